What follows belongs to an exercise in optimizing a design on an open flow for small area and a short achievable clock period; a production flow would make more cautious choices. In this exercise RTL edits were held to simulation tests only and were not proved equivalent to the original. Order is by start time. A run may have started before the one above it ended, and the first run may already hold edits. The series may have gaps, and a smaller design here may also do less where the tests do not look. Power figures rest on the tool's default switching activity, not on a simulated workload.

**run.sh**
```bash
#!/bin/bash
# synth_recipe.tcl (not shown) runs the flow's synth.tcl, then flattens the netlist and writes it again
# the make line also repeats each setting of config.mk as NAME=value (left out here)
make -C /OpenROAD-flow-scripts/flow DESIGN_CONFIG=/design/flow/config.mk WORK_HOME=/design/flow/orfs CLKGATE_MAP_FILE= SYNTH_SCRIPT=/design/flow/synth_recipe.tcl finish
```
**config.mk**
```make
export PLATFORM = sky130hd
export DESIGN_NAME = Pipelined_design
export DESIGN_NICKNAME = Pipelined_design
export VERILOG_FILES = /design/flow/design.v
export SDC_FILE = /design/flow/constraint.sdc
export NUM_CORES = 4
export LEC_CHECK = 0
export CAP_MARGIN = 20
export CORE_MARGIN = 2
export CORE_UTILIZATION = 30
export PLACE_DENSITY = 0.45
export SLEW_MARGIN = 20
```
**constraint.sdc**
```tcl
create_clock -name core_clock -period 18.0 [get_ports {clk}]
set_input_delay 3.6000 -clock core_clock [delete_from_list [all_inputs] [get_ports {clk}]]
set_output_delay 3.6000 -clock core_clock [all_outputs]
set_load 0.01 [all_outputs]
```
**design.v**
```verilog
`timescale 1ns / 1ps
module HA(
    input x,
    input y,
    output cout,
    output s);
    assign cout = x & y;
    assign s = x ^ y;
endmodule
`timescale 1ns / 1ps
module FA(
    input x,
    input y,
    input ci,
    output cout,
    output s);
    wire c0, c1, s0;
    HA half_adder_1(
        .x(x),
        .y(y),
        .cout(c0),
        .s(s0));
    HA half_adder_2(
        .x(ci),
        .y(s0),
        .cout(c1),
        .s(s));
    assign cout = c0 | c1;
endmodule
`timescale 1ns / 1ps
module RCA#(parameter size = 32)(x,y,ci,cout,s);
    input  [size-1:0] x;
    input  [size-1:0] y;
    input        ci;
    output       cout;
    output [size-1:0] s;
    wire [size:0] c;
    assign c[0] = ci;
    assign cout = c[size];
    genvar i;
    generate
        for(i=0;i < size;i=i+1) begin
            FA full_adder(
                .x(x[i]),
                .y(y[i]),
                .ci(c[i]),
                .cout(c[i+1]),
                .s(s[i]));
        end  
    endgenerate
endmodule
`timescale 1ns / 1ps
module CSA#(parameter size = 32)(
    input [size-1:0] A,
    input [size-1:0] B,
    input [size-1:0] C,
    output [size-1:0] S,
    output cout,
    output v);
    wire [size-1:0] S1;
    wire [size-1:0] C1;
    wire [size-1:0] RCA_out;
    assign S[0] = S1[0];
    assign S[size-1:1] = RCA_out[size-2:0];
    assign cout = RCA_out[size-1];
    assign v = (S[size-1]^A[size-1]) & ~(A[size-1]^B[size-1]);
    genvar i;
    generate 
        for(i = 0; i < size; i = i+1)
        begin 
            FA first_stage(
                .x(A[i]),
                .y(B[i]),
                .ci(C[i]),
                .cout(C1[i]),
                .s(S1[i]));
        end
    endgenerate
    defparam final_stage.size = size;
    RCA final_stage(
        .x({1'b0,S1[size-1:1]}),
        .y(C1),
        .ci(1'b0),
        .cout(),
        .s(RCA_out));
endmodule
`timescale 1ns / 1ps
module Parametric_mux#(parameter mem_width = 16, parameter mem_depth = 16)(
    input [$clog2(mem_depth)-1 : 0] addr,
    input [mem_width*mem_depth-1 : 0] data_in,
    output [mem_width-1 : 0] data_out );
    wire [mem_width-1:0]inside_w[0:mem_depth-1] ;
    genvar i ;
    generate 
        for(i = 0; i < mem_depth; i=i+1) begin
             assign inside_w[i] = data_in[(i+1)*mem_width-1 : i*mem_width]; 
        end 
    endgenerate
    assign data_out = inside_w[addr];
endmodule
`timescale 1ns / 1ps
module Parametric_decoder#(parameter mem_depth = 8)(
    input [$clog2(mem_depth)-1 : 0] addr,
    output [mem_depth-1:0] dec_out );
    genvar i;
	generate 
	  for (i = 0; i < mem_depth; i = i + 1)  begin
		assign dec_out[i] = addr==i ? 1'b1 : 1'b0;
	  end
	endgenerate
endmodule
`timescale 1ns / 1ps
module D_FF_async_rst#(parameter mem_width = 8)(
    input clk,
    input reset,
    input [mem_width-1 : 0] Rin,
    input we,
    output reg [mem_width-1 : 0] Rout);
    always @(posedge clk) begin 
        if(!reset) begin
            Rout <= 0;
        end
        else if(we) begin
            Rout <= Rin;
        end
    end
endmodule
`timescale 1ns / 1ps
module new_DFF#(parameter mem_width = 8)(
    input clk,
    input reset,
    input [mem_width-1 : 0] Rin,
    input we,
    output reg [mem_width-1 : 0] Rout);
    always @(posedge clk) begin 
        if(!reset) begin
            Rout <= 0;
        end
        else if(we) begin
            Rout <= Rin;
        end
    end
endmodule
`timescale 1ns / 1ps
module new_DFF_block#(parameter mem_width = 16, parameter mem_depth = 16)(
    input clk,
    input reset,
    input [mem_width-1 : 0] Rin,
    input we,
    input [mem_depth-1:0] S,
    output [mem_width*mem_depth-1:0] Rout);
    genvar i;
    generate 
    for(i = 0; i < mem_depth; i = i+1) begin
        defparam DFF.mem_width = mem_width;
        new_DFF DFF(
        .clk(clk),
        .reset(reset),
        .Rin(Rin),
        .we(S[i] & we),
        .Rout(Rout[(i+1)*mem_width-1 :i*mem_width])
        );
    end
    endgenerate
endmodule
`timescale 1ns / 1ps
module RegisterFile#(parameter mem_width = 32, parameter mem_depth = 32)(
    input clk,
    input reset,
    input we,
    input [mem_width-1 : 0] Rin,
    input [$clog2(mem_depth)-1 : 0] A_select,
	input [$clog2(mem_depth)-1 : 0] B_select,
	input [$clog2(mem_depth)-1 : 0] D_addr,
    output [mem_width-1 : 0] A_out,
	output [mem_width-1 : 0] B_out);
    wire [mem_depth-1:0] S;
    wire [mem_width*mem_depth-1:0] FF_out;
    wire [mem_width-1 : 0] A_reg;
    wire [mem_width-1 : 0] B_reg;
    defparam decoder_in.mem_depth = mem_depth;
    defparam registers.mem_depth = mem_depth;
    defparam A_mux_out.mem_depth = mem_depth;
	defparam B_mux_out.mem_depth = mem_depth;
    defparam registers.mem_width = mem_width;
    defparam A_mux_out.mem_width = mem_width;
	defparam B_mux_out.mem_width = mem_width;
    Parametric_decoder decoder_in(
        .addr(D_addr),
        .dec_out(S));
    new_DFF_block registers(
        .clk(clk),
        .reset(reset),
        .Rin(Rin),
        .we(we),
        .S(S),
        .Rout(FF_out));
    Parametric_mux A_mux_out(
        .addr(A_select),
        .data_in(FF_out),
        .data_out(A_reg));
    Parametric_mux B_mux_out(
        .addr(B_select),
        .data_in(FF_out),
        .data_out(B_reg));
    assign A_out = (we & (D_addr == A_select)) ? Rin : A_reg;
    assign B_out = (we & (D_addr == B_select)) ? Rin : B_reg;
endmodule
`timescale 1ns / 1ps
module Zero_comparator#(parameter size = 32)(
    input [size-1:0] A,
    output Z);
    wire [15:0] first_stage; 
    wire [7:0] second_stage;
	wire [3:0] third_stage;
	wire [1:0] fourth_stage;
	genvar i;
	for(i=0;i<16;i = i+1) begin
		assign first_stage[i] = A[2*i] | A[2*i+1];
	end
	for(i=0;i<8;i = i+1) begin	
		assign second_stage[i] = first_stage[2*i] | first_stage[2*i+1];
	end
	for(i=0;i<4;i = i+1) begin
		assign third_stage[i] = second_stage[2*i] | second_stage[2*i+1];
	end
	assign fourth_stage[0] = third_stage[1] | third_stage[0];
	assign fourth_stage[1] = third_stage[3] | third_stage[2];
	assign Z = ~(fourth_stage[0] | fourth_stage[1]);
endmodule
`timescale 1ns / 1ps
module arithmetic_unit#(parameter size = 32)(
    input [size-1:0] A,
    input [size-1:0] B,
    input [1:0] Sel,
    output [size-1:0] S,
    output C,
    output V,
    output N,
    output Z);
    wire [size-1:0] B1;
    wire [size-1:0] add_sub_out;
    wire sub;
    wire usign;
    wire out_select;
    assign sub = (Sel[0] | Sel[1]);
    assign usign = Sel[1] & Sel[0];
    assign out_select = Sel[1];
    assign B1 = {size{sub}} ^ B;
    defparam ADD_SUB.size = size;
    defparam N_mux.mem_width = 1;
    defparam N_mux.mem_depth = 2;
    defparam zero.size = size;
    defparam out_mux.mem_width = size;
    defparam out_mux.mem_depth = 2;
    CSA ADD_SUB(
        .A(A),
        .B(B1),
        .C({{(size-1){1'b0}},sub}),
        .S(add_sub_out),
        .cout(C),
        .v(V));
    Parametric_mux N_mux(
        .addr((A[size-1] ^ B[size-1]) & usign),
        .data_in({B[size-1],add_sub_out[size-1]}),
        .data_out(N));
    Zero_comparator zero(
        .A(S),
        .Z(Z));
    Parametric_mux out_mux(
        .addr(out_select),
        .data_in({{size-1{1'b0}},N,add_sub_out}),
        .data_out(S));
endmodule
`timescale 1ns / 1ps
module logical_unit#(parameter size = 32)(
    input [size-1:0] A,
    input [size-1:0] B,
    input [1:0] Sel,
    output [size-1:0] S);
    wire [size-1:0] xor_w;
    wire [size-1:0] or_w;
    wire [size-1:0] and_w;
    assign xor_w = A ^ B;
    assign or_w  = A | B;
    assign and_w = A & B;
    defparam out_mux.mem_width = size;
    defparam out_mux.mem_depth = 4;
    Parametric_mux out_mux(
        .addr(Sel),
        .data_in({{size{1'b0}},and_w,or_w,xor_w}),
        .data_out(S));
endmodule
`timescale 1ns / 1ps
module ALU#(parameter size = 32)(
    input [size-1:0] A,
    input [size-1:0] B,
    input [2:0] Sel,
    output [size-1:0] S,
    output C,
    output V,
    output Z,
    output N);
    wire [size-1:0] arithmetic_out;
    wire [size-1:0] logical_out;
    defparam arithmetic.size = size;
    defparam logical.size = size;
    defparam out_mux.mem_width = size;
    defparam out_mux.mem_depth = 2;
    arithmetic_unit arithmetic(
        .A(A),
        .B(B),
        .Sel(Sel[1:0]),
        .S(arithmetic_out),
        .C(C),
        .V(V),
        .Z(Z),
        .N(N));
    logical_unit logical(
        .A(A),
        .B(B),
        .Sel(Sel[1:0]),
        .S(logical_out));
    Parametric_mux out_mux(
        .addr(Sel[2]),
        .data_in({logical_out, arithmetic_out}),
        .data_out(S));
endmodule
`timescale 1ns / 1ps
module shifter#(parameter size = 32)(
    input [1:0] Sel,
    input [$clog2(size)-1 : 0] shamt,
    input [size-1:0] Data_in,
    output [size-1:0] Data_out);
    wire [size-1:0] shifter_in;
    wire [size-1:0] shifter_out;
    wire arithmetic_shifter_in;
	wire left;
    genvar i;
    genvar j;
    assign arithmetic_shifter_in = Data_in[size-1]  & Sel[0];
	assign left = ~(Sel[1] | Sel[0]);
    for(j = 0; j <size; j= j+1)
    begin    
        assign shifter_in[j] = (left & Data_in[size-1-j]) | (~left & Data_in[j]);
        assign Data_out[j] = (left & shifter_out[size-1-j]) | (~left & shifter_out[j]);
    end
    generate 
        for(i = 0; i < size; i = i+1) begin
            defparam mux.mem_width = 1;
            defparam mux.mem_depth = size;
            Parametric_mux mux(
                .addr(shamt),
                .data_in({{i{arithmetic_shifter_in}},{shifter_in[(size-1):i]}}),
                .data_out(shifter_out[i]));
        end
    endgenerate
endmodule
`timescale 1ns / 1ps
module FU#(parameter size = 32)(
    input [size-1:0] A, 
    input [size-1:0] B, 
    input [3:0] Sel, 
    output [size-1:0] S,
    output C,
    output V,
    output N,
    output Z);
    wire [size-1:0] alu_out; 
    wire [size-1:0] shifter_out; 
    wire ALU_C, ALU_V, ALU_N, ALU_Z;
    assign C = ALU_C & ~Sel[3];
    assign V = ALU_V & ~Sel[3];
    assign N = ALU_N & ~Sel[3];
    assign Z = ALU_Z & ~Sel[3];
    defparam ALU.size = size;
    defparam shifter.size = size;
    defparam out_mux.mem_width = size;
    defparam out_mux.mem_depth = 2; 
    ALU ALU(
        .A(A),
        .B(B),
        .Sel(Sel[2:0]),
        .S(alu_out),
        .C(ALU_C),
        .V(ALU_V),
        .Z(ALU_Z),
        .N(ALU_N));
    shifter shifter(
        .Sel(Sel[1:0]),
        .shamt(B[$clog2(size)-1 :0]),
        .Data_in(A),
        .Data_out(shifter_out));
    Parametric_mux out_mux(
        .addr(Sel[3]),
        .data_in({shifter_out,alu_out}),
        .data_out(S));
endmodule
`timescale 1ns / 1ps
module Branch_predictor#(parameter size = 32)(
    input [size-1 : 0] instruction,
    input [size-1 : 0] IMM,
    input isValid,
    output Predicted_MPC,
	output JALR);
	wire J;
	wire B;
	assign J = instruction[6] & instruction[5] & ~instruction[4] & instruction[3] & instruction[2];
	assign B = instruction[6] & instruction[5] & ~instruction[4] & ~instruction[3] & ~instruction[2];
    assign Predicted_MPC = J | (B & 1'b1);
	assign JALR = (instruction[6] & instruction[5] & ~instruction[4] & ~instruction[3] & instruction[2]);
endmodule
`timescale 1ns / 1ps
module ES_IMM_Decoder#(parameter size = 32)(
    input [size-1 : 0] instruction,
    output [size-1 : 0 ] IMM_out);
    wire [size-1: 0] I_imm;
    wire [size-1: 0] S_imm;
    wire [size-1: 0] B_imm;
    wire [size-1: 0] U_imm;
    wire [size-1: 0] J_imm;
    wire [2:0] IMM_sel;
    wire S;
    wire B;
    wire U;
    wire J;
    assign S = ~instruction[6] & instruction[5] &  ~instruction[4] & ~instruction[3] & ~instruction[2];
    assign B = instruction[6] & instruction[5] & ~instruction[4] & ~instruction[3] & ~instruction[2];
    assign U = ~instruction[6] & instruction[4] & ~instruction[3] & instruction[2];
    assign J = instruction[6] & instruction[5] & ~instruction[4] & instruction[3] & instruction[2];
    assign IMM_sel[2] = J;
    assign IMM_sel[1] = U | B;
    assign IMM_sel[0] = U | S;
    assign I_imm = {{20{instruction[31]}},instruction[31:20]};
    assign S_imm = {{20{instruction[31]}},instruction[31:25],instruction[11:7]};
    assign B_imm = {{20{instruction[31]}},instruction[7],instruction[30:25],instruction[11:8], 1'b0};
    assign U_imm = {instruction[31:12], {12{1'b0}}};
    assign J_imm = {{12{instruction[31]}},instruction[19:12],instruction[20],instruction[30:21],1'b0};
    defparam MUX.mem_width = size;
    defparam MUX.mem_depth = 8;
    Parametric_mux MUX(
        .data_in({96'd0,J_imm,U_imm,B_imm,S_imm,I_imm}),
        .addr(IMM_sel),
        .data_out(IMM_out));
endmodule
`timescale 1ns / 1ps
module PC_new#(parameter size = 32)(
	input clk,
	input reset,
	input buble,
	input MPC,
	input JALR,
	input [size-1 : 0] IMM,
	input [size-1 : 0] Correct_PC,
	input isValid,
	output [size-1 : 0] PC_Addr,
	output [size-1 : 0] PC_save);
    wire [size-1 : 0] PC_current_val;
    wire [size-1 : 0] PC_new_val;
	wire [size-1 : 0] PC_plus_four;
   	wire [size-1 : 0] PC_plus_imm;
	wire [size-1 : 0] PC_plus;
	defparam PC_reg.mem_width = size;
	defparam Adder1.size = size;
	defparam inner_mux.mem_width = size;
	defparam inner_mux.mem_depth = 2;
	defparam out_mux.mem_width = size;
	defparam out_mux.mem_depth = 2;
	defparam correction_mux.mem_width = size;
	defparam correction_mux.mem_depth = 2;
	D_FF_async_rst PC_reg(
		.clk(clk),
        .reset(reset),
        .Rin(PC_new_val),
        .we(~buble),
        .Rout(PC_current_val));
	RCA Adder1(
		.x(PC_current_val),
		.y(32'd1),
		.ci(1'b0),
		.cout(),
		.s(PC_plus_four));
	RCA Adder2(
		.x(PC_current_val),
		.y(IMM),
		.ci(1'b0),
		.cout(),
		.s(PC_plus_imm));
	Parametric_mux inner_mux(
		.addr(MPC),
		.data_in({PC_plus_imm, PC_plus_four}),
		.data_out(PC_plus));
	Parametric_mux out_mux(
		.addr(MPC|JALR),
		.data_in({PC_plus_four, PC_plus_imm}),
		.data_out(PC_save));
	Parametric_mux correction_mux(
		.addr(isValid),
		.data_in({PC_plus,Correct_PC}),
		.data_out(PC_new_val));
	assign PC_Addr = PC_current_val;
endmodule
`timescale 1ns / 1ps
module IF#(parameter size = 32)(
    input clk,
    input reset,
    input buble,
    input [size-1 : 0] instruction_i,
    input isValid,
	input [size-1 : 0] Correct_PC,
    output [size-1 : 0] instruction_o,
    output [size-1 : 0] ins_address,
    output [size-1 : 0] IMM,
    output [size-1 : 0] PCplus,
    output Predicted_MPC);
    wire w_Predicted_MPC;
    wire [size-1 : 0] w_IMM;
	wire JALR;
    Branch_predictor branch_predictor(
        .instruction(instruction_i),
        .IMM(w_IMM),
        .isValid(isValid),
        .Predicted_MPC(w_Predicted_MPC),
		.JALR(JALR));
    ES_IMM_Decoder  ES_IMM(
        .instruction(instruction_i),
        .IMM_out(w_IMM));
    PC_new PC(
        .clk(clk),
        .reset(reset),
        .buble(buble),
        .MPC(w_Predicted_MPC),
		.JALR(JALR),
		.Correct_PC(Correct_PC),
		.isValid(isValid),
        .IMM(w_IMM),
        .PC_Addr(ins_address),
        .PC_save(PCplus));
    assign instruction_o = instruction_i;
    assign IMM = w_IMM;
    assign Predicted_MPC = w_Predicted_MPC;
endmodule
`timescale 1ns / 1ps
module IF_ID#(parameter size = 32)(
    input clk,
    input reset,
    input buble,
    input flush,
    input [size-1 : 0] instruction_i,
    input [size-1 : 0] IMM_i,
    input [size-1 : 0] PCplus_i,
    input Predicted_MPC_i,
    output [size-1 : 0] instruction_o,
    output [size-1 : 0] IMM_o,
    output [size-1 : 0] PCplus_o,
    output Predicted_MPC_o);
    defparam INS.mem_width = size;
    defparam IMM.mem_width = size;
    defparam PC.mem_width = size;
    defparam MPC.mem_width = 1;
    D_FF_async_rst INS(
        .clk(clk),
        .reset(reset & ~flush),
        .Rin(instruction_i),
        .we(~buble),              
        .Rout(instruction_o));
    D_FF_async_rst IMM(
        .clk(clk),
        .reset(reset & ~flush),
        .Rin(IMM_i),
        .we(~buble),             
        .Rout(IMM_o));
    D_FF_async_rst PC(
        .clk(clk),
        .reset(reset & ~flush),
        .Rin(PCplus_i),
        .we(~buble),             
        .Rout(PCplus_o));
    D_FF_async_rst MPC(
        .clk(clk),
        .reset(reset & ~flush),
        .Rin(Predicted_MPC_i),
        .we(~buble),              
        .Rout(Predicted_MPC_o));
endmodule
`timescale 1ns / 1ps
module Instruction_decoder#(parameter size = 32)(
    input [size-1 : 0] instruction,
    output [2:0] IMM_sel,
	output [2:0] Branch_sel,
	output [2:0] Mem_type_sel,
	output [$clog2(size)-1 : 0] A_select,
	output [$clog2(size)-1 : 0] B_select,
	output [$clog2(size)-1 : 0] D_addr,
	output we,
	output MR,
	output MD,
	output MB,
	output [3:0] FS);
    wire R;
    wire S;
    wire B;
    wire U;
    wire J;
	wire Load;
	wire I_normal;
	wire JALR;
    wire [2:0] func3;
    wire fs0_1;
    wire fs0_2;
    wire fs0_3;
    assign func3 = instruction[14:12];
    assign Load = ~(instruction[6]| instruction[5]| instruction[4]| instruction[3]|instruction[2]);
	assign JALR = (instruction[6] & instruction[5] & ~instruction[4] & ~instruction[3] & instruction[2]);
	assign I_normal = (~instruction[6] & ~instruction[5] & instruction[4] & ~instruction[3] & ~instruction[2]);
    assign R = ~instruction[6] & instruction[5] & instruction[4] & ~instruction[3] & ~instruction[2]; 
    assign S = ~instruction[6] & instruction[5] &  ~instruction[4] & ~instruction[3] & ~instruction[2];
    assign B = instruction[6] & instruction[5] & ~instruction[4] & ~instruction[3] & ~instruction[2];
    assign U = ~instruction[6] & instruction[4] & ~instruction[3] & instruction[2];
    assign J = instruction[6] & instruction[5] & ~instruction[4] & instruction[3] & instruction[2];
    assign fs0_1 = B;
    assign fs0_2 = (R | I_normal) & ((func3[2] & func3[1] & ~func3[0]) | (~func3[2] & func3[1] & func3[0]));
	assign fs0_3 = ((R | I_normal) & instruction[30] & ((func3[2] & ~func3[1] & func3[0]) | (~func3[2] & ~func3[1] & ~func3[0])));
	assign FS[3] = (R | I_normal) & (~func3[1] & func3[0]);
	assign FS[2] = (R | I_normal) & (func3[2] & (func3[1] | ~func3[0]));
	assign FS[1] = (B & func3[2] & func3[1]) | ((R | I_normal) & ((func3[2] & func3[0]) | (~func3[2] & func3[1])));
	assign FS[0] = fs0_1 | fs0_2 | fs0_3;
    assign we = ~(B|S);
	assign MR = J | JALR | (U & ~instruction[5]);
	assign MD = Load;
	assign MB = ~(B | R);
    assign A_select = {$clog2(size){(~(U|J))}} & instruction[19:15];
    assign B_select = instruction[24:20];
    assign D_addr = instruction[11:7];
    assign Mem_type_sel = func3;
    assign IMM_sel[2] = J;
    assign IMM_sel[1] = U | B;
    assign IMM_sel[0] = U | S;
	assign Branch_sel[0] = (B & func3[0]) | JALR;
    assign Branch_sel[1] = (B & ~func3[2]) | J | JALR;
    assign Branch_sel[2] = (B & func3[2]) | J | JALR;
endmodule
`timescale 1ns / 1ps
module ID#(parameter size = 32)(
    input clk,
    input reset,
    input buble,
    input [size-1 : 0] instruction_i,
    input [size-1 : 0] IMM_i,
    input [size-1 : 0] PCplus_i,
    input Predicted_MPC_i,
    input [5:0] Control_Signal_WB,
    input [size-1:0] DATA_in_WB,
    output Predicted_MPC_o,
    output [size-1 : 0] A,
    output [size-1 : 0] B,
    output [size-1 : 0] RAM_DATA,
    output [size-1 : 0] PCplus_o,
    output [25 : 0] Control_Signal,
    output [25 : 0] Control_Signal_raw,
    output [2:0] Branch_sel);
    wire [size-1 : 0] B_data;
    wire [4:0] RD, RB, RA;
    wire [3:0] FS;
    wire [2:0] Mem_Type_Sel;
    wire WE;
    wire MR;
    wire MD;
    wire MB;
    defparam ins_decoder.size = size;
    defparam RegFile.mem_width = size;
	defparam RegFile.mem_depth = size;
    defparam Mux_B.mem_width = size;
	defparam Mux_B.mem_depth = 2;
	defparam Hazard.mem_width = 26;
	defparam Hazard.mem_depth = 2;
     Instruction_decoder ins_decoder(
        .instruction(instruction_i),
        .IMM_sel(),
        .Branch_sel(Branch_sel),
		.Mem_type_sel(Mem_Type_Sel),
        .A_select(RA),
        .B_select(RB),
        .D_addr(RD),
        .we(WE),
        .MR(MR),
        .MD(MD),
        .MB(MB),
        .FS(FS));
    RegisterFile RegFile(
        .clk(clk),
        .reset(reset),
        .we(Control_Signal_WB[0]),
        .Rin(DATA_in_WB),
        .A_select(RA),
        .B_select(RB),
        .D_addr(Control_Signal_WB[5:1]),
        .A_out(A),
        .B_out(B_data));
 	Parametric_mux Mux_B(
		.addr(MB),
        .data_in({IMM_i,B_data}),
        .data_out(B));
	assign Control_Signal_raw = {RD,RB,RA,FS,WE,MR,MD,MB,Mem_Type_Sel} & {26{instruction_i[0]}};
	Parametric_mux Hazard(
	   .addr(buble),
	   .data_in({26'd0,Control_Signal_raw}),
	   .data_out(Control_Signal));
    assign Predicted_MPC_o = Predicted_MPC_i;
    assign RAM_DATA = B_data;
    assign PCplus_o = PCplus_i;
endmodule
`timescale 1ns / 1ps
module ID_EX#(parameter size = 32)(
    input clk,
    input reset,
    input flush,
    input Predicted_MPC_i,
    input [size-1 : 0] A_i,
    input [size-1 : 0] B_i,
    input [size-1 : 0] RAM_DATA_i,
    input [size-1 : 0] PCplus_i,
    input [25 : 0] Control_Signal_i,
    input [2:0] Branch_sel_i,
    output Predicted_MPC_o,          
    output [size-1 : 0] A_o,           
    output [size-1 : 0] B_o,           
    output [size-1 : 0] RAM_DATA_o,  
    output [size-1 : 0] PCplus_o,    
    output [25 : 0] Control_Signal_o,
    output [2:0] Branch_sel_o);
    defparam MPC.mem_width = 1;
    defparam A.mem_width = size;
    defparam B.mem_width = size;
    defparam RAM.mem_width = size;
    defparam PC.mem_width = size;
    defparam Control.mem_width = 26;
    defparam Branch.mem_width = 3;
    D_FF_async_rst MPC(
        .clk(clk),
        .reset(reset & ~flush),
        .Rin(Predicted_MPC_i),
        .we(1'b1),              
        .Rout(Predicted_MPC_o));
    D_FF_async_rst A(
        .clk(clk),
        .reset(reset & ~flush),
        .Rin(A_i),
        .we(1'b1),              
        .Rout(A_o));
    D_FF_async_rst B(
        .clk(clk),
        .reset(reset & ~flush),
        .Rin(B_i),
        .we(1'b1),              
        .Rout(B_o));
   D_FF_async_rst RAM(
        .clk(clk),
        .reset(reset & ~flush),
        .Rin(RAM_DATA_i),
        .we(1'b1),              
        .Rout(RAM_DATA_o));
   D_FF_async_rst PC(
        .clk(clk),
        .reset(reset & ~flush),
        .Rin(PCplus_i),
        .we(1'b1),             
        .Rout(PCplus_o));
   D_FF_async_rst Control(
        .clk(clk),
        .reset(reset & ~flush),
        .Rin(Control_Signal_i),
        .we(1'b1),              
        .Rout(Control_Signal_o));
    D_FF_async_rst Branch(
        .clk(clk),
        .reset(reset & ~flush),
        .Rin(Branch_sel_i),
        .we(1'b1),              
        .Rout(Branch_sel_o));
endmodule
`timescale 1ns / 1ps
module Branch_Controller(
    input [2:0] Branch_sel, 
	input Z,
	input N,
    output MPC,
	output JALR);
	assign JALR = Branch_sel[2] & Branch_sel[1] & Branch_sel[0];
    defparam MUX.mem_width = 1;
    defparam MUX.mem_depth = 8;
    Parametric_mux MUX(
        .data_in({1'b1, 1'b1, ~N, N, ~Z, Z,1'b0, 1'b0}),
        .addr(Branch_sel),
        .data_out(MPC));
endmodule
`timescale 1ns / 1ps
module EX#(parameter size = 32)(
    input clk,
    input reset,
    input Predicted_MPC_i,
    input [size-1 : 0] A_i,
    input [size-1 : 0] B_i,
    input [size-1 : 0] RAM_DATA_i,
    input [size-1 : 0] PCplus_i,
    input [25 : 0] Control_Signal_i,
    input [size-1 : 0] Data_MEM,
    input [size-1 : 0] Data_WB,
    input [1 : 0] A_sel,
    input [1 : 0] B_sel,
    input [2:0] Branch_sel,
    output [size-1 : 0] FU_o,
    output [size-1 : 0] RAM_DATA_o,
    output [size-1 : 0] PCplus_o,
    output [11 : 0] Control_Signal_o,
    output [4:0] RA,
    output [4:0] RB,
    output isValid,
	output [size-1 : 0] Correct_PC);
    wire [size-1:0] A;
    wire [size-1:0] B;
    wire N,Z;
    wire Real_MPC;
	wire isJALR;
    defparam A_mux.mem_width = size;
	defparam A_mux.mem_depth = 4;
	defparam B_mux.mem_width = size;
	defparam B_mux.mem_depth = 4;
	defparam correction_mux.mem_width = size;
	defparam correction_mux.mem_depth = 2;
	defparam Func_Unit.size = size;
    Parametric_mux A_mux(
        .addr(A_sel),
        .data_in({Data_MEM,Data_WB,Data_MEM,A_i}),
        .data_out(A));
   Parametric_mux B_mux(
        .addr(B_sel),
        .data_in({Data_MEM,Data_WB,Data_MEM,B_i}),
        .data_out(B)); 
   FU Func_Unit(
		.A(A), 
		.B(B), 
		.Sel(Control_Signal_i[10:7]), 
		.S(FU_o),
		.C(),
		.V(),
		.N(N),
		.Z(Z));
    Branch_Controller branch_controller(
        .Branch_sel(Branch_sel), 
        .Z(Z),
        .N(N),
        .MPC(Real_MPC),
        .JALR(isJALR));
	Parametric_mux correction_mux(
		.addr(isJALR),
		.data_in({FU_o, PCplus_i}),
		.data_out(Correct_PC));
    assign RAM_DATA_o = RAM_DATA_i;
    assign PCplus_o = PCplus_i;
    assign Control_Signal_o = {Control_Signal_i[25:21],Control_Signal_i[6:0]};
    assign RA = Control_Signal_i[15:11]; 
    assign RB = Control_Signal_i[20:16];
    assign isValid =  ~(Real_MPC ^  Predicted_MPC_i);
endmodule
`timescale 1ns / 1ps
module EX_MEM#(parameter size = 32)(
    input clk,
    input reset,
    input [size-1 : 0] FU_i,
    input [size-1 : 0] RAM_DATA_i,
    input [size-1 : 0] PCplus_i,
    input [11 : 0] Control_Signal_i,
    output [size-1 : 0] FU_o,
    output [size-1 : 0] RAM_DATA_o,
    output [size-1 : 0] PCplus_o,
    output [11 : 0] Control_Signal_o);
    defparam FU.mem_width = size;
    defparam RAM.mem_width = size;
    defparam PC.mem_width = size;
    defparam Control.mem_width = 12;
    D_FF_async_rst FU(
        .clk(clk),
        .reset(reset),
        .Rin(FU_i),
        .we(1'b1),              
        .Rout(FU_o));
    D_FF_async_rst RAM(
        .clk(clk),
        .reset(reset),
        .Rin(RAM_DATA_i),
        .we(1'b1),              
        .Rout(RAM_DATA_o));
    D_FF_async_rst PC(
        .clk(clk),
        .reset(reset),
        .Rin(PCplus_i),
        .we(1'b1),              
        .Rout(PCplus_o));
   D_FF_async_rst Control(
        .clk(clk),
        .reset(reset),
        .Rin(Control_Signal_i),
        .we(1'b1),             
        .Rout(Control_Signal_o));
endmodule
`timescale 1ns / 1ps
module MEM#(parameter size = 32)(
    input [size-1 : 0] FU_i,
    input [size-1 : 0] RAM_DATA_i,
    input [size-1 : 0] PCplus_i,
    input [size-1 : 0] MEM_result_i,
    input [11 : 0] Control_Signal_i,
    output [size-1 : 0] RAM_DATA_o,
    output [2:0] RAM_DATA_control,
    output RAM_rw,
    output [4:0] RD_MEM,
    output WE_MEM,
    output [size-1 : 0] FU_o,
    output [size-1 : 0] MEM_result_o,
    output [size-1 : 0] PCplus_o,
    output [7 : 0] Control_Signal_o);
    assign RAM_DATA_o = RAM_DATA_i;
    assign RAM_DATA_control = Control_Signal_i[2:0];
    assign RAM_rw = Control_Signal_i[3] & ~Control_Signal_i[6];
    assign FU_o = FU_i;
    assign MEM_result_o = MEM_result_i;
    assign PCplus_o = PCplus_i;
    assign Control_Signal_o = Control_Signal_i[11:4];
    assign RD_MEM = Control_Signal_i[11:7];
    assign WE_MEM = Control_Signal_i[6];
endmodule
`timescale 1ns / 1ps
module MEM_WB#(parameter size = 32)(
    input clk,
    input reset,
    input [size-1 : 0] FU_i,
    input [size-1 : 0] MEM_result_i,
    input [size-1 : 0] PCplus_i,
    input [7 : 0] Control_Signal_i,
    output [size-1 : 0] FU_o,
    output [size-1 : 0] MEM_result_o,
    output [size-1 : 0] PCplus_o,
    output [7 : 0] Control_Signal_o);
    defparam FU.mem_width = size;
    defparam MEM.mem_width = size;
    defparam PC.mem_width = size;
    defparam Control.mem_width = 8;
    D_FF_async_rst FU(
        .clk(clk),
        .reset(reset),
        .Rin(FU_i),
        .we(1'b1),              
        .Rout(FU_o));
    D_FF_async_rst MEM(
        .clk(clk),
        .reset(reset),
        .Rin(MEM_result_i),
        .we(1'b1),              
        .Rout(MEM_result_o));
    D_FF_async_rst PC(
        .clk(clk),
        .reset(reset),
        .Rin(PCplus_i),
        .we(1'b1),              
        .Rout(PCplus_o));
   D_FF_async_rst Control(
        .clk(clk),
        .reset(reset),
        .Rin(Control_Signal_i),
        .we(1'b1),              
        .Rout(Control_Signal_o));
endmodule
`timescale 1ns / 1ps
module WB#(parameter size = 32)(
    input [size-1 : 0] FU_i,
    input [size-1 : 0] MEM_result_i,
    input [size-1 : 0] PCplus_i,
    input [7 : 0] Control_Signal_i,
    output [4:0] RD_WB,
    output WE_WB,
    output [size-1 : 0] Final_Result,
    output [5 : 0] Control_Signal_o);
    defparam Final_mux.mem_width = size;
    defparam Final_mux.mem_depth = 4;
    Parametric_mux Final_mux(
        .addr(Control_Signal_i[1:0]),
        .data_in({{size{1'b0}},PCplus_i,MEM_result_i,FU_i}),
        .data_out(Final_Result));
    assign Control_Signal_o = Control_Signal_i[7:2];
    assign RD_WB = Control_Signal_i[7:3];
    assign WE_WB = Control_Signal_i[2];
endmodule
`timescale 1ns / 1ps
module Data_Forward(
    input [4:0] RA,
    input [4:0] RB,
	input MB,
    input [4:0] RD_MEM,
    input [4:0] RD_WB,
    input WE_MEM,
    input WE_WB,
    output [1:0] A_sel,
    output [1:0] B_sel);
    wire RA_RD_MEM;          
    wire RA_RD_WB;
    wire RB_RD_MEM;
    wire RB_RD_WB;
    wire [4:0] RA_RD_MEM_exor; 
    wire [4:0] RA_RD_WB_exor;
    wire [4:0] RB_RD_MEM_exor;
    wire [4:0] RB_RD_WB_exor;
    assign RA_RD_MEM_exor = RA ^ RD_MEM;
    assign RA_RD_WB_exor = RA ^ RD_WB;
    assign RB_RD_MEM_exor = RB ^ RD_MEM;
    assign RB_RD_WB_exor = RB ^ RD_WB;
    assign RA_RD_MEM = RA_RD_MEM_exor[4] | RA_RD_MEM_exor[3] | RA_RD_MEM_exor[2] | RA_RD_MEM_exor[1] | RA_RD_MEM_exor[0]; 
    assign RA_RD_WB = RA_RD_WB_exor[4] | RA_RD_WB_exor[3] | RA_RD_WB_exor[2] | RA_RD_WB_exor[1] | RA_RD_WB_exor[0];
    assign RB_RD_MEM = RB_RD_MEM_exor[4] | RB_RD_MEM_exor[3] | RB_RD_MEM_exor[2] | RB_RD_MEM_exor[1] | RB_RD_MEM_exor[0]; 
    assign RB_RD_WB = RB_RD_WB_exor[4] | RB_RD_WB_exor[3] | RB_RD_WB_exor[2] | RB_RD_WB_exor[1] | RB_RD_WB_exor[0];  
    assign A_sel[0] = WE_MEM & ~RA_RD_MEM;
    assign A_sel[1] = WE_WB & ~RA_RD_WB;
    assign B_sel[0] = WE_MEM & ~RB_RD_MEM & ~MB;
    assign B_sel[1] = WE_WB & ~RB_RD_WB & ~MB;
endmodule
`timescale 1ns / 1ps
module Hazard_Detection#(parameter size = 32)(
    input [4:0] RD_EX,
    input isLoad_EX,
    input [4:0] RA_ID, 
    input [4:0] RB_ID,
    output buble);
    wire [4:0] RD_RA;
    wire [4:0] RD_RB;
    wire isRA;
    wire isRB;
    assign RD_RA = RD_EX ^ RA_ID;
    assign RD_RB = RD_EX ^ RB_ID;
    assign isRA = ~(RD_RA[4] | RD_RA[3] | RD_RA[2] | RD_RA[1] | RD_RA[0]);
    assign isRB = ~(RD_RB[4] | RD_RB[3] | RD_RB[2] | RD_RB[1] | RD_RB[0]);
    assign buble = isLoad_EX & (isRA | isRB);
endmodule
`timescale 1ns / 1ps
module Pipelined_design#(parameter size = 32)(
    input clk,
    input reset,
    input [size-1 : 0] instruction_i,
    input [size-1 : 0] MEM_result_i,
    output [size-1 : 0] ins_address,
    output [size-1 : 0] RAM_DATA_o,
    output [size-1 : 0] RAM_Addr_o,
    output [2:0] RAM_DATA_control,
    output RAM_rw);
    wire [size-1:0] instruction_IF_o;
    wire [size-1:0] IMM_IF_o;
    wire [size-1:0] PCPlus_IF_o;
    wire Predicted_MPC_IF_o;
    wire [size-1:0] instruction_ID_i;
    wire [size-1:0] IMM_ID_i;
    wire [size-1:0] PCPlus_ID_i;
    wire Predicted_MPC_ID_i;
    wire Predicted_MPC_ID_o;
    wire [size-1 : 0] A_ID_o;
    wire [size-1 : 0] B_ID_o;
    wire [size-1 : 0] RAM_DATA_ID_o;
    wire [size-1 : 0] PCplus_ID_o;
    wire [25 : 0] Control_Signal_ID_o;
    wire [25 : 0] Control_Signal_ID_raw;
    wire [2:0] Branch_sel_ID_o;
    wire Predicted_MPC_EX_i;
    wire [size-1 : 0] A_EX_i;
    wire [size-1 : 0] B_EX_i;
    wire [size-1 : 0] RAM_DATA_EX_i;
    wire [size-1 : 0] PCplus_EX_i;
    wire [25 : 0] Control_Signal_EX_i;
    wire [2:0] Branch_sel_EX_i;
    wire [size-1 : 0] FU_EX_o;
    wire [size-1 : 0] RAM_DATA_EX_o;
    wire [size-1 : 0] PCplus_EX_o;
    wire [11 : 0] Control_Signal_EX_o;
    wire [size-1 : 0] FU_MEM_i;
    wire [size-1 : 0] RAM_DATA_MEM_i;
    wire [size-1 : 0] PCplus_MEM_i;
    wire [11 : 0] Control_Signal_MEM_i;
    wire [size-1 : 0] FU_MEM_o;
    wire [size-1 : 0] MEM_result_MEM_o;
    wire [size-1 : 0] PCplus_MEM_o;
    wire [7 : 0] Control_Signal_MEM_o;
    wire [size-1 : 0] FU_WB_i;
    wire [size-1 : 0] MEM_result_WB_i;
    wire [size-1 : 0] PCplus_WB_i;
    wire [7 : 0] Control_Signal_WB_i;
    wire [size-1 : 0] Final_Result_WB_o;
    wire [5 : 0] Control_Signal_WB_o;
    wire isValid;
    wire buble;
    wire [4:0] RA_DF, RB_DF, RD_MEM, RD_WB;
    wire WE_MEM, WE_WB, isLoadMem;
    wire [1:0] A_sel_DF;
    wire [1:0] B_sel_DF;
	wire [size-1 : 0] PC_EX_o;
    IF Ins_Fetch(
        .clk(clk),
        .reset(reset),
        .buble(buble),
        .instruction_i(instruction_i),
        .isValid(isValid),
		.Correct_PC(PC_EX_o),
        .instruction_o(instruction_IF_o),
        .ins_address(ins_address),
        .IMM(IMM_IF_o),
        .PCplus(PCPlus_IF_o),
        .Predicted_MPC(Predicted_MPC_IF_o));
    IF_ID IF_ID(
        .clk(clk),
        .reset(reset),
        .buble(buble),
		.flush(~isValid),
        .instruction_i(instruction_IF_o),
        .IMM_i(IMM_IF_o),
        .PCplus_i(PCPlus_IF_o),
        .Predicted_MPC_i(Predicted_MPC_IF_o),
        .instruction_o(instruction_ID_i),
        .IMM_o(IMM_ID_i),
        .PCplus_o(PCPlus_ID_i),
        .Predicted_MPC_o(Predicted_MPC_ID_i));
    ID ID(
        .clk(clk),
        .reset(reset),
        .buble(buble),
        .instruction_i(instruction_ID_i),
        .IMM_i(IMM_ID_i),
        .PCplus_i(PCPlus_ID_i),
        .Predicted_MPC_i(Predicted_MPC_ID_i),
        .Control_Signal_WB(Control_Signal_WB_o),
        .DATA_in_WB(Final_Result_WB_o),
        .Predicted_MPC_o(Predicted_MPC_ID_o),
        .A(A_ID_o),
        .B(B_ID_o),
        .RAM_DATA(RAM_DATA_ID_o),
        .PCplus_o(PCplus_ID_o),
        .Control_Signal(Control_Signal_ID_o),
        .Control_Signal_raw(Control_Signal_ID_raw),
        .Branch_sel(Branch_sel_ID_o));
    ID_EX ID_EX(
        .clk(clk),
        .reset(reset),
		.flush(~isValid),
        .Predicted_MPC_i(Predicted_MPC_ID_o),
        .A_i(A_ID_o),
        .B_i(B_ID_o),
        .RAM_DATA_i(RAM_DATA_ID_o),
        .PCplus_i(PCplus_ID_o),
        .Control_Signal_i(Control_Signal_ID_o),
        .Branch_sel_i(Branch_sel_ID_o),
        .Predicted_MPC_o(Predicted_MPC_EX_i),          
        .A_o(A_EX_i),
        .B_o(B_EX_i),
        .RAM_DATA_o(RAM_DATA_EX_i),
        .PCplus_o(PCplus_EX_i),
        .Control_Signal_o(Control_Signal_EX_i),
        .Branch_sel_o(Branch_sel_EX_i));    
    EX EX(
        .clk(clk),
        .reset(reset),
        .Predicted_MPC_i(Predicted_MPC_EX_i),
        .A_i(A_EX_i),
        .B_i(B_EX_i),
        .RAM_DATA_i(RAM_DATA_EX_i),
        .PCplus_i(PCplus_EX_i),
        .Control_Signal_i(Control_Signal_EX_i),
        .Branch_sel(Branch_sel_EX_i),
        .Data_MEM(FU_MEM_i),    
        .Data_WB(Final_Result_WB_o),     
        .A_sel(A_sel_DF),       
        .B_sel(B_sel_DF),       
        .FU_o(FU_EX_o),
        .RAM_DATA_o(RAM_DATA_EX_o),
        .PCplus_o(PCplus_EX_o),
        .Control_Signal_o(Control_Signal_EX_o),
        .RA(RA_DF),          
        .RB(RB_DF),          
        .isValid(isValid),
		.Correct_PC(PC_EX_o));         
    EX_MEM EX_MEM(
        .clk(clk),
        .reset(reset),
        .FU_i(FU_EX_o),
        .RAM_DATA_i(RAM_DATA_EX_o),
        .PCplus_i(PCplus_EX_o),
        .Control_Signal_i(Control_Signal_EX_o),
        .FU_o(FU_MEM_i),
        .RAM_DATA_o(RAM_DATA_MEM_i),
        .PCplus_o(PCplus_MEM_i),
        .Control_Signal_o(Control_Signal_MEM_i));
    MEM MEM(
        .FU_i(FU_MEM_i),
        .RAM_DATA_i(RAM_DATA_MEM_i),
        .PCplus_i(PCplus_MEM_i),
        .MEM_result_i(MEM_result_i),
        .Control_Signal_i(Control_Signal_MEM_i),
        .RAM_DATA_o(RAM_DATA_o),
        .RAM_DATA_control(RAM_DATA_control),
        .RAM_rw(RAM_rw),
        .RD_MEM(RD_MEM),
        .WE_MEM(WE_MEM),
        .FU_o(FU_MEM_o),
        .MEM_result_o(MEM_result_MEM_o),
        .PCplus_o(PCplus_MEM_o),
        .Control_Signal_o(Control_Signal_MEM_o));
    MEM_WB MEM_WB(
        .clk(clk),
        .reset(reset),
        .FU_i(FU_MEM_o),
        .MEM_result_i(MEM_result_MEM_o),
        .PCplus_i(PCplus_MEM_o),
        .Control_Signal_i(Control_Signal_MEM_o),
        .FU_o(FU_WB_i),
        .MEM_result_o(MEM_result_WB_i),
        .PCplus_o(PCplus_WB_i),
        .Control_Signal_o(Control_Signal_WB_i));
    WB WB(
        .FU_i(FU_WB_i),
        .MEM_result_i(MEM_result_WB_i),
        .PCplus_i(PCplus_WB_i),
        .Control_Signal_i(Control_Signal_WB_i),
        .RD_WB(RD_WB),
        .WE_WB(WE_WB),
        .Final_Result(Final_Result_WB_o),
        .Control_Signal_o(Control_Signal_WB_o));
    Data_Forward DF(
        .RA(RA_DF),
        .RB(RB_DF),
		.MB(Control_Signal_EX_i[3]),
        .RD_MEM(RD_MEM),
        .RD_WB(RD_WB),
        .WE_MEM(WE_MEM),
        .WE_WB(WE_WB),
        .A_sel(A_sel_DF),
        .B_sel(B_sel_DF));   
    Hazard_Detection HD(
        .RD_EX(Control_Signal_EX_o[11:7]),
        .isLoad_EX(Control_Signal_EX_o[4]),
        .RA_ID(Control_Signal_ID_raw[15:11]),
        .RB_ID(Control_Signal_ID_raw[20:16]),
        .buble(buble));
    assign RAM_Addr_o = FU_MEM_o;
endmodule
```
==> metrics.yaml, run 1 <==
outcome:
  status: "complete, no violations"
global_route:
  grt_pass1_wl_um: 615800
  track_usage: 0.3372
  grt_pass1_vias: 73310
  grt_max_degree: 215
  antenna_found_initial: 29
  grt-ovfl-total: 0
logic_synthesis:
  async_reset_ff_frac: 0
  ys_warn_count: 15
  syn_area_per_cell_sq_um: 8.446
  synth.distinct_cells: 104
  synthCells: 8997
  syn_area_sq_mm: 0.07599
  synth-main-ff-cell: "dfxtp_1"
  synth_seq_cells: 1516
  seq_area_frac_synth: 0.3994
  synth_edf_count: 0
layout:
  syn_to_final_growth_pct: 15.94
  drive_above_1_share: 0.1084
  stdcell_count: 12200
  nNetsFinal: 8942
floorplan:
  dieHeight_um: 507.3
  row_count: 184
  start_util: 0.3020
  fp.dieW_um: 507.3
  core_sq_mm: 0.2516
  io_pins: 166
  dieArea_sq_mm: 0.2573
power:
  total_power_mw: 8.246
  leakage_nw: 28.57
  irDropWorstVdd_v: 0.00009407
  powerDensity_mw_per_mm2: 93.59
clock_network:
  clock-sinks: 1516
  htreeDepth: 4
  cts_setup_buffers: 0
  cts_tree: "built"
  clock_latency_ps: 880
  root_buffer: "clkbuf_16"
  clk_pin_slew_ps: 60
  cts_buffer_depth: 3
  cts_buffers: 175
worst_setup_path:
  cp_max_fo: 3
  start_kind: "primary input"
  worstSetupPathType: "primary input to flip-flop"
  slowest_stage: "clkdlybuf4s50_1"
  crit_path_end_kind: "flip-flop"
  critPathArrivalTime_ps: 18240
  crit_required_ps: 18780
  cpMostUsedCell: "fa_1"
  crit_path_max_incr_delay_ps: 460
detailed_routing:
  ant_nets: 0
  drc_errors: 0
  wl_per_cell_um: 37.19
  firstDrtPassIters: 9
  vias_per_cell: 6.566
  num_vias: 80080
  drt_iter0_drc: 13470
  routed_wl_um: 453600
sta:
  fin_worst_skew_ps: 79.48
  period_minus_slack_ps: 17460
  final.setup.tns_ps: 0
  drv_slew: 0
  whs_ps: 392.2
  slew_headroom: 0.1220
  setup_viol: 0
  clock.fmax_mhz: 57.26
  rsz0062_at_grt: "false"
  fin_ws_ps: 535.4
  hold_viol_final: 0
  fin_crit_sh: 0.9703
  worst_pin_slew_ps: 1300
job:
  maxCapViolations: 0
place:
  dp_slack_ps: -1124
  place_inst: 11860
  dp_hpwl_um: 280600
  io_buffers: 164
  gp_congestion: 0.9559
min_path:
  min_path_type: "flip-flop to flip-flop"
[state kept, by name, summed over array words and instances, names as in the netlist]
signal and count:
IF_ID.IMM.Rout 32, EX_MEM.RAM.Rout 32, ID_EX.A.Rout 32, ID.RegFile.registers.genblk1.DFF.Rout 1024, EX_MEM.PC.Rout 32, ID_EX.Branch.Rout 3, IF_ID.PC.Rout 32, IF_ID.MPC.Rout 1
EX_MEM.FU.Rout 32, MEM_WB.PC.Rout 32, MEM_WB.Control.Rout 8, ID_EX.MPC.Rout 1, ID_EX.Control.Rout 26, MEM_WB.FU.Rout 32, ID_EX.B.Rout 32, ID_EX.RAM.Rout 32
EX_MEM.Control.Rout 12, MEM_WB.MEM.Rout 32, ID_EX.PC.Rout 32, Ins_Fetch.PC.PC_reg.Rout 32, IF_ID.INS.Rout 25
[path summary, 6_finish.rpt]
| check | from | depth (start not counted) | end | slack (ps) |
|---|---|---|---|---|
| setup / recovery | instruction_i[4] | 43 | Ins_Fetch.PC.PC_reg.Rout[31] | 540 |
| hold / removal | EX_MEM.PC.Rout[2] | 1 | MEM_WB.PC.Rout[2] | 390 |
| setup reg to reg | MEM_WB.Control.Rout[5] | 48 | ID_EX.B.Rout[24] | 600 |
| hold reg to reg | EX_MEM.PC.Rout[2] | 1 | MEM_WB.PC.Rout[2] | 390 |
[per-layer routing]
layer,up-vias,share of wire,track usage
li1,33110,-,-
met4,10,0.069,0.1973
met5,-,0.00015,0.0003704
met2,6182,0.40,0.4658
met3,1546,0.12,0.1020
met1,39240,0.41,0.4589
[layout by cell type (no fill, tap or decap), types with 235 or more instances in the layout]
cell	n
a221oi_1	271
nor2_1	1417
a22o_1	235
dfxtp_1	1511
o21ai_0	246
buf_4	371
a21oi_1	239
a211oi_1	1120
a22oi_1	396
nand2_1	391
[power breakdown]
group | switching (mW) | internal [mW] | leakage (nW)
combinational | 0.709 | 0.281 | 13.4
sequential | 0.0881 | 3.43 | 12.3
clock | 1.60 | 2.15 | 2.91
total | 2.39 | 5.85 | 28.6
[layout make-up]
| type | count | area (sq um) |
|---|---|---|
| clock inverter | 68 | 904.6 |
| multi-input combinational | 6284 | 42170 |
| tap | 3348 | 4189 |
| sequential | 1516 | 30360 |
| clock buffer | 244 | 5000 |
| inverter | 162 | 615.6 |
| antenna | 23 | 57.56 |
| fill | 25750 | 163500 |
| timing repair buffer | 552 | 4811 |
[Yosys cell counts, types with 148 or more instances]
library cell | number | area [sq um]
a22o_1 | 235 | 2058
o22ai_1 | 148 | 925.9
and2_1 | 196 | 1226
a22oi_1 | 398 | 2988
inv_1 | 159 | 596.8
nand4_1 | 154 | 963.4
dfxtp_1 | 1516 | 30350
a211oi_1 | 1120 | 8408
nor2_1 | 1498 | 5623
clkbuf_1 | 799 | 2999
nand2_1 | 394 | 1479
a21oi_1 | 262 | 1311
o21ai_0 | 253 | 1266
a221oi_1 | 275 | 2409
[metrics by stage]
| stage | instance area [sq um] | util |
|---|---|---|
| 2_1_floorplan | 75990 | - |
| 3_3_place_gp | 81760 | 0.3249 |
| 3_5_place_dp | 81860 | 0.3253 |
| 4_1_cts | 87780 | 0.3489 |
| 5_1_grt | 88050 | 0.3499 |
| 6_report | 88110 | 0.3501 |
[timing repair]
item	CTS	global route
gates cloned	0	1
pin swaps	2	2
setup endpoints to repair	2	85
gates resized for setup	8	19
hold buffers	0	0
[logic make-up (layout without fill, tap and decap cells)]
| family | after synthesis | in the layout | share of synthesized area |
|---|---|---|---|
| simple gates | 2707 | 2708 | 0.1590 |
| fa+ha+maj | 185 | 185 | 0.03629 |
| xor+xnor | 71 | 71 | 0.008183 |
| compound gates | 3163 | 3163 | 0.3089 |
| mux | 157 | 157 | 0.02386 |
| buf+inv | 1198 | 1026 | 0.06438 |
| flops | 1516 | 1516 | 0.3994 |
| other cells | 0 | 23 | 0 |
[critical path, delay by kind of cell]
kind | cells | cell delay [ps]
XOR/XNOR | 1 | 170
AO/OA/AOI/OAI | 2 | 340
buffers and inverters | 4 | 830
AND/OR/NAND/NOR | 4 | 800
multiplexers | 1 | 100
adder cells (fa/ha/maj) | 31 | 12360
==> inputs of run 2 (changes only) <==
==> design.v (replaced) <==
module ks_add_19(input [18:0] x, input [18:0] y, output [19:0] s);
    wire [18:0] p0 = x ^ y;
    wire [18:0] g0 = x & y;
    wire G1_1; pfx_gn c0_1(.g1(g0[1]), .p1(p0[1]), .g0(g0[0]), .gn(G1_1));
    wire G1_2, P1_2; pfx_bn c0_2(.g1(g0[2]), .p1(p0[2]), .g0(g0[1]), .p0(p0[1]), .gn(G1_2), .pn(P1_2));
    wire G1_3, P1_3; pfx_bn c0_3(.g1(g0[3]), .p1(p0[3]), .g0(g0[2]), .p0(p0[2]), .gn(G1_3), .pn(P1_3));
    wire G1_4, P1_4; pfx_bn c0_4(.g1(g0[4]), .p1(p0[4]), .g0(g0[3]), .p0(p0[3]), .gn(G1_4), .pn(P1_4));
    wire G1_5, P1_5; pfx_bn c0_5(.g1(g0[5]), .p1(p0[5]), .g0(g0[4]), .p0(p0[4]), .gn(G1_5), .pn(P1_5));
    wire G1_6, P1_6; pfx_bn c0_6(.g1(g0[6]), .p1(p0[6]), .g0(g0[5]), .p0(p0[5]), .gn(G1_6), .pn(P1_6));
    wire G1_7, P1_7; pfx_bn c0_7(.g1(g0[7]), .p1(p0[7]), .g0(g0[6]), .p0(p0[6]), .gn(G1_7), .pn(P1_7));
    wire G1_8, P1_8; pfx_bn c0_8(.g1(g0[8]), .p1(p0[8]), .g0(g0[7]), .p0(p0[7]), .gn(G1_8), .pn(P1_8));
    wire G1_9, P1_9; pfx_bn c0_9(.g1(g0[9]), .p1(p0[9]), .g0(g0[8]), .p0(p0[8]), .gn(G1_9), .pn(P1_9));
    wire G1_10, P1_10; pfx_bn c0_10(.g1(g0[10]), .p1(p0[10]), .g0(g0[9]), .p0(p0[9]), .gn(G1_10), .pn(P1_10));
    wire G1_11, P1_11; pfx_bn c0_11(.g1(g0[11]), .p1(p0[11]), .g0(g0[10]), .p0(p0[10]), .gn(G1_11), .pn(P1_11));
    wire G1_12, P1_12; pfx_bn c0_12(.g1(g0[12]), .p1(p0[12]), .g0(g0[11]), .p0(p0[11]), .gn(G1_12), .pn(P1_12));
    wire G1_13, P1_13; pfx_bn c0_13(.g1(g0[13]), .p1(p0[13]), .g0(g0[12]), .p0(p0[12]), .gn(G1_13), .pn(P1_13));
    wire G1_14, P1_14; pfx_bn c0_14(.g1(g0[14]), .p1(p0[14]), .g0(g0[13]), .p0(p0[13]), .gn(G1_14), .pn(P1_14));
    wire G1_15, P1_15; pfx_bn c0_15(.g1(g0[15]), .p1(p0[15]), .g0(g0[14]), .p0(p0[14]), .gn(G1_15), .pn(P1_15));
    wire G1_16, P1_16; pfx_bn c0_16(.g1(g0[16]), .p1(p0[16]), .g0(g0[15]), .p0(p0[15]), .gn(G1_16), .pn(P1_16));
    wire G1_17, P1_17; pfx_bn c0_17(.g1(g0[17]), .p1(p0[17]), .g0(g0[16]), .p0(p0[16]), .gn(G1_17), .pn(P1_17));
    wire G1_18, P1_18; pfx_bn c0_18(.g1(g0[18]), .p1(p0[18]), .g0(g0[17]), .p0(p0[17]), .gn(G1_18), .pn(P1_18));
    wire gi1_0 = ~g0[0];
    wire G2_2; pfx_gp c1_2(.gn1(G1_2), .pn1(P1_2), .gn0(gi1_0), .g(G2_2));
    wire G2_3; pfx_gp c1_3(.gn1(G1_3), .pn1(P1_3), .gn0(G1_1), .g(G2_3));
    wire G2_4, P2_4; pfx_bp c1_4(.gn1(G1_4), .pn1(P1_4), .gn0(G1_2), .pn0(P1_2), .g(G2_4), .p(P2_4));
    wire G2_5, P2_5; pfx_bp c1_5(.gn1(G1_5), .pn1(P1_5), .gn0(G1_3), .pn0(P1_3), .g(G2_5), .p(P2_5));
    wire G2_6, P2_6; pfx_bp c1_6(.gn1(G1_6), .pn1(P1_6), .gn0(G1_4), .pn0(P1_4), .g(G2_6), .p(P2_6));
    wire G2_7, P2_7; pfx_bp c1_7(.gn1(G1_7), .pn1(P1_7), .gn0(G1_5), .pn0(P1_5), .g(G2_7), .p(P2_7));
    wire G2_8, P2_8; pfx_bp c1_8(.gn1(G1_8), .pn1(P1_8), .gn0(G1_6), .pn0(P1_6), .g(G2_8), .p(P2_8));
    wire G2_9, P2_9; pfx_bp c1_9(.gn1(G1_9), .pn1(P1_9), .gn0(G1_7), .pn0(P1_7), .g(G2_9), .p(P2_9));
    wire G2_10, P2_10; pfx_bp c1_10(.gn1(G1_10), .pn1(P1_10), .gn0(G1_8), .pn0(P1_8), .g(G2_10), .p(P2_10));
    wire G2_11, P2_11; pfx_bp c1_11(.gn1(G1_11), .pn1(P1_11), .gn0(G1_9), .pn0(P1_9), .g(G2_11), .p(P2_11));
    wire G2_12, P2_12; pfx_bp c1_12(.gn1(G1_12), .pn1(P1_12), .gn0(G1_10), .pn0(P1_10), .g(G2_12), .p(P2_12));
    wire G2_13, P2_13; pfx_bp c1_13(.gn1(G1_13), .pn1(P1_13), .gn0(G1_11), .pn0(P1_11), .g(G2_13), .p(P2_13));
    wire G2_14, P2_14; pfx_bp c1_14(.gn1(G1_14), .pn1(P1_14), .gn0(G1_12), .pn0(P1_12), .g(G2_14), .p(P2_14));
    wire G2_15, P2_15; pfx_bp c1_15(.gn1(G1_15), .pn1(P1_15), .gn0(G1_13), .pn0(P1_13), .g(G2_15), .p(P2_15));
    wire G2_16, P2_16; pfx_bp c1_16(.gn1(G1_16), .pn1(P1_16), .gn0(G1_14), .pn0(P1_14), .g(G2_16), .p(P2_16));
    wire G2_17, P2_17; pfx_bp c1_17(.gn1(G1_17), .pn1(P1_17), .gn0(G1_15), .pn0(P1_15), .g(G2_17), .p(P2_17));
    wire G2_18, P2_18; pfx_bp c1_18(.gn1(G1_18), .pn1(P1_18), .gn0(G1_16), .pn0(P1_16), .g(G2_18), .p(P2_18));
    wire G3_4; pfx_gn c2_4(.g1(G2_4), .p1(P2_4), .g0(g0[0]), .gn(G3_4));
    wire gi2_1 = ~G1_1;
    wire G3_5; pfx_gn c2_5(.g1(G2_5), .p1(P2_5), .g0(gi2_1), .gn(G3_5));
    wire G3_6; pfx_gn c2_6(.g1(G2_6), .p1(P2_6), .g0(G2_2), .gn(G3_6));
    wire G3_7; pfx_gn c2_7(.g1(G2_7), .p1(P2_7), .g0(G2_3), .gn(G3_7));
    wire G3_8, P3_8; pfx_bn c2_8(.g1(G2_8), .p1(P2_8), .g0(G2_4), .p0(P2_4), .gn(G3_8), .pn(P3_8));
    wire G3_9, P3_9; pfx_bn c2_9(.g1(G2_9), .p1(P2_9), .g0(G2_5), .p0(P2_5), .gn(G3_9), .pn(P3_9));
    wire G3_10, P3_10; pfx_bn c2_10(.g1(G2_10), .p1(P2_10), .g0(G2_6), .p0(P2_6), .gn(G3_10), .pn(P3_10));
    wire G3_11, P3_11; pfx_bn c2_11(.g1(G2_11), .p1(P2_11), .g0(G2_7), .p0(P2_7), .gn(G3_11), .pn(P3_11));
    wire G3_12, P3_12; pfx_bn c2_12(.g1(G2_12), .p1(P2_12), .g0(G2_8), .p0(P2_8), .gn(G3_12), .pn(P3_12));
    wire G3_13, P3_13; pfx_bn c2_13(.g1(G2_13), .p1(P2_13), .g0(G2_9), .p0(P2_9), .gn(G3_13), .pn(P3_13));
    wire G3_14, P3_14; pfx_bn c2_14(.g1(G2_14), .p1(P2_14), .g0(G2_10), .p0(P2_10), .gn(G3_14), .pn(P3_14));
    wire G3_15, P3_15; pfx_bn c2_15(.g1(G2_15), .p1(P2_15), .g0(G2_11), .p0(P2_11), .gn(G3_15), .pn(P3_15));
    wire G3_16, P3_16; pfx_bn c2_16(.g1(G2_16), .p1(P2_16), .g0(G2_12), .p0(P2_12), .gn(G3_16), .pn(P3_16));
    wire G3_17, P3_17; pfx_bn c2_17(.g1(G2_17), .p1(P2_17), .g0(G2_13), .p0(P2_13), .gn(G3_17), .pn(P3_17));
    wire G3_18, P3_18; pfx_bn c2_18(.g1(G2_18), .p1(P2_18), .g0(G2_14), .p0(P2_14), .gn(G3_18), .pn(P3_18));
    wire gi3_0 = ~g0[0];
    wire G4_8; pfx_gp c3_8(.gn1(G3_8), .pn1(P3_8), .gn0(gi3_0), .g(G4_8));
    wire G4_9; pfx_gp c3_9(.gn1(G3_9), .pn1(P3_9), .gn0(G1_1), .g(G4_9));
    wire gi3_2 = ~G2_2;
    wire G4_10; pfx_gp c3_10(.gn1(G3_10), .pn1(P3_10), .gn0(gi3_2), .g(G4_10));
    wire gi3_3 = ~G2_3;
    wire G4_11; pfx_gp c3_11(.gn1(G3_11), .pn1(P3_11), .gn0(gi3_3), .g(G4_11));
    wire G4_12; pfx_gp c3_12(.gn1(G3_12), .pn1(P3_12), .gn0(G3_4), .g(G4_12));
    wire G4_13; pfx_gp c3_13(.gn1(G3_13), .pn1(P3_13), .gn0(G3_5), .g(G4_13));
    wire G4_14; pfx_gp c3_14(.gn1(G3_14), .pn1(P3_14), .gn0(G3_6), .g(G4_14));
    wire G4_15; pfx_gp c3_15(.gn1(G3_15), .pn1(P3_15), .gn0(G3_7), .g(G4_15));
    wire G4_16, P4_16; pfx_bp c3_16(.gn1(G3_16), .pn1(P3_16), .gn0(G3_8), .pn0(P3_8), .g(G4_16), .p(P4_16));
    wire G4_17, P4_17; pfx_bp c3_17(.gn1(G3_17), .pn1(P3_17), .gn0(G3_9), .pn0(P3_9), .g(G4_17), .p(P4_17));
    wire G4_18, P4_18; pfx_bp c3_18(.gn1(G3_18), .pn1(P3_18), .gn0(G3_10), .pn0(P3_10), .g(G4_18), .p(P4_18));
    wire G5_16; pfx_gn c4_16(.g1(G4_16), .p1(P4_16), .g0(g0[0]), .gn(G5_16));
    wire gi4_1 = ~G1_1;
    wire G5_17; pfx_gn c4_17(.g1(G4_17), .p1(P4_17), .g0(gi4_1), .gn(G5_17));
    wire G5_18; pfx_gn c4_18(.g1(G4_18), .p1(P4_18), .g0(G2_2), .gn(G5_18));
    assign s[0] = p0[0];
    assign s[1] = p0[1] ^ g0[0];
    assign s[2] = p0[2] ^ ~G1_1;
    assign s[3] = p0[3] ^ G2_2;
    assign s[4] = p0[4] ^ G2_3;
    assign s[5] = p0[5] ^ ~G3_4;
    assign s[6] = p0[6] ^ ~G3_5;
    assign s[7] = p0[7] ^ ~G3_6;
    assign s[8] = p0[8] ^ ~G3_7;
    assign s[9] = p0[9] ^ G4_8;
    assign s[10] = p0[10] ^ G4_9;
    assign s[11] = p0[11] ^ G4_10;
    assign s[12] = p0[12] ^ G4_11;
    assign s[13] = p0[13] ^ G4_12;
    assign s[14] = p0[14] ^ G4_13;
    assign s[15] = p0[15] ^ G4_14;
    assign s[16] = p0[16] ^ G4_15;
    assign s[17] = p0[17] ^ ~G5_16;
    assign s[18] = p0[18] ^ ~G5_17;
    assign s[19] = ~G5_18;
endmodule
module ks_add_33(input [32:0] x, input [32:0] y, output [33:0] s);
    wire [32:0] p0 = x ^ y;
    wire [32:0] g0 = x & y;
    wire G1_1; pfx_gn c0_1(.g1(g0[1]), .p1(p0[1]), .g0(g0[0]), .gn(G1_1));
    wire G1_2, P1_2; pfx_bn c0_2(.g1(g0[2]), .p1(p0[2]), .g0(g0[1]), .p0(p0[1]), .gn(G1_2), .pn(P1_2));
    wire G1_3, P1_3; pfx_bn c0_3(.g1(g0[3]), .p1(p0[3]), .g0(g0[2]), .p0(p0[2]), .gn(G1_3), .pn(P1_3));
    wire G1_4, P1_4; pfx_bn c0_4(.g1(g0[4]), .p1(p0[4]), .g0(g0[3]), .p0(p0[3]), .gn(G1_4), .pn(P1_4));
    wire G1_5, P1_5; pfx_bn c0_5(.g1(g0[5]), .p1(p0[5]), .g0(g0[4]), .p0(p0[4]), .gn(G1_5), .pn(P1_5));
    wire G1_6, P1_6; pfx_bn c0_6(.g1(g0[6]), .p1(p0[6]), .g0(g0[5]), .p0(p0[5]), .gn(G1_6), .pn(P1_6));
    wire G1_7, P1_7; pfx_bn c0_7(.g1(g0[7]), .p1(p0[7]), .g0(g0[6]), .p0(p0[6]), .gn(G1_7), .pn(P1_7));
    wire G1_8, P1_8; pfx_bn c0_8(.g1(g0[8]), .p1(p0[8]), .g0(g0[7]), .p0(p0[7]), .gn(G1_8), .pn(P1_8));
    wire G1_9, P1_9; pfx_bn c0_9(.g1(g0[9]), .p1(p0[9]), .g0(g0[8]), .p0(p0[8]), .gn(G1_9), .pn(P1_9));
    wire G1_10, P1_10; pfx_bn c0_10(.g1(g0[10]), .p1(p0[10]), .g0(g0[9]), .p0(p0[9]), .gn(G1_10), .pn(P1_10));
    wire G1_11, P1_11; pfx_bn c0_11(.g1(g0[11]), .p1(p0[11]), .g0(g0[10]), .p0(p0[10]), .gn(G1_11), .pn(P1_11));
    wire G1_12, P1_12; pfx_bn c0_12(.g1(g0[12]), .p1(p0[12]), .g0(g0[11]), .p0(p0[11]), .gn(G1_12), .pn(P1_12));
    wire G1_13, P1_13; pfx_bn c0_13(.g1(g0[13]), .p1(p0[13]), .g0(g0[12]), .p0(p0[12]), .gn(G1_13), .pn(P1_13));
    wire G1_14, P1_14; pfx_bn c0_14(.g1(g0[14]), .p1(p0[14]), .g0(g0[13]), .p0(p0[13]), .gn(G1_14), .pn(P1_14));
    wire G1_15, P1_15; pfx_bn c0_15(.g1(g0[15]), .p1(p0[15]), .g0(g0[14]), .p0(p0[14]), .gn(G1_15), .pn(P1_15));
    wire G1_16, P1_16; pfx_bn c0_16(.g1(g0[16]), .p1(p0[16]), .g0(g0[15]), .p0(p0[15]), .gn(G1_16), .pn(P1_16));
    wire G1_17, P1_17; pfx_bn c0_17(.g1(g0[17]), .p1(p0[17]), .g0(g0[16]), .p0(p0[16]), .gn(G1_17), .pn(P1_17));
    wire G1_18, P1_18; pfx_bn c0_18(.g1(g0[18]), .p1(p0[18]), .g0(g0[17]), .p0(p0[17]), .gn(G1_18), .pn(P1_18));
    wire G1_19, P1_19; pfx_bn c0_19(.g1(g0[19]), .p1(p0[19]), .g0(g0[18]), .p0(p0[18]), .gn(G1_19), .pn(P1_19));
    wire G1_20, P1_20; pfx_bn c0_20(.g1(g0[20]), .p1(p0[20]), .g0(g0[19]), .p0(p0[19]), .gn(G1_20), .pn(P1_20));
    wire G1_21, P1_21; pfx_bn c0_21(.g1(g0[21]), .p1(p0[21]), .g0(g0[20]), .p0(p0[20]), .gn(G1_21), .pn(P1_21));
    wire G1_22, P1_22; pfx_bn c0_22(.g1(g0[22]), .p1(p0[22]), .g0(g0[21]), .p0(p0[21]), .gn(G1_22), .pn(P1_22));
    wire G1_23, P1_23; pfx_bn c0_23(.g1(g0[23]), .p1(p0[23]), .g0(g0[22]), .p0(p0[22]), .gn(G1_23), .pn(P1_23));
    wire G1_24, P1_24; pfx_bn c0_24(.g1(g0[24]), .p1(p0[24]), .g0(g0[23]), .p0(p0[23]), .gn(G1_24), .pn(P1_24));
    wire G1_25, P1_25; pfx_bn c0_25(.g1(g0[25]), .p1(p0[25]), .g0(g0[24]), .p0(p0[24]), .gn(G1_25), .pn(P1_25));
    wire G1_26, P1_26; pfx_bn c0_26(.g1(g0[26]), .p1(p0[26]), .g0(g0[25]), .p0(p0[25]), .gn(G1_26), .pn(P1_26));
    wire G1_27, P1_27; pfx_bn c0_27(.g1(g0[27]), .p1(p0[27]), .g0(g0[26]), .p0(p0[26]), .gn(G1_27), .pn(P1_27));
    wire G1_28, P1_28; pfx_bn c0_28(.g1(g0[28]), .p1(p0[28]), .g0(g0[27]), .p0(p0[27]), .gn(G1_28), .pn(P1_28));
    wire G1_29, P1_29; pfx_bn c0_29(.g1(g0[29]), .p1(p0[29]), .g0(g0[28]), .p0(p0[28]), .gn(G1_29), .pn(P1_29));
    wire G1_30, P1_30; pfx_bn c0_30(.g1(g0[30]), .p1(p0[30]), .g0(g0[29]), .p0(p0[29]), .gn(G1_30), .pn(P1_30));
    wire G1_31, P1_31; pfx_bn c0_31(.g1(g0[31]), .p1(p0[31]), .g0(g0[30]), .p0(p0[30]), .gn(G1_31), .pn(P1_31));
    wire G1_32, P1_32; pfx_bn c0_32(.g1(g0[32]), .p1(p0[32]), .g0(g0[31]), .p0(p0[31]), .gn(G1_32), .pn(P1_32));
    wire gi1_0 = ~g0[0];
    wire G2_2; pfx_gp c1_2(.gn1(G1_2), .pn1(P1_2), .gn0(gi1_0), .g(G2_2));
    wire G2_3; pfx_gp c1_3(.gn1(G1_3), .pn1(P1_3), .gn0(G1_1), .g(G2_3));
    wire G2_4, P2_4; pfx_bp c1_4(.gn1(G1_4), .pn1(P1_4), .gn0(G1_2), .pn0(P1_2), .g(G2_4), .p(P2_4));
    wire G2_5, P2_5; pfx_bp c1_5(.gn1(G1_5), .pn1(P1_5), .gn0(G1_3), .pn0(P1_3), .g(G2_5), .p(P2_5));
    wire G2_6, P2_6; pfx_bp c1_6(.gn1(G1_6), .pn1(P1_6), .gn0(G1_4), .pn0(P1_4), .g(G2_6), .p(P2_6));
    wire G2_7, P2_7; pfx_bp c1_7(.gn1(G1_7), .pn1(P1_7), .gn0(G1_5), .pn0(P1_5), .g(G2_7), .p(P2_7));
    wire G2_8, P2_8; pfx_bp c1_8(.gn1(G1_8), .pn1(P1_8), .gn0(G1_6), .pn0(P1_6), .g(G2_8), .p(P2_8));
    wire G2_9, P2_9; pfx_bp c1_9(.gn1(G1_9), .pn1(P1_9), .gn0(G1_7), .pn0(P1_7), .g(G2_9), .p(P2_9));
    wire G2_10, P2_10; pfx_bp c1_10(.gn1(G1_10), .pn1(P1_10), .gn0(G1_8), .pn0(P1_8), .g(G2_10), .p(P2_10));
    wire G2_11, P2_11; pfx_bp c1_11(.gn1(G1_11), .pn1(P1_11), .gn0(G1_9), .pn0(P1_9), .g(G2_11), .p(P2_11));
    wire G2_12, P2_12; pfx_bp c1_12(.gn1(G1_12), .pn1(P1_12), .gn0(G1_10), .pn0(P1_10), .g(G2_12), .p(P2_12));
    wire G2_13, P2_13; pfx_bp c1_13(.gn1(G1_13), .pn1(P1_13), .gn0(G1_11), .pn0(P1_11), .g(G2_13), .p(P2_13));
    wire G2_14, P2_14; pfx_bp c1_14(.gn1(G1_14), .pn1(P1_14), .gn0(G1_12), .pn0(P1_12), .g(G2_14), .p(P2_14));
    wire G2_15, P2_15; pfx_bp c1_15(.gn1(G1_15), .pn1(P1_15), .gn0(G1_13), .pn0(P1_13), .g(G2_15), .p(P2_15));
    wire G2_16, P2_16; pfx_bp c1_16(.gn1(G1_16), .pn1(P1_16), .gn0(G1_14), .pn0(P1_14), .g(G2_16), .p(P2_16));
    wire G2_17, P2_17; pfx_bp c1_17(.gn1(G1_17), .pn1(P1_17), .gn0(G1_15), .pn0(P1_15), .g(G2_17), .p(P2_17));
    wire G2_18, P2_18; pfx_bp c1_18(.gn1(G1_18), .pn1(P1_18), .gn0(G1_16), .pn0(P1_16), .g(G2_18), .p(P2_18));
    wire G2_19, P2_19; pfx_bp c1_19(.gn1(G1_19), .pn1(P1_19), .gn0(G1_17), .pn0(P1_17), .g(G2_19), .p(P2_19));
    wire G2_20, P2_20; pfx_bp c1_20(.gn1(G1_20), .pn1(P1_20), .gn0(G1_18), .pn0(P1_18), .g(G2_20), .p(P2_20));
    wire G2_21, P2_21; pfx_bp c1_21(.gn1(G1_21), .pn1(P1_21), .gn0(G1_19), .pn0(P1_19), .g(G2_21), .p(P2_21));
    wire G2_22, P2_22; pfx_bp c1_22(.gn1(G1_22), .pn1(P1_22), .gn0(G1_20), .pn0(P1_20), .g(G2_22), .p(P2_22));
    wire G2_23, P2_23; pfx_bp c1_23(.gn1(G1_23), .pn1(P1_23), .gn0(G1_21), .pn0(P1_21), .g(G2_23), .p(P2_23));
    wire G2_24, P2_24; pfx_bp c1_24(.gn1(G1_24), .pn1(P1_24), .gn0(G1_22), .pn0(P1_22), .g(G2_24), .p(P2_24));
    wire G2_25, P2_25; pfx_bp c1_25(.gn1(G1_25), .pn1(P1_25), .gn0(G1_23), .pn0(P1_23), .g(G2_25), .p(P2_25));
    wire G2_26, P2_26; pfx_bp c1_26(.gn1(G1_26), .pn1(P1_26), .gn0(G1_24), .pn0(P1_24), .g(G2_26), .p(P2_26));
    wire G2_27, P2_27; pfx_bp c1_27(.gn1(G1_27), .pn1(P1_27), .gn0(G1_25), .pn0(P1_25), .g(G2_27), .p(P2_27));
    wire G2_28, P2_28; pfx_bp c1_28(.gn1(G1_28), .pn1(P1_28), .gn0(G1_26), .pn0(P1_26), .g(G2_28), .p(P2_28));
    wire G2_29, P2_29; pfx_bp c1_29(.gn1(G1_29), .pn1(P1_29), .gn0(G1_27), .pn0(P1_27), .g(G2_29), .p(P2_29));
    wire G2_30, P2_30; pfx_bp c1_30(.gn1(G1_30), .pn1(P1_30), .gn0(G1_28), .pn0(P1_28), .g(G2_30), .p(P2_30));
    wire G2_31, P2_31; pfx_bp c1_31(.gn1(G1_31), .pn1(P1_31), .gn0(G1_29), .pn0(P1_29), .g(G2_31), .p(P2_31));
    wire G2_32, P2_32; pfx_bp c1_32(.gn1(G1_32), .pn1(P1_32), .gn0(G1_30), .pn0(P1_30), .g(G2_32), .p(P2_32));
    wire G3_4; pfx_gn c2_4(.g1(G2_4), .p1(P2_4), .g0(g0[0]), .gn(G3_4));
    wire gi2_1 = ~G1_1;
    wire G3_5; pfx_gn c2_5(.g1(G2_5), .p1(P2_5), .g0(gi2_1), .gn(G3_5));
    wire G3_6; pfx_gn c2_6(.g1(G2_6), .p1(P2_6), .g0(G2_2), .gn(G3_6));
    wire G3_7; pfx_gn c2_7(.g1(G2_7), .p1(P2_7), .g0(G2_3), .gn(G3_7));
    wire G3_8, P3_8; pfx_bn c2_8(.g1(G2_8), .p1(P2_8), .g0(G2_4), .p0(P2_4), .gn(G3_8), .pn(P3_8));
    wire G3_9, P3_9; pfx_bn c2_9(.g1(G2_9), .p1(P2_9), .g0(G2_5), .p0(P2_5), .gn(G3_9), .pn(P3_9));
    wire G3_10, P3_10; pfx_bn c2_10(.g1(G2_10), .p1(P2_10), .g0(G2_6), .p0(P2_6), .gn(G3_10), .pn(P3_10));
    wire G3_11, P3_11; pfx_bn c2_11(.g1(G2_11), .p1(P2_11), .g0(G2_7), .p0(P2_7), .gn(G3_11), .pn(P3_11));
    wire G3_12, P3_12; pfx_bn c2_12(.g1(G2_12), .p1(P2_12), .g0(G2_8), .p0(P2_8), .gn(G3_12), .pn(P3_12));
    wire G3_13, P3_13; pfx_bn c2_13(.g1(G2_13), .p1(P2_13), .g0(G2_9), .p0(P2_9), .gn(G3_13), .pn(P3_13));
    wire G3_14, P3_14; pfx_bn c2_14(.g1(G2_14), .p1(P2_14), .g0(G2_10), .p0(P2_10), .gn(G3_14), .pn(P3_14));
    wire G3_15, P3_15; pfx_bn c2_15(.g1(G2_15), .p1(P2_15), .g0(G2_11), .p0(P2_11), .gn(G3_15), .pn(P3_15));
    wire G3_16, P3_16; pfx_bn c2_16(.g1(G2_16), .p1(P2_16), .g0(G2_12), .p0(P2_12), .gn(G3_16), .pn(P3_16));
    wire G3_17, P3_17; pfx_bn c2_17(.g1(G2_17), .p1(P2_17), .g0(G2_13), .p0(P2_13), .gn(G3_17), .pn(P3_17));
    wire G3_18, P3_18; pfx_bn c2_18(.g1(G2_18), .p1(P2_18), .g0(G2_14), .p0(P2_14), .gn(G3_18), .pn(P3_18));
    wire G3_19, P3_19; pfx_bn c2_19(.g1(G2_19), .p1(P2_19), .g0(G2_15), .p0(P2_15), .gn(G3_19), .pn(P3_19));
    wire G3_20, P3_20; pfx_bn c2_20(.g1(G2_20), .p1(P2_20), .g0(G2_16), .p0(P2_16), .gn(G3_20), .pn(P3_20));
    wire G3_21, P3_21; pfx_bn c2_21(.g1(G2_21), .p1(P2_21), .g0(G2_17), .p0(P2_17), .gn(G3_21), .pn(P3_21));
    wire G3_22, P3_22; pfx_bn c2_22(.g1(G2_22), .p1(P2_22), .g0(G2_18), .p0(P2_18), .gn(G3_22), .pn(P3_22));
    wire G3_23, P3_23; pfx_bn c2_23(.g1(G2_23), .p1(P2_23), .g0(G2_19), .p0(P2_19), .gn(G3_23), .pn(P3_23));
    wire G3_24, P3_24; pfx_bn c2_24(.g1(G2_24), .p1(P2_24), .g0(G2_20), .p0(P2_20), .gn(G3_24), .pn(P3_24));
    wire G3_25, P3_25; pfx_bn c2_25(.g1(G2_25), .p1(P2_25), .g0(G2_21), .p0(P2_21), .gn(G3_25), .pn(P3_25));
    wire G3_26, P3_26; pfx_bn c2_26(.g1(G2_26), .p1(P2_26), .g0(G2_22), .p0(P2_22), .gn(G3_26), .pn(P3_26));
    wire G3_27, P3_27; pfx_bn c2_27(.g1(G2_27), .p1(P2_27), .g0(G2_23), .p0(P2_23), .gn(G3_27), .pn(P3_27));
    wire G3_28, P3_28; pfx_bn c2_28(.g1(G2_28), .p1(P2_28), .g0(G2_24), .p0(P2_24), .gn(G3_28), .pn(P3_28));
    wire G3_29, P3_29; pfx_bn c2_29(.g1(G2_29), .p1(P2_29), .g0(G2_25), .p0(P2_25), .gn(G3_29), .pn(P3_29));
    wire G3_30, P3_30; pfx_bn c2_30(.g1(G2_30), .p1(P2_30), .g0(G2_26), .p0(P2_26), .gn(G3_30), .pn(P3_30));
    wire G3_31, P3_31; pfx_bn c2_31(.g1(G2_31), .p1(P2_31), .g0(G2_27), .p0(P2_27), .gn(G3_31), .pn(P3_31));
    wire G3_32, P3_32; pfx_bn c2_32(.g1(G2_32), .p1(P2_32), .g0(G2_28), .p0(P2_28), .gn(G3_32), .pn(P3_32));
    wire gi3_0 = ~g0[0];
    wire G4_8; pfx_gp c3_8(.gn1(G3_8), .pn1(P3_8), .gn0(gi3_0), .g(G4_8));
    wire G4_9; pfx_gp c3_9(.gn1(G3_9), .pn1(P3_9), .gn0(G1_1), .g(G4_9));
    wire gi3_2 = ~G2_2;
    wire G4_10; pfx_gp c3_10(.gn1(G3_10), .pn1(P3_10), .gn0(gi3_2), .g(G4_10));
    wire gi3_3 = ~G2_3;
    wire G4_11; pfx_gp c3_11(.gn1(G3_11), .pn1(P3_11), .gn0(gi3_3), .g(G4_11));
    wire G4_12; pfx_gp c3_12(.gn1(G3_12), .pn1(P3_12), .gn0(G3_4), .g(G4_12));
    wire G4_13; pfx_gp c3_13(.gn1(G3_13), .pn1(P3_13), .gn0(G3_5), .g(G4_13));
    wire G4_14; pfx_gp c3_14(.gn1(G3_14), .pn1(P3_14), .gn0(G3_6), .g(G4_14));
    wire G4_15; pfx_gp c3_15(.gn1(G3_15), .pn1(P3_15), .gn0(G3_7), .g(G4_15));
    wire G4_16, P4_16; pfx_bp c3_16(.gn1(G3_16), .pn1(P3_16), .gn0(G3_8), .pn0(P3_8), .g(G4_16), .p(P4_16));
    wire G4_17, P4_17; pfx_bp c3_17(.gn1(G3_17), .pn1(P3_17), .gn0(G3_9), .pn0(P3_9), .g(G4_17), .p(P4_17));
    wire G4_18, P4_18; pfx_bp c3_18(.gn1(G3_18), .pn1(P3_18), .gn0(G3_10), .pn0(P3_10), .g(G4_18), .p(P4_18));
    wire G4_19, P4_19; pfx_bp c3_19(.gn1(G3_19), .pn1(P3_19), .gn0(G3_11), .pn0(P3_11), .g(G4_19), .p(P4_19));
    wire G4_20, P4_20; pfx_bp c3_20(.gn1(G3_20), .pn1(P3_20), .gn0(G3_12), .pn0(P3_12), .g(G4_20), .p(P4_20));
    wire G4_21, P4_21; pfx_bp c3_21(.gn1(G3_21), .pn1(P3_21), .gn0(G3_13), .pn0(P3_13), .g(G4_21), .p(P4_21));
    wire G4_22, P4_22; pfx_bp c3_22(.gn1(G3_22), .pn1(P3_22), .gn0(G3_14), .pn0(P3_14), .g(G4_22), .p(P4_22));
    wire G4_23, P4_23; pfx_bp c3_23(.gn1(G3_23), .pn1(P3_23), .gn0(G3_15), .pn0(P3_15), .g(G4_23), .p(P4_23));
    wire G4_24, P4_24; pfx_bp c3_24(.gn1(G3_24), .pn1(P3_24), .gn0(G3_16), .pn0(P3_16), .g(G4_24), .p(P4_24));
    wire G4_25, P4_25; pfx_bp c3_25(.gn1(G3_25), .pn1(P3_25), .gn0(G3_17), .pn0(P3_17), .g(G4_25), .p(P4_25));
    wire G4_26, P4_26; pfx_bp c3_26(.gn1(G3_26), .pn1(P3_26), .gn0(G3_18), .pn0(P3_18), .g(G4_26), .p(P4_26));
    wire G4_27, P4_27; pfx_bp c3_27(.gn1(G3_27), .pn1(P3_27), .gn0(G3_19), .pn0(P3_19), .g(G4_27), .p(P4_27));
    wire G4_28, P4_28; pfx_bp c3_28(.gn1(G3_28), .pn1(P3_28), .gn0(G3_20), .pn0(P3_20), .g(G4_28), .p(P4_28));
    wire G4_29, P4_29; pfx_bp c3_29(.gn1(G3_29), .pn1(P3_29), .gn0(G3_21), .pn0(P3_21), .g(G4_29), .p(P4_29));
    wire G4_30, P4_30; pfx_bp c3_30(.gn1(G3_30), .pn1(P3_30), .gn0(G3_22), .pn0(P3_22), .g(G4_30), .p(P4_30));
    wire G4_31, P4_31; pfx_bp c3_31(.gn1(G3_31), .pn1(P3_31), .gn0(G3_23), .pn0(P3_23), .g(G4_31), .p(P4_31));
    wire G4_32, P4_32; pfx_bp c3_32(.gn1(G3_32), .pn1(P3_32), .gn0(G3_24), .pn0(P3_24), .g(G4_32), .p(P4_32));
    wire G5_16; pfx_gn c4_16(.g1(G4_16), .p1(P4_16), .g0(g0[0]), .gn(G5_16));
    wire gi4_1 = ~G1_1;
    wire G5_17; pfx_gn c4_17(.g1(G4_17), .p1(P4_17), .g0(gi4_1), .gn(G5_17));
    wire G5_18; pfx_gn c4_18(.g1(G4_18), .p1(P4_18), .g0(G2_2), .gn(G5_18));
    wire G5_19; pfx_gn c4_19(.g1(G4_19), .p1(P4_19), .g0(G2_3), .gn(G5_19));
    wire gi4_4 = ~G3_4;
    wire G5_20; pfx_gn c4_20(.g1(G4_20), .p1(P4_20), .g0(gi4_4), .gn(G5_20));
    wire gi4_5 = ~G3_5;
    wire G5_21; pfx_gn c4_21(.g1(G4_21), .p1(P4_21), .g0(gi4_5), .gn(G5_21));
    wire gi4_6 = ~G3_6;
    wire G5_22; pfx_gn c4_22(.g1(G4_22), .p1(P4_22), .g0(gi4_6), .gn(G5_22));
    wire gi4_7 = ~G3_7;
    wire G5_23; pfx_gn c4_23(.g1(G4_23), .p1(P4_23), .g0(gi4_7), .gn(G5_23));
    wire G5_24; pfx_gn c4_24(.g1(G4_24), .p1(P4_24), .g0(G4_8), .gn(G5_24));
    wire G5_25; pfx_gn c4_25(.g1(G4_25), .p1(P4_25), .g0(G4_9), .gn(G5_25));
    wire G5_26; pfx_gn c4_26(.g1(G4_26), .p1(P4_26), .g0(G4_10), .gn(G5_26));
    wire G5_27; pfx_gn c4_27(.g1(G4_27), .p1(P4_27), .g0(G4_11), .gn(G5_27));
    wire G5_28; pfx_gn c4_28(.g1(G4_28), .p1(P4_28), .g0(G4_12), .gn(G5_28));
    wire G5_29; pfx_gn c4_29(.g1(G4_29), .p1(P4_29), .g0(G4_13), .gn(G5_29));
    wire G5_30; pfx_gn c4_30(.g1(G4_30), .p1(P4_30), .g0(G4_14), .gn(G5_30));
    wire G5_31; pfx_gn c4_31(.g1(G4_31), .p1(P4_31), .g0(G4_15), .gn(G5_31));
    wire G5_32, P5_32; pfx_bn c4_32(.g1(G4_32), .p1(P4_32), .g0(G4_16), .p0(P4_16), .gn(G5_32), .pn(P5_32));
    wire gi5_0 = ~g0[0];
    wire G6_32; pfx_gp c5_32(.gn1(G5_32), .pn1(P5_32), .gn0(gi5_0), .g(G6_32));
    assign s[0] = p0[0];
    assign s[1] = p0[1] ^ g0[0];
    assign s[2] = p0[2] ^ ~G1_1;
    assign s[3] = p0[3] ^ G2_2;
    assign s[4] = p0[4] ^ G2_3;
    assign s[5] = p0[5] ^ ~G3_4;
    assign s[6] = p0[6] ^ ~G3_5;
    assign s[7] = p0[7] ^ ~G3_6;
    assign s[8] = p0[8] ^ ~G3_7;
    assign s[9] = p0[9] ^ G4_8;
    assign s[10] = p0[10] ^ G4_9;
    assign s[11] = p0[11] ^ G4_10;
    assign s[12] = p0[12] ^ G4_11;
    assign s[13] = p0[13] ^ G4_12;
    assign s[14] = p0[14] ^ G4_13;
    assign s[15] = p0[15] ^ G4_14;
    assign s[16] = p0[16] ^ G4_15;
    assign s[17] = p0[17] ^ ~G5_16;
    assign s[18] = p0[18] ^ ~G5_17;
    assign s[19] = p0[19] ^ ~G5_18;
    assign s[20] = p0[20] ^ ~G5_19;
    assign s[21] = p0[21] ^ ~G5_20;
    assign s[22] = p0[22] ^ ~G5_21;
    assign s[23] = p0[23] ^ ~G5_22;
    assign s[24] = p0[24] ^ ~G5_23;
    assign s[25] = p0[25] ^ ~G5_24;
    assign s[26] = p0[26] ^ ~G5_25;
    assign s[27] = p0[27] ^ ~G5_26;
    assign s[28] = p0[28] ^ ~G5_27;
    assign s[29] = p0[29] ^ ~G5_28;
    assign s[30] = p0[30] ^ ~G5_29;
    assign s[31] = p0[31] ^ ~G5_30;
    assign s[32] = p0[32] ^ ~G5_31;
    assign s[33] = G6_32;
endmodule
module pfx_bn(input g1, input p1, input g0, input p0, output gn, output pn);
    assign gn = ~(g1 | (p1 & g0));
    assign pn = ~(p1 & p0);
endmodule
module pfx_bp(input gn1, input pn1, input gn0, input pn0, output g, output p);
    assign g = ~(gn1 & (pn1 | gn0));
    assign p = ~(pn1 | pn0);
endmodule
module pfx_gn(input g1, input p1, input g0, output gn);
    assign gn = ~(g1 | (p1 & g0));
endmodule
module pfx_gp(input gn1, input pn1, input gn0, output g);
    assign g = ~(gn1 & (pn1 | gn0));
endmodule
`timescale 1ns / 1ps
module Pipelined_design#(parameter size = 32)(
    input clk,
    input reset,
    input [size-1 : 0] instruction_i,
    input [size-1 : 0] MEM_result_i,
    output [size-1 : 0] ins_address,
    output [size-1 : 0] RAM_DATA_o,
    output [size-1 : 0] RAM_Addr_o,
    output [2:0] RAM_DATA_control,
    output RAM_rw);
    reg  [19:0] pc_lo;
    reg  [11:0] pc_h0, pc_hp, pc_hm;
    reg         pc_s0, pc_sp, pc_sm;
    reg  [1:0]  po_s0, po_sp, po_sm;      
    reg  [31:0] d_ins;
    reg  [31:0] d_pc;        
    reg  [31:0] e_a, e_b;
    reg  [31:0] e_x;         
    reg  [4:0]  e_rd;
    reg  [3:0]  e_fs;
    reg         e_sub;
    reg         e_we, e_mr, e_md, e_rw;
    reg  [2:0]  e_f3;
    reg         e_fz, e_fn, e_pol, e_jalr;    
    reg         e_sam, e_saw, e_saa;          
    reg         e_sbm, e_sbw, e_sbb;          
    reg         e_ssm, e_ssw, e_ssb;          
    reg  [31:0] m_fu, m_x;
    reg  [4:0]  m_rd;
    reg         m_we, m_rw;
    reg         m_sm, m_sx, m_sf;    
    reg  [2:0]  m_f3;
    reg  [31:0] w_res;       
    reg         rf_clr;      
    reg  [4:0]  w_rd;
    reg         w_we;
    wire        bubble;
    wire        flush;
    wire [31:0] correct_pc;
    wire [31:0] fi = instruction_i;
    wire [4:0]  fop = fi[6:2];
    wire        f_mpc = (fop == 5'b11011) | (fop == 5'b11000);    
    wire [11:0] pc_hi = ({12{pc_s0}} & pc_h0) | ({12{pc_sp}} & pc_hp) | ({12{pc_sm}} & pc_hm);
    wire [31:0] pc = {pc_hi, pc_lo};
    wire [11:0] pc_hi_o;
    generate
        for (gi = 0; gi < 12; gi = gi + 1) begin : PO
            wire n0, n1, n2;
            nd2 u0(.a(po_s0[gi/6]), .b(pc_h0[gi]), .y(n0));
            nd2 u1(.a(po_sp[gi/6]), .b(pc_hp[gi]), .y(n1));
            nd2 u2(.a(po_sm[gi/6]), .b(pc_hm[gi]), .y(n2));
            nd3 u3(.a(n0), .b(n1), .c(n2), .y(pc_hi_o[gi]));
        end
    endgenerate
    wire [31:0] pc_inc = pc + 32'd1;
    wire [18:0] b_imm19 = {{8{fi[31]}}, fi[7], fi[30:25], fi[11:8]};
    wire [18:0] j_imm19 = {fi[19:12], fi[20], fi[30:21]};
    wire [19:0] b_sum, j_sum;
    ks_add_19 b_add(.x(pc[19:1]), .y(b_imm19), .s(b_sum));
    ks_add_19 j_add(.x(pc[19:1]), .y(j_imm19), .s(j_sum));
    wire [11:0] hp, hm;
    incdec #(.W(12)) hid(.x(pc_hi), .p(hp), .m(hm));
    wire [19:0] lo_d;
    wire [11:0] h0_d;
    wire        s0_d, sp_d, sm_d;
    wire        take_d, c_d, neg_d;
    wire [1:0]  so0_d, sop_d, som_d;
    hsel hs_o0(.take(take_d), .c(c_d), .neg(neg_d), .s0(so0_d[0]), .sp(sop_d[0]), .sm(som_d[0]));
    hsel hs_o1(.take(take_d), .c(c_d), .neg(neg_d), .s0(so0_d[1]), .sp(sop_d[1]), .sm(som_d[1]));
    pc_next pcn(.reset(reset), .bubble(bubble), .flush(flush), .mpc(f_mpc),
                .sel_j(fi[3]), .neg(fi[31]), .pc(pc), .pc_inc(pc_inc),
                .correct_pc(correct_pc), .b_sum(b_sum), .j_sum(j_sum),
                .lo_d(lo_d), .h0_d(h0_d), .s0_d(s0_d), .sp_d(sp_d), .sm_d(sm_d),
                .take_o(take_d), .c_o(c_d), .neg_o(neg_d));
    always @(posedge clk) begin
        pc_lo <= lo_d;
        pc_h0 <= h0_d;
        pc_hp <= hp;
        pc_hm <= hm;
        pc_s0 <= s0_d;
        pc_sp <= sp_d;
        pc_sm <= sm_d;
        po_s0 <= so0_d;
        po_sp <= sop_d;
        po_sm <= som_d;
    end
    always @(posedge clk) begin
        if (!reset || flush)
            d_ins <= 32'd0;
        else if (!bubble)
            d_ins <= fi;
    end
    always @(posedge clk) begin
        if (!bubble)
            d_pc <= pc;
    end
    assign ins_address = {pc_hi_o, pc_lo};
    wire [4:0] dop = d_ins[6:2];
    wire [2:0] f3  = d_ins[14:12];
    wire d_load  = (dop == 5'b00000);
    wire d_jalr  = (dop == 5'b11001);
    wire d_inorm = (dop == 5'b00100);
    wire d_r     = (dop == 5'b01100);
    wire d_s     = (dop == 5'b01000);
    wire d_b     = (dop == 5'b11000);
    wire d_u     = ~d_ins[6] & d_ins[4] & ~d_ins[3] & d_ins[2];
    wire d_j     = (dop == 5'b11011);
    wire d_ri    = d_r | d_inorm;
    wire d_mpc   = d_b | d_j;
    wire [3:0] fs_d;
    assign fs_d[3] = d_ri & ~f3[1] & f3[0];
    assign fs_d[2] = d_ri & f3[2] & (f3[1] | ~f3[0]);
    assign fs_d[1] = (d_b & f3[2] & f3[1]) | (d_ri & ((f3[2] & f3[0]) | (~f3[2] & f3[1])));
    assign fs_d[0] = d_b | (d_ri & ((f3 == 3'b110) | (f3 == 3'b011)))
                   | (d_ri & d_ins[30] & ((f3 == 3'b101) | (f3 == 3'b000)));
    wire we_d = ~(d_b | d_s);
    wire mr_d = d_j | d_jalr | (d_u & ~d_ins[5]);
    wire md_d = d_load;
    wire mb_d = ~(d_b | d_r);
    wire [4:0] ra_d = (d_u | d_j) ? 5'd0 : d_ins[19:15];
    wire [4:0] rb_d = d_ins[24:20];
    wire [4:0] rd_d = d_ins[11:7];
    wire [2:0] bsel_d = {(d_b & f3[2]) | d_j | d_jalr,
                         (d_b & ~f3[2]) | d_j | d_jalr,
                         (d_b & f3[0]) | d_jalr};
    wire [31:0] i_imm = {{20{d_ins[31]}}, d_ins[31:20]};
    wire [31:0] s_imm = {{20{d_ins[31]}}, d_ins[31:25], d_ins[11:7]};
    wire [31:0] b_imm = {{20{d_ins[31]}}, d_ins[7], d_ins[30:25], d_ins[11:8], 1'b0};
    wire [31:0] u_imm = {d_ins[31:12], 12'd0};
    wire [31:0] j_imm = {{12{d_ins[31]}}, d_ins[19:12], d_ins[20], d_ins[30:21], 1'b0};
    wire [31:0] imm_d = d_j ? j_imm : d_u ? u_imm : d_b ? b_imm : d_s ? s_imm : i_imm;
    wire [31:0] rf_q [0:31];
    genvar gi;
    generate
        for (gi = 0; gi < 32; gi = gi + 1) begin : RF
            reg [31:0] r;
            always @(posedge clk) begin
                if (rf_clr)
                    r <= 32'd0;
                else if (w_we && (w_rd == gi))
                    r <= w_res;
            end
            assign rf_q[gi] = r;
        end
    endgenerate
    wire [1023:0] rf_all;
    generate
        for (gi = 0; gi < 32; gi = gi + 1) begin : RFALL
            assign rf_all[gi*32 +: 32] = rf_q[gi];
        end
    endgenerate
    wire byp_a = w_we & (w_rd == ra_d);
    wire byp_b = w_we & (w_rd == rb_d);
    wire [31:0] oh_a, oh_b;
    generate
        for (gi = 0; gi < 32; gi = gi + 1) begin : OH
            assign oh_a[gi] = ~rf_clr & ~byp_a & (ra_d == gi);
            assign oh_b[gi] = ~rf_clr & ~byp_b & (rb_d == gi);
        end
    endgenerate
    wire [31:0] rfa, rfb;
    rf_read rd_a(.q(rf_all), .sel(oh_a), .byp(byp_a), .w(w_res), .o(rfa));
    rf_read rd_b(.q(rf_all), .sel(oh_b), .byp(byp_b), .w(w_res), .o(rfb));
    wire [4:0] ra_raw = d_ins[0] ? ra_d : 5'd0;
    wire [4:0] rb_raw = d_ins[0] ? rb_d : 5'd0;
    assign bubble = e_md & ((e_rd == ra_raw) | (e_rd == rb_raw));
    wire kill0 = bubble | ~d_ins[0];
    wire kill = kill0 | flush;
    wire [4:0] ra_n = kill0 ? 5'd0 : ra_d;
    wire [4:0] rb_n = kill0 ? 5'd0 : rb_d;
    wire       mb_n = ~kill0 & mb_d;
    wire sam_n, saw_n, saa_n, sbm_n, sbw_n, sbb_n, ssm_n, ssw_n, ssb_n;
    wire sam_z, saw_z, sbm_z, sbw_z, ssm_z, ssw_z;
    fwd_sel fs_a(.we_e(e_we), .rd_e(e_rd), .we_m(m_we), .rd_m(m_rd), .r(ra_n),
                 .off(1'b0), .sm(sam_n), .sw(saw_n), .sr(saa_n), .sm_z(sam_z), .sw_z(saw_z));
    fwd_sel fs_b(.we_e(e_we), .rd_e(e_rd), .we_m(m_we), .rd_m(m_rd), .r(rb_n),
                 .off(mb_n), .sm(sbm_n), .sw(sbw_n), .sr(sbb_n), .sm_z(sbm_z), .sw_z(sbw_z));
    fwd_sel fs_s(.we_e(e_we), .rd_e(e_rd), .we_m(m_we), .rd_m(m_rd), .r(rb_n),
                 .off(mb_n), .sm(ssm_n), .sw(ssw_n), .sr(ssb_n), .sm_z(ssm_z), .sw_z(ssw_z));
    wire d_inc   = d_b | d_j | d_jalr;
    wire d_auipc = d_u & ~d_ins[5];
    wire [12:0] pcx_lo;
    add_c #(.W(12)) pcx_lo_add(.x(d_pc[11:0]), .y({11'd0, d_inc}), .s(pcx_lo));
    wire [21:0] pcx_hi;
    add_c #(.W(21)) pcx_hi_add(.x({d_pc[31:12], 1'b1}), .y({{20{d_auipc}} & d_ins[31:12], pcx_lo[12]}), .s(pcx_hi));
    wire [31:0] pcx = {pcx_hi[20:1], pcx_lo[11:0]};
    wire [2:0] bs_n = flush ? 3'd0 : bsel_d;
    wire mpc_n = ~flush & d_mpc;
    wire taken_c = (bs_n == 3'd3) | (bs_n == 3'd5) | (bs_n == 3'd6) | (bs_n == 3'd7);
    always @(posedge clk) begin
        if (!reset) begin
            e_rd <= 5'd0; e_fs <= 4'd0; e_sub <= 1'b0;
            e_we <= 1'b0; e_mr <= 1'b0; e_md <= 1'b0; e_rw <= 1'b0;
            e_f3 <= 3'd0;
            e_fz <= 1'b0; e_fn <= 1'b0; e_pol <= 1'b0; e_jalr <= 1'b0;
            e_sam <= 1'b0; e_saw <= 1'b0; e_saa <= 1'b0;
            e_sbm <= 1'b0; e_sbw <= 1'b0; e_sbb <= 1'b0;
            e_ssm <= 1'b0; e_ssw <= 1'b0; e_ssb <= 1'b0;
        end else begin
            e_rd <= kill ? 5'd0 : rd_d;
            e_fs <= kill ? 4'd0 : fs_d;
            e_sub <= ~kill & (fs_d[0] | fs_d[1]);
            e_we <= ~kill & we_d;
            e_mr <= ~kill & mr_d;
            e_md <= ~kill & md_d;
            e_rw <= ~kill & mb_d & ~we_d;
            e_f3 <= kill ? 3'd0 : f3;
            e_fz <= (bs_n[2:1] == 2'b01);
            e_fn <= (bs_n[2:1] == 2'b10);
            e_pol <= mpc_n ^ taken_c;
            e_jalr <= (bs_n == 3'd7);
            e_sam <= flush ? sam_z : sam_n;
            e_saw <= flush ? saw_z : saw_n;
            e_saa <= ~flush & saa_n;
            e_sbm <= flush ? sbm_z : sbm_n;
            e_sbw <= flush ? sbw_z : sbw_n;
            e_sbb <= ~flush & sbb_n;
            e_ssm <= flush ? ssm_z : ssm_n;
            e_ssw <= flush ? ssw_z : ssw_n;
            e_ssb <= ~flush & ssb_n;
        end
    end
    always @(posedge clk) begin
        e_a <= rfa;
        e_b <= mb_d ? imm_d : rfb;
        e_x <= d_s ? rfb : pcx;
    end
    wire [31:0] a = ({32{e_sam}} & m_fu) | ({32{e_saw}} & w_res) | ({32{e_saa}} & e_a);
    wire [31:0] b = ({32{e_sbm}} & m_fu) | ({32{e_sbw}} & w_res) | ({32{e_sbb}} & e_b);
    wire [4:0] shamt = ({5{e_ssm}} & m_fu[4:0]) | ({5{e_ssw}} & w_res[4:0]) | ({5{e_ssb}} & e_b[4:0]);
    wire sub   = e_sub;
    wire usign = e_fs[1] & e_fs[0];
    wire [31:0] bx = b ^ {32{sub}};
    wire [33:0] sum33;
    ks_add_33 alu_add(.x({a, 1'b1}), .y({bx, sub}), .s(sum33));
    wire [31:0] sum = sum33[32:1];
    wire n_ar = ((a[31] ^ b[31]) & usign) ? b[31] : sum[31];
    wire [31:0] arith = e_fs[1] ? {31'd0, n_ar} : sum;
    wire [31:0] kz = {a[30:0] | bx[30:0], sub};
    wire sum_zero = &(~(a ^ bx ^ kz));
    reg [31:0] lo;
    always @(*) begin
        case (e_fs[1:0])
            2'b00: lo = a ^ b;
            2'b01: lo = a | b;
            2'b10: lo = a & b;
            default: lo = 32'd0;
        endcase
    end
    wire [31:0] alu = e_fs[2] ? lo : arith;
    wire left = ~(e_fs[1] | e_fs[0]);
    wire ar = a[31] & e_fs[0];
    wire [31:0] a_rev;
    wire [31:0] sr_rev;
    wire [31:0] sin = left ? a_rev : a;
    wire [31:0] s1 = shamt[0] ? {ar, sin[31:1]} : sin;
    wire [31:0] s2 = shamt[1] ? {{2{ar}}, s1[31:2]} : s1;
    wire [31:0] s3 = shamt[2] ? {{4{ar}}, s2[31:4]} : s2;
    wire [31:0] s4 = shamt[3] ? {{8{ar}}, s3[31:8]} : s3;
    wire [31:0] sr = shamt[4] ? {{16{ar}}, s4[31:16]} : s4;
    generate
        for (gi = 0; gi < 32; gi = gi + 1) begin : REV
            assign a_rev[gi] = a[31-gi];
            assign sr_rev[gi] = sr[31-gi];
        end
    endgenerate
    wire [31:0] sh = left ? sr_rev : sr;
    wire [31:0] fu = e_fs[3] ? sh : alu;
    assign flush = ((e_fz & sum_zero) | (e_fn & n_ar)) ^ e_pol;
    assign correct_pc = e_jalr ? sum : e_x;
    always @(posedge clk) begin
        if (!reset) begin
            m_fu <= 32'd0;
            m_rd <= 5'd0; m_we <= 1'b0; m_rw <= 1'b0;
            m_f3 <= 3'd0;
        end else begin
            m_fu <= fu;
            m_rd <= e_rd; m_we <= e_we; m_rw <= e_rw;
            m_f3 <= e_f3;
        end
    end
    always @(posedge clk) begin
        m_x <= e_x;
        m_sm <= e_md & ~e_mr;
        m_sx <= e_mr & ~e_md;
        m_sf <= ~e_md & ~e_mr;
    end
    assign RAM_Addr_o = m_fu;
    assign RAM_DATA_o = m_x;
    assign RAM_DATA_control = m_f3;
    assign RAM_rw = m_rw;
    wire [31:0] res_m;
    wb_sel wbs_r(.sm(m_sm), .sx(m_sx), .sf(m_sf), .mem(MEM_result_i), .x(m_x), .fu(m_fu), .o(res_m));
    always @(posedge clk) begin
        if (!reset) begin
            w_rd <= 5'd0; w_we <= 1'b0;
        end else begin
            w_rd <= m_rd; w_we <= m_we;
        end
    end
    always @(posedge clk) begin
        w_res <= res_m;
        rf_clr <= ~reset;
    end
endmodule
module add_c #(parameter W = 8)(
    input  [W-1:0] x,
    input  [W-1:0] y,
    output [W:0]   s);
    assign s = {1'b0, x} + {1'b0, y};
endmodule
module incdec #(parameter W = 8)(
    input  [W-1:0] x,
    output [W-1:0] p,
    output [W-1:0] m);
    wire [W:0] cp, cm;
    assign cp[0] = 1'b1;
    assign cm[0] = 1'b1;
    genvar i;
    generate
        for (i = 0; i < W; i = i + 1) begin : S
            inc_slice ui(.x(x[i]), .ci(cp[i]), .s(p[i]), .co(cp[i+1]));
            dec_slice ud(.x(x[i]), .bi(cm[i]), .s(m[i]), .bo(cm[i+1]));
        end
    endgenerate
endmodule
module inc_slice(input x, input ci, output s, output co);
    assign s = x ^ ci;
    assign co = x & ci;
endmodule
module dec_slice(input x, input bi, output s, output bo);
    assign s = x ^ bi;
    assign bo = ~x & bi;
endmodule
module pc_next(
    input         reset,
    input         bubble,
    input         flush,
    input         mpc,
    input         sel_j,
    input         neg,
    input  [31:0] pc,
    input  [31:0] pc_inc,
    input  [31:0] correct_pc,
    input  [19:0] b_sum,
    input  [19:0] j_sum,
    output [19:0] lo_d,
    output [11:0] h0_d,
    output        s0_d,
    output        sp_d,
    output        sm_d,
    output        take_o,
    output        c_o,
    output        neg_o);
    wire [31:0] other = !reset ? 32'd0 : bubble ? pc : flush ? correct_pc : pc_inc;
    wire take = reset & ~bubble & ~flush & mpc;
    wire [19:0] tgt_lo = {sel_j ? j_sum[18:0] : b_sum[18:0], pc[0]};
    wire c = sel_j ? j_sum[19] : b_sum[19];
    assign lo_d = take ? tgt_lo : other[19:0];
    assign h0_d = take ? pc[31:20] : other[31:20];
    assign sp_d = take & c & ~neg;
    assign sm_d = take & ~c & neg;
    assign s0_d = ~(sp_d | sm_d);
    assign take_o = take;
    assign c_o = c;
    assign neg_o = neg;
endmodule
module hsel(input take, input c, input neg, output s0, output sp, output sm);
    assign sp = take & c & ~neg;
    assign sm = take & ~c & neg;
    assign s0 = ~(sp | sm);
endmodule
module nd2(input a, input b, output y);
    assign y = ~(a & b);
endmodule
module nd3(input a, input b, input c, output y);
    assign y = ~(a & b & c);
endmodule
module rf_read(
    input  [1023:0] q,
    input  [31:0]   sel,
    input           byp,
    input  [31:0]   w,
    output [31:0]   o);
    genvar j, k;
    generate
        for (j = 0; j < 32; j = j + 1) begin : BIT
            wire [10:0] t;
            for (k = 0; k < 10; k = k + 1) begin : T
                ao222n g(.a0(sel[3*k]), .b0(q[(3*k)*32+j]),
                         .a1(sel[3*k+1]), .b1(q[(3*k+1)*32+j]),
                         .a2(sel[3*k+2]), .b2(q[(3*k+2)*32+j]),
                         .y(t[k]));
            end
            ao222n g10(.a0(sel[30]), .b0(q[30*32+j]),
                       .a1(sel[31]), .b1(q[31*32+j]),
                       .a2(byp), .b2(w[j]),
                       .y(t[10]));
            assign o[j] = ~&t;
        end
    endgenerate
endmodule
module ao222n(
    input a0, input b0,
    input a1, input b1,
    input a2, input b2,
    output y);
    assign y = ~((a0 & b0) | (a1 & b1) | (a2 & b2));
endmodule
module fwd_sel(
    input        we_e,
    input  [4:0] rd_e,
    input        we_m,
    input  [4:0] rd_m,
    input  [4:0] r,
    input        off,
    output       sm,
    output       sw,
    output       sr,
    output       sm_z,
    output       sw_z);
    wire fm = we_e & (rd_e == r) & ~off;
    wire fw = we_m & (rd_m == r) & ~off;
    assign sm = fm;
    assign sw = ~fm & fw;
    assign sr = ~fm & ~fw;
    wire fm_z = we_e & (rd_e == 5'd0);
    wire fw_z = we_m & (rd_m == 5'd0);
    assign sm_z = fm_z;
    assign sw_z = ~fm_z & fw_z;
endmodule
module wb_sel(
    input         sm,
    input         sx,
    input         sf,
    input  [31:0] mem,
    input  [31:0] x,
    input  [31:0] fu,
    output [31:0] o);
    assign o = ({32{sm}} & mem) | ({32{sx}} & x) | ({32{sf}} & fu);
endmodule
==> flow/run.sh (new file) <==
#!/bin/bash
# Standard ORFS layout (standard.sh, synthesis unchanged) with the
# timing repair steps asked to aim below the 18 ns period, and plain buffers
# on the ports.
set -euo pipefail
bash standard.sh SETUP_SLACK_MARGIN=13 "BUFFER_PORTS_ARGS=-buffer_cell sky130_fd_sc_hd__buf_2" finish > orfs_make.log 2>&1
==> standard.sh (new file) <==
#!/bin/bash
# synth_recipe.tcl (not shown) runs the flow's synth.tcl, then flattens the netlist and writes it again
# the make line also repeats each setting of config.mk as NAME=value (left out here)
make -C /OpenROAD-flow-scripts/flow DESIGN_CONFIG=/design/flow/config.mk WORK_HOME=/design/flow/orfs CLKGATE_MAP_FILE= SYNTH_SCRIPT=/design/flow/synth_recipe.tcl "${@:-finish}"
--- a/config.mk
+++ b/config.mk
@@ -7,6 +7,7 @@
 export LEC_CHECK = 0
 export CAP_MARGIN = 20
 export CORE_MARGIN = 2
-export CORE_UTILIZATION = 30
-export PLACE_DENSITY = 0.45
+export CORE_UTILIZATION = 42
+export PLACE_DENSITY = 0.55
 export SLEW_MARGIN = 20
+export SYNTH_HIERARCHICAL = 1
removed: run.sh
==> metrics.yaml, run 2 <==
layout:
  final_common_cell: "nand2_1"
  nNetsFinal: 9334  # +4.4%
  regMostFlops: "RF.r"
  drive_above_1_share: 0.1586  # +0.05021
  fin_util: 0.4883  # +0.1382
  stdcell_count: 11490  # -5.8%
  final_cell_mix: "2434 x nand2_1, 1277 x dfxtp_1, 1175 x a21oi_1, 811 x a222oi_1, 335 x buf_4"
  largest_reg_flops: 1024  # unchanged
  syn_to_final_growth_pct: 15.78
detailed_routing:
  drc_errors: 0  # unchanged
  ant_nets: 0  # unchanged
  routed_wl_um: 357000  # -21%
  wl_per_cell_um: 31.07  # -16%
  drt_iter0_drc: 14750  # +9.5%
  firstDrtPassIters: 14  # +5
  num_vias: 75540  # -5.7%
  vias_per_cell: 6.574  # +0.13%
sta:
  period_minus_slack_ps: 5105  # -12360 ps
  rsz0062_at_grt: "true"
  whs_ps: 350.9  # -41.30 ps
  setup_viol: 0  # unchanged
  fin_crit_sh: 0.2836  # -0.6866
  worst_pin_slew_ps: 1338  # +37.88 ps
  clock.fmax_mhz: 195.9  # +240%
  slew_headroom: 0.1068  # -0.01521
  fin_worst_skew_ps: 41.81  # -37.67 ps
  final.setup.tns_ps: 0  # unchanged
  drv_slew: 0  # unchanged
  hold_viol_final: 0  # unchanged
clock_network:
  cts_buffers: 156  # -11%
  cts_hold_buf: 0  # unchanged
  clock-sinks: 1394  # -8.0%
  cts_tree: "built"
  clk_pin_slew_ps: 60  # about the same
  cts_buffer_depth: 3  # unchanged
  htreeDepth: 4  # unchanged
  root_buffer: "clkbuf_16"
  clock_latency_ps: 850  # -30 ps
power:
  total_power_mw: 7.317  # -11%
  leakage_nw: 29.65  # +3.8%
  irDropWorstVdd_v: 0.0001153  # +23%
  powerDensity_mw_per_mm2: 87.44  # -6.6%
floorplan:
  row_count: 152  # -17%
  dieHeight_um: 418.8  # -17%
  start_util: 0.4218  # +0.1198
  fp.dieW_um: 418.8  # -17%
  core_sq_mm: 0.1714  # -32%
  io_pins: 166  # unchanged
  dieArea_sq_mm: 0.1754  # -32%
worst_setup_path:
  crit_chain: "nand2_1, nand3_1, buf_2"
  crit_family: "flip-flops"
  crit_path_end_kind: "output pin"
  critPathBufInv: 1  # -3
  slowest_stage: "dfxtp_4"
  start_kind: "flip-flop"
  critPathArrivalTime_ps: 1500  # -16740 ps
  worstSetupPathType: "flip-flop to output pin"
  cp_max_fo: 6  # +3
  crit_path_max_incr_delay_ps: 410  # -50 ps
  crit_required_ps: 14400  # -4380 ps
logic_synthesis:
  syn_area_sq_mm: 0.07228  # -4.9%
  syn_area_per_cell_sq_um: 8.043  # -4.8%
  ys_warn_count: 7  # -8
  synthCells: 8986  # -0.12%
job:
  maxCapViolations: 0  # unchanged
place:
  io_buffers: 164  # unchanged
  dp_hpwl_um: 224400  # -20%
  place_inst: 11050  # -6.8%
  gp_congestion: 1.016  # +6.3%
outcome:
  status: "complete, no violations"
global_route:
  grt_max_degree: 214  # -0.47%
  antenna_found_initial: 34  # +17%
  grt-ovfl-total: 0  # unchanged
  track_usage: 0.3875  # +0.05024
  grt_pass1_wl_um: 494400  # -20%
  grt_pass1_vias: 68090  # -7.1%
min_path:
  min_path_type: "flip-flop to flip-flop"
[run 2: metrics by stage]
step / setup slack (ps) / instance area (sq um)
final: 12900 / 83680
after global routing: 12850 / 83660
after CTS: 12870 / 83060
after detailed placement: 11430 / 76350
after global placement: 11350 / 76270
after floorplan: 12940 / 72860
[run 2: what timing repair did]
action / CTS / global route
pin swaps: 65 / 46
gates cloned: 6 / 2
resized for setup: 188 / 87
endpoints found under the setup margin: 250 / 172
buffers inserted: 116 / 12
[run 2: worst paths after layout]
path | slack (ps) | endpoint | startpoint | cells after the start
hold reg to reg | 350 | m_x[23] | e_x[23] | 0
setup / recovery | 12900 | ins_address[24] | po_s0[0] | 3
hold / removal | 350 | m_x[23] | e_x[23] | 0
setup reg to reg | 12960 | e_b[2] | d_ins[21] | 15
[run 2: final cells by class]
type | count | area [sq um]
clock buffer | 237 | 4653
antenna | 21 | 52.55
clock inverter | 41 | 504.2
tap | 2310 | 2890
inverter | 202 | 758.2
fill | 16610 | 87680
multi-input combinational | 6750 | 42340
timing repair buffer | 535 | 4006
sequential | 1394 | 28470
[run 2: report_power, final]
part	switching, mW	leakage, nW	internal, mW
sequential	0.0746	11.4	3.16
combinational	0.564	15.7	0.253
clock	1.39	2.52	1.87
total	2.03	29.7	5.29
[run 2: metal layers]
metal,wire length (um),share of wire,vias to the layer above,track usage
met4,22560,0.063,36,0.2055
met2,142800,0.40,5303,0.5458
met1,139400,0.39,36170,0.5171
li1,-,-,33060,-
met5,494,0.0014,-,0
met3,51740,0.14,970,0.1335
==> inputs of run 3 (changes only) <==
--- a/design.v
+++ b/design.v
@@ -324,6 +324,7 @@
     reg         m_sm, m_sx, m_sf;    
     reg  [2:0]  m_f3;
     reg  [31:0] w_res;       
+    reg  [31:0] w_fw;        
     reg         rf_clr;      
     reg  [4:0]  w_rd;
     reg         w_we;
@@ -518,9 +519,9 @@
         e_b <= mb_d ? imm_d : rfb;
         e_x <= d_s ? rfb : pcx;
     end
-    wire [31:0] a = ({32{e_sam}} & m_fu) | ({32{e_saw}} & w_res) | ({32{e_saa}} & e_a);
-    wire [31:0] b = ({32{e_sbm}} & m_fu) | ({32{e_sbw}} & w_res) | ({32{e_sbb}} & e_b);
-    wire [4:0] shamt = ({5{e_ssm}} & m_fu[4:0]) | ({5{e_ssw}} & w_res[4:0]) | ({5{e_ssb}} & e_b[4:0]);
+    wire [31:0] a = ({32{e_sam}} & m_fu) | ({32{e_saw}} & w_fw) | ({32{e_saa}} & e_a);
+    wire [31:0] b = ({32{e_sbm}} & m_fu) | ({32{e_sbw}} & w_fw) | ({32{e_sbb}} & e_b);
+    wire [4:0] shamt = ({5{e_ssm}} & m_fu[4:0]) | ({5{e_ssw}} & w_fw[4:0]) | ({5{e_ssb}} & e_b[4:0]);
     wire sub   = e_sub;
     wire usign = e_fs[1] & e_fs[0];
     wire [31:0] bx = b ^ {32{sub}};
@@ -582,8 +583,9 @@
     assign RAM_DATA_o = m_x;
     assign RAM_DATA_control = m_f3;
     assign RAM_rw = m_rw;
-    wire [31:0] res_m;
+    wire [31:0] res_m, res_f;
     wb_sel wbs_r(.sm(m_sm), .sx(m_sx), .sf(m_sf), .mem(MEM_result_i), .x(m_x), .fu(m_fu), .o(res_m));
+    wb_sel wbs_f(.sm(m_sm), .sx(m_sx), .sf(m_sf), .mem(MEM_result_i), .x(m_x), .fu(m_fu), .o(res_f));
     always @(posedge clk) begin
         if (!reset) begin
             w_rd <= 5'd0; w_we <= 1'b0;
@@ -593,6 +595,7 @@
     end
     always @(posedge clk) begin
         w_res <= res_m;
+        w_fw <= res_f;
         rf_clr <= ~reset;
     end
 endmodule
--- a/config.mk
+++ b/config.mk
@@ -7,7 +7,7 @@
 export LEC_CHECK = 0
 export CAP_MARGIN = 20
 export CORE_MARGIN = 2
-export CORE_UTILIZATION = 42
-export PLACE_DENSITY = 0.55
+export CORE_UTILIZATION = 50
+export PLACE_DENSITY = 0.6
 export SLEW_MARGIN = 20
 export SYNTH_HIERARCHICAL = 1
==> metrics.yaml, run 3 <==
clock_network:
  clock-sinks: 1426  # +2.3%
  clock_latency_ps: 810  # -40 ps
  clk_pin_slew_ps: 60  # about the same
  cts_tree: "built"
  cts_buffer_depth: 3  # unchanged
  cts_buffers: 154  # -1.3%
  htreeDepth: 4  # unchanged
  root_buffer: "clkbuf_16"
detailed_routing:
  ant_nets: 0  # unchanged
  drc_errors: 0  # unchanged
  vias_per_cell: 6.887  # +4.8%
  routed_wl_um: 356100  # -0.25%
  drt_iter0_drc: 16300  # +10%
  wl_per_cell_um: 31.73  # +2.1%
  firstDrtPassIters: 13  # -1
  num_vias: 77310  # +2.3%
layout:
  final_cell_mix: "2400 x nand2_1, 1309 x dfxtp_1, 1167 x a21oi_1, 843 x a222oi_1, 346 x buf_4"
  final_area_sq_mm: 0.08483  # +1.4%
  drive_above_1_share: 0.1581  # -0.0005714
  fin_util: 0.5759  # +0.08752
  syn_to_final_growth_pct: 14.60
  nNetsFinal: 9458  # +1.3%
  num-fill-cells: 13570  # -18%
  final_common_cell: "nand2_1"
  largest_reg_flops: 1024  # unchanged
  stdcell_count: 11230  # -2.3%
  regMostFlops: "RF.r"
  register_area_sq_mm: 0.02912  # +2.3%
  multiInputGateArea_sq_mm: 0.04314  # +1.9%
place:
  io_buffers: 164  # unchanged
  dp_slack_ps: 11740  # +312.9 ps
  place_area_sq_mm: 0.07772  # +1.8%
  place_inst: 10820  # -2.1%
  gp_congestion: 1.037  # +2.0%
  dp_hpwl_um: 231900  # +3.4%
sta:
  worst_pin_slew_ps: 1262  # -76.35 ps
  fin_worst_skew_ps: 52.36  # +10.55 ps
  setup_viol: 0  # unchanged
  slew_headroom: 0.1567  # +0.04986
  fin_ws_ps: 12930  # +32.60 ps
  fin_crit_sh: 0.2818  # -0.001811
  drv_slew: 0  # unchanged
  whs_ps: 344.0  # -6.840 ps
  rsz0062_at_grt: "true"
  clock.fmax_mhz: 197.1  # +0.64%
  final.setup.tns_ps: 0  # unchanged
  period_minus_slack_ps: 5072  # -32.60 ps
  hold_viol_final: 0  # unchanged
global_route:
  track_usage: 0.4478  # +0.06035
  antenna_found_initial: 40  # +18%
  grt_pass1_wl_um: 496600  # +0.45%
  grt-ovfl-total: 0  # unchanged
  grt_max_degree: 223  # +4.2%
  grt_pass1_vias: 69300  # +1.8%
floorplan:
  dieHeight_um: 388.8  # -7.2%
  fp.dieW_um: 388.8  # -7.2%
  dieArea_sq_mm: 0.1511  # -14%
  start_util: 0.5025  # +0.08073
  row_count: 141  # -7.2%
  io_pins: 166  # unchanged
  core_sq_mm: 0.1473  # -14%
logic_synthesis:
  syn_area_sq_mm: 0.07403  # +2.4%
  syn_area_per_cell_sq_um: 8.124  # +1.0%
  ys_warn_count: 7  # unchanged
  synthCells: 9112  # +1.4%
power:
  leakage_nw: 30.50  # +2.9%
  irDropWorstVdd_v: 0.0001039  # -9.9%
  powerDensity_mw_per_mm2: 86.94  # -0.57%
  total_power_mw: 7.375  # +0.80%
worst_setup_path:
  slowest_stage: "dfxtp_4"
  cp_max_fo: 6  # unchanged
  crit_required_ps: 14400  # about the same
  worstSetupPathType: "flip-flop to output pin"
  crit-reg2reg-launch: "w_rd[2]"
  crit_path_end_kind: "output pin"
  crit_path_max_incr_delay_ps: 380  # -30 ps
  crit_chain: "nand2_2, nand3_2, buf_6"
  worstReg2RegEnd: "e_x[27]"
  rr_worst_depth: 12  # -3
  start_kind: "flip-flop"
  critPathArrivalTime_ps: 1470  # -30 ps
  rrSetupSlack_ps: 12970  # about the same
outcome:
  status: "complete, no violations"
min_path:
  worstHoldPathCells: 0  # unchanged
  holdPathEnd: "m_x[30]"
  worstHoldStart: "e_x[30]"
  min_path_type: "flip-flop to flip-flop"
job:
  maxCapViolations: 0  # unchanged
-- run 3: power breakdown --
| part | switching, mW | total [mW] | internal, mW |
|---|---|---|---|
| combinational | 0.502 | 0.724 | 0.221 |
| clock | 1.42 | 3.35 | 1.93 |
| sequential | 0.0752 | 3.30 | 3.23 |
| total | 2.00 | 7.38 | 5.38 |
-- run 3: worst max path at each step --
stage	start	endpoint	slack (ps)	depth (start not counted)
after floorplan	instruction_i[27]	po_s0[0]	12940	11
after global routing	w_rd[3]	e_b[4]	12870	13
after CTS	po_sp[1]	ins_address[31]	12880	3
final	po_s0[1]	ins_address[28]	12930	3
after detailed placement	instruction_i[3]	po_sm[0]	11740	6
after global placement	instruction_i[3]	pc_h0[0]	11800	6
-- run 3: worst max-delay path: cells and delay by family (launching register included) --
family,cells,cell delay [ps]
buffers and inverters,1,130
DFF,1,380
and+or+nand+nor,2,180
-- run 3: cell type report --
cell class,count,area share
Antenna cell,8,0.0002360
Clock buffer,228,0.05320
Clock inverter,52,0.009941
Inverter,245,0.01089
Multi-Input combinational cell,6806,0.5085
Sequential cell,1426,0.3433
Tap cell,1930,0.02847
Timing Repair Buffer,530,0.04546
-- run 3: per-layer routing --
| metal | GRT usage | vias up | part of all wire |
|---|---|---|---|
| li1 | - | 33540 | - |
| met2 | 0.6345 | 5893 | 0.40 |
| met4 | 0.2371 | 40 | 0.065 |
| met1 | 0.6035 | 36750 | 0.38 |
| met3 | 0.1433 | 1085 | 0.15 |
| met5 | 0.001595 | - | 0.00080 |
-- run 3: repair_timing --
action,CTS,global route
hold buffers,0,0
pin swaps,60,35
gates resized for setup,174,82
gates cloned,3,2
setup buffers,90,14
setup endpoints to repair,193,178

what the ideal ports hide:
In the flow no input, the clock included, has a driving cell. The finished layouts below were timed again as built, in two steps.
Step 1 (the two cells are an assumption about what drives the block):
set clk [get_ports {clk}]
set_driving_cell -lib_cell sky130_fd_sc_hd__clkbuf_16 $clk
set_driving_cell -lib_cell sky130_fd_sc_hd__buf_2 [delete_from_list [all_inputs] $clk]
Step 2 adds t to the input delays and takes it off the output delays; t is the mean of the earliest and latest rising clock arrival at the registers after step 1. Input paths then give back, and output paths get back, about the clock's delay inside the block.
a / b / c = ideal / step 1 / step 2; a / b = the first two.
| run | t, ns | setup WS [ns] | worst slew at a driven data input, ns | cell pins on the clock port's net |
|---|---|---|---|---|
| run 1 | 0.951 | 0.535 / 0.585 / -0.366 | 0.10 | 1 |
| run 2 | 0.925 | 12.895 / 12.799 / 12.222 | 0.08 | 1 |
| run 3 | 0.871 | 12.928 / 12.845 / 12.267 | 0.08 | 1 |
Met with ideal ports but missed after step 2: setup timing in run 1. The setup slack of run 1, which loses most, moves by +0.050 ns with the drivers and by -0.901 ns with both steps.
